What follows belongs to an exercise in optimizing a design on an open flow for small area, a short achievable clock period and few clock cycles per item; a production flow would make more cautious choices.
Only simulation tests tie the RTL to the original design; equivalence was not proved.
Runs are listed by start time; runs that overlapped did not see each other's results, and the first one shown may already differ from the original design.
Not every run is shown, and edits may drop behaviour that the tests do not exercise.

==> flow/design.v <==
`timescale 1ns / 1ps
module DEC(a, d);
    parameter DATAWIDTH = 8;
    input [DATAWIDTH-1:0] a;
    output reg [DATAWIDTH-1:0] d;
    always @ (a) begin
        d <= a - 1;
    end
endmodule
`timescale 1ns / 1ps
module INC(a, d);
    parameter DATAWIDTH = 0;
    input [DATAWIDTH-1:0] a;
    output reg [DATAWIDTH-1:0] d;
    always @ (a) begin
       d <= a + 1;
    end
endmodule
`timescale 1ns / 1ps
module MOD(a, b, rem);
    parameter DATAWIDTH = 0;
    input [DATAWIDTH-1:0] a, b;
    output reg [DATAWIDTH-1:0] rem;
    always @ (a, b) begin
       rem <= a % b;
    end
endmodule
`timescale 1ns / 1ps
module COMP(a, b, gt, lt, eq);
    parameter DATAWIDTH = 2;
    input [DATAWIDTH-1:0] a, b;
    output reg gt, lt, eq;
    always @ (a, b) begin
        gt <= 0; lt <= 0; eq <= 0;
        if(a > b)
            gt <= 1;
        else if(a < b) 
            lt <= 1;
        else 
            eq <= 1;
    end
endmodule
`timescale 1ns / 1ps
module MUX2x1(a, b, sel, d);
    parameter DATAWIDTH = 2;
    input [DATAWIDTH-1:0] a, b;
    input sel;
    output reg [DATAWIDTH-1:0] d;
    always @ (a, b, sel) begin
        if(~sel)
            d <= a;
        else
            d <= b;
    end
endmodule
`timescale 1ns / 1ps
module REG(d, clk, rst, q);
    parameter DATAWIDTH = 16;
    input [DATAWIDTH-1:0] d;
    input clk, rst;
    output reg [DATAWIDTH-1:0] q;
    always @(posedge clk) begin
        if(rst)
            q <= 0;
        else 
            q <= d;
    end
endmodule
`timescale 1ns / 1ps
module circuit8(a, b, c, zero, clk, rst, start, z, done);
    input [63:0] a, b, c, zero;
    input clk, rst;
    input start;
    output [63:0] z;
    output done;
    wire [63:0] e, f, g, zwire;
    wire  gEQz;
    DEC     #(.DATAWIDTH(64))   DEC_0(a, e);
    INC     #(.DATAWIDTH(64))   INC_0(c, f);
    MOD     #(.DATAWIDTH(64))   MOD_0(a, c, g);
    COMP    #(.DATAWIDTH(64))   COMP_0(.a(g), .b(zero), .eq(gEQz));
    MUX2x1  #(.DATAWIDTH(64))   MUX2x1_0(f, e, gEQz, zwire);
    REG     #(.DATAWIDTH(64))   REG_0(zwire, clk, rst, z);
    REG     #(.DATAWIDTH(1))    REG_1(start, clk, rst, done);
endmodule
==> flow/run.sh <==
#!/bin/bash
# synth_recipe.tcl (not shown) runs the flow's synth.tcl, then flattens the netlist and writes it again
# the make line also repeats each setting of config.mk as NAME=value (left out here)
make -C /OpenROAD-flow-scripts/flow DESIGN_CONFIG=/design/flow/config.mk WORK_HOME=/design/flow/orfs CLKGATE_MAP_FILE= SYNTH_SCRIPT=/design/flow/synth_recipe.tcl finish
==> flow/config.mk <==
export PLATFORM = sky130hd
export DESIGN_NAME = circuit8
export DESIGN_NICKNAME = circuit8
export VERILOG_FILES = /design/flow/design.v
export SDC_FILE = /design/flow/constraint.sdc
export NUM_CORES = 4
export LEC_CHECK = 0
export CAP_MARGIN = 20
export CORE_MARGIN = 2
export CORE_UTILIZATION = 25
export SETUP_SLACK_MARGIN = 5
export SLEW_MARGIN = 20
==> flow/constraint.sdc <==
create_clock -name core_clock -period 250.0 [get_ports {clk}]
set_input_delay 50.0000 -clock core_clock [delete_from_list [all_inputs] [get_ports {clk}]]
set_output_delay 50.0000 -clock core_clock [all_outputs]
set_load 0.01 [all_outputs]
==> impl_metrics.env, run 1 <==
export IMPL_min_path_type="in -> reg"
export IMPL_syn_inst=19700
export IMPL_synth_top_family_by_area="compound AO/OA/AOI/OAI gates"
export IMPL_synth_seq_area_share_pct=1.00
export IMPL_fmax_ghz=0.00417
export IMPL_routed_wl_mm=857
export IMPL_numCtsBuffers=9
export IMPL_htree_num_levels=3
export IMPL_yosys_area_share_xor_xnor_pct=11.6
export IMPL_clk_pin_slew_worst_paths_ns=0.06
export IMPL_cts_sinks=65
export IMPL_syn2layout_area_growth_pct=51.8
export IMPL_grt_overflow=0
export IMPL_slew_violations=0
export IMPL_worst_pin_slew_ns=1.38
export IMPL_slowest_stage="clkdlybuf4s50_1"
export IMPL_synthMuxAreaShare_pct=2.11
export IMPL_cp_buffers_inverters=224
export IMPL_finalCoreUtilization_pct=38.1
export IMPL_vias=187000
export IMPL_finalCriticalPeriod_ns=239.93
export IMPL_place_ws_ns=2.04
export IMPL_worstPathArrival_ns=240.11
export IMPL_crit_end="REG_0.q[47]"
export IMPL_holdCritStartpoint="start"
export IMPL_worstHoldPathCells=2
export IMPL_cts_root_buffer_cell="clkbuf_16"
export IMPL_dieArea_um2=524000
export IMPL_yosysWarnings=7
export IMPL_grt_max_degree=66
export IMPL_die_w_um=724
export IMPL_path_common_cell="buf_4"
export IMPL_avgSynthCellArea_um2=6.57
export IMPL_wl_per_cell_um=25.5
export IMPL_synth_seq_cells=65
export IMPL_die_height_um=724
export IMPL_crit_type="in -> reg"
export IMPL_slew_headroom_pct=7.77
export IMPL_drive_gt1_share_pct=30.9
export IMPL_synth_fa_ha_area_share_pct=20.7
export IMPL_rsz0062_at_grt="no"
export IMPL_status="timing/DRC/antenna clean"
export IMPL_drtIter0Drc=20600
export IMPL_setup_ws_ns=10.07
export IMPL_hold_violations=0
export IMPL_ys_flop_type="dfxtp_1"
export IMPL_max_cap_violations=0
export IMPL_fin_crit_sh_pct=96.0
export IMPL_grt_pass1_vias=176000
export IMPL_endpoint_kind="register"
export IMPL_required_ns=250.18
export IMPL_cts_tree="built"
export IMPL_core_area_um2=517000
export IMPL_grt_first_pass_wirelength_mm=1210
export IMPL_initial_core_util_pct=25.1
export IMPL_fin_tns_setup_ns=0
export IMPL_grt_use_total_pct=31.0
export IMPL_synth_top_area_share_pct=20.7
export IMPL_synth_top_area_cell="ha_1"
export IMPL_crit_path_start="c[35]"
export IMPL_ios=324
export IMPL_holdPathEnd="REG_1.q"
export IMPL_hpwlAfterDp_mm=727
export IMPL_synth_compound_area_share_pct=33.7
export IMPL_start_kind="primary input"
export IMPL_synth_edf_count=0
export IMPL_antenna_found_initial=69
export IMPL_firstDrtPassIters=9
export IMPL_gp_congestion=1.09
export IMPL_cp_slowest_stage_delay_ns=0.78
export IMPL_final_cell_mix="buf_4, nand2_1, ha_1, nor2_1, a21oi_1"
export IMPL_io_buffer_count=259
export IMPL_vias_per_cell=5.56
export IMPL_route_detailed_drc=0
export IMPL_synthArstFlopShare_pct=0
export IMPL_critical_path_top_delay_family="compound AO/OA/AOI/OAI gates"
export IMPL_fp_row_count=264
export IMPL_mostFrequentLayoutCell="buf_4"
export IMPL_synth_area_um2=130000
export IMPL_drtAntennaViolNets=0
export IMPL_cp_num_cells=1158
export IMPL_synthTopCellsByArea="ha_1, nand2_1, xnor2_1, a21oi_1, nor2_1"
export IMPL_yosysUniqueCellTypes=122
export IMPL_clockBufferDepth=2
export IMPL_nets=29100
export IMPL_setup_viol=0
export IMPL_synthSimpleGateAreaFrac_pct=26.7
export IMPL_cp_max_fo=31
## kinds of logic (layout without fill, tap and decap cells)
group,after synthesis,after routing
XOR/XNOR,1720,1720
AO/OA/AOI/OAI,6638,6638
multiplexers,254,254
flip-flops,65,65
AND/OR/NAND/NOR,7484,7484
buffers and inverters,1408,8412
adder cells (fa/ha/maj),2149,2149
other,0,27
## cell type report
type                    instances  area, µm²
inverters                     740       2830
clock buffers                  10        239
diodes                         27       67.6
fillers                     55000     320000
repair buffers               7656      59200
flip-flops and latches         65       1300
clock inverters                 6       51.3
well taps                    6916       8650
multi-input cells           18200     124000
## cell usage after synthesis, types with 43 or more instances
master,n
a31o_2,77
a31oi_1,301
or4_1,48
o31ai_1,144
nand3_1,536
or3_1,235
mux2_2,155
clkbuf_1,507
and4_1,62
o2111ai_1,60
o21a_1,447
and3_1,179
nor2_1,2084
o31a_1,51
nor2b_1,281
o21bai_1,215
a311oi_1,51
a21o_1,875
nand2b_1,202
a21oi_1,1793
buf_1,121
ha_1,2148
a2111oi_0,43
inv_1,735
a211oi_1,223
o211ai_1,164
nor4_1,97
a211o_1,74
mux2i_1,99
nor3_1,536
o221ai_1,48
o21ai_0,1168
nand2_1,2517
xor2_1,653
a21boi_0,102
dfxtp_1,65
o21ai_1,78
o22ai_1,77
and2_1,161
nand4_1,250
xnor2_1,1067
or2_2,138
a221o_1,48
a221oi_1,78
## repair_timing
item,4_1_cts,5_1_grt
setup buffers,0,36
gates resized for setup,23,213
endpoints found under the setup margin,64,64
pin swaps,0,20
hold endpoints to repair,0,0
hold buffers,0,0
## metrics by stage
step / area, µm² / hold WS [ns] / instances
2_1_floorplan: 130000 / 50.13 / 19700
3_3_place_gp: 195000 / 50.56 / 33600
3_5_place_dp: 195000 / 50.56 / 33600
4_1_cts: 196000 / 50.21 / 33600
5_1_grt: 197000 / 50.21 / 33600
6_report: 197000 / 50.21 / 33700
## routing by layer
layer / wire length, µm / vias up / global-route usage (%) / share of wire [%]
met1: 352000 / 88800 / 40.1 / 41
met4: 67200 / 34 / 19.7 / 7.8
met3: 79100 / 2000 / 4.76 / 9.2
met2: 359000 / 9323 / 47.8 / 42
met5: 227 / - / 0 / 0.026
li1: - / 86900 / - / -
## state kept, by name, summed over array words and instances, names as in the netlist
name / flops
REG_0.q: 64
REG_1.q: 1
Testbench counts, summed over its fixed seeds: cycles 12,000, items 12,000.
Power of run 1 is not shown: the default activity estimate is doubtful for this run.
==> run 2: changes to the inputs <==
==> flow/design.v (replaced) <==
module DEC(a, d);
    parameter DATAWIDTH = 8;
    input  [DATAWIDTH-1:0] a;
    output [DATAWIDTH-1:0] d;
    wire [DATAWIDTH:0] bw;
    assign bw[0] = 1'b1;
    genvar i;
    generate
        for (i = 0; i < DATAWIDTH; i = i + 1) begin : b
            assign d[i] = a[i] ^ bw[i];
            assign bw[i+1] = bw[i] & ~a[i];
        end
    endgenerate
endmodule
module INC(a, d);
    parameter DATAWIDTH = 8;
    input  [DATAWIDTH-1:0] a;
    output [DATAWIDTH-1:0] d;
    wire [DATAWIDTH:0] cy;
    assign cy[0] = 1'b1;
    genvar i;
    generate
        for (i = 0; i < DATAWIDTH; i = i + 1) begin : b
            assign d[i] = a[i] ^ cy[i];
            assign cy[i+1] = cy[i] & a[i];
        end
    endgenerate
endmodule
module MOD(R, D, first, rk, dsh, gm1);
    parameter K = 8;
    localparam NG = (64 + K - 1) / K;
    localparam DW = 64 + K - 1;
    localparam SB = (NG > 32) ? 6 : (NG > 16) ? 5 : (NG > 8) ? 4 : (NG > 4) ? 3 : 2;
    input  [63:0]     R;
    input  [DW-1:0]   D;
    input             first;
    output reg [63:0]   rk;
    output reg [DW-1:0] dsh;
    output reg [5:0]    gm1;
    function [5:0] lzg;
        input [63:0] x;
        integer i;
        reg [K*NG-1:0] xe;
        begin
            xe = {x, {(K*NG-64){1'b0}}};
            lzg = NG - 1;
            for (i = NG - 1; i >= 0; i = i - 1)
                if (|xe[K*NG-1-K*i -: K]) lzg = i;
        end
    endfunction
    function [64:0] subge;
        input [63:0] a, b;
        reg [63:0] p, gg, pp;
        integer l, j;
        begin
            p  = a ^ ~b;
            gg = a & ~b;
            gg[0] = gg[0] | p[0];       
            pp = p;
            for (l = 0; l < 6; l = l + 1)
                for (j = (2 << l) - 1; j < 64; j = j + (2 << l)) begin
                    gg[j] = gg[j] | (pp[j] & gg[j - (1 << l)]);
                    pp[j] = pp[j] & pp[j - (1 << l)];
                end
            for (l = 4; l >= 0; l = l - 1)
                for (j = (3 << l) - 1; j < 64; j = j + (2 << l)) begin
                    gg[j] = gg[j] | (pp[j] & gg[j - (1 << l)]);
                    pp[j] = pp[j] & pp[j - (1 << l)];
                end
            subge = {gg[63], p ^ {gg[62:0], 1'b1}};
        end
    endfunction
    reg [6:0]    gw;
    reg [64:0]   t;
    reg [DW-1:0] dv;
    integer i;
    always @* begin
        gw  = {1'b0, lzg(D[63:0])} - {1'b0, lzg(R)};
        gm1 = (first && !gw[6]) ? gw[5:0] : 6'd0;
        dsh = first ? {D[63:0], {(K-1){1'b0}}} : D;
        for (i = 0; i < SB; i = i + 1)
            if (gm1[i]) dsh = dsh << (K << i);
        rk = R;
        for (i = 0; i < K; i = i + 1) begin
            dv = dsh >> i;
            t = subge(rk, dv[63:0]);
            if (t[64] && (dv >> 64) == 0)
                rk = t[63:0];
        end
    end
endmodule
`timescale 1ns / 1ps
module COMP(a, b, gt, lt, eq);
    parameter DATAWIDTH = 2;
    input [DATAWIDTH-1:0] a, b;
    output reg gt, lt, eq;
    always @ (a, b) begin
        gt <= 0; lt <= 0; eq <= 0;
        if(a > b)
            gt <= 1;
        else if(a < b) 
            lt <= 1;
        else 
            eq <= 1;
    end
endmodule
`timescale 1ns / 1ps
module MUX2x1(a, b, sel, d);
    parameter DATAWIDTH = 2;
    input [DATAWIDTH-1:0] a, b;
    input sel;
    output reg [DATAWIDTH-1:0] d;
    always @ (a, b, sel) begin
        if(~sel)
            d <= a;
        else
            d <= b;
    end
endmodule
`timescale 1ns / 1ps
module REG(d, clk, rst, q);
    parameter DATAWIDTH = 16;
    input [DATAWIDTH-1:0] d;
    input clk, rst;
    output reg [DATAWIDTH-1:0] q;
    always @(posedge clk) begin
        if(rst)
            q <= 0;
        else 
            q <= d;
    end
endmodule
module circuit8(a, b, c, zero, clk, rst, start, z, done);
    input [63:0] a, b, c, zero;
    input clk, rst;
    input start;
    output [63:0] z;
    output done;
    localparam K  = 8;                 
    localparam DW = 64 + K - 1;        
    reg         busy, first, done_r;
    reg  [5:0]  cnt;                   
    reg  [63:0] Zr;                    
    reg  [63:0] R;                     
    reg  [63:0] ZR;                    
    reg  [DW-1:0] D;                   
    wire [63:0]   rk;
    wire [DW-1:0] dsh;
    wire [5:0]    gm1;
    MOD #(.K(K)) steps (.R(R), .D(D), .first(first), .rk(rk), .dsh(dsh), .gm1(gm1));
    wire fin = first ? (gm1 == 6'd0) : (cnt == 6'd0);
    wire [63:0] cfin = dsh[K-1 +: 64];
    wire eq = (rk == ZR);
    wire [63:0] am1, cp1;
    DEC #(.DATAWIDTH(64)) dec0 (.a(Zr), .d(am1));
    INC #(.DATAWIDTH(64)) inc0 (.a(cfin), .d(cp1));
    wire [63:0] res = eq ? am1 : cp1;
    always @(posedge clk) begin
        if (start) begin
            Zr <= a;
            R  <= a;
            D  <= {{(K-1){1'b0}}, c};
            ZR <= zero;
        end else begin
            R <= rk;
            D <= dsh >> K;
            if (busy && fin) Zr <= res;
        end
    end
    always @(posedge clk) begin
        if (rst) begin
            busy <= 1'b0;
            done_r <= 1'b0;
            first <= 1'b0;
            cnt <= 6'd0;
        end else if (start) begin
            busy <= 1'b1;
            done_r <= 1'b0;
            first <= 1'b1;
            cnt <= 6'd0;
        end else begin
            first <= 1'b0;
            cnt <= first ? gm1 - 6'd1 : cnt - 6'd1;
            done_r <= busy & fin;
            if (fin) busy <= 1'b0;
        end
    end
    assign z = Zr;
    assign done = done_r;
endmodule
==> run 2 against run 1 <==
  * Largest cell class unchanged
  * Utilization shrank 9.1 points
  * Synthesized area shrank 64%
  * Hold slack lost 50 ns
==> impl_metrics.env, run 2 <==
export IMPL_fill_cells=19900
export IMPL_grt_first_pass_wirelength_mm=340
export IMPL_initial_core_util_pct=25.2
export IMPL_cts_resized=0
export IMPL_ios=324
export IMPL_grt_use_met2_pct=36.1
export IMPL_die_w_um=437
export IMPL_endpoint_kind="register"
export IMPL_dieArea_um2=191000
export IMPL_regArea_um2=6590
export IMPL_grt_max_degree=136
export IMPL_start_kind="primary input"
export IMPL_drtAntennaViolNets=0
export IMPL_htree_num_levels=1
export IMPL_synth_area_um2=46800
export IMPL_worst_pin_slew_ns=1.37
export IMPL_crit_end="Zr[45]"
export IMPL_yosys_top_cells_count="nand2_1, ha_1, a21oi_1"
export IMPL_drtIter0Drc=6470
export IMPL_grt_busiest_layer="met2"
export IMPL_grt_use_total_pct=24.6
export IMPL_synth_seq_area_share_pct=14.1
export IMPL_rr_startpoint="R[16]"
export IMPL_routed_wl_mm=246
export IMPL_drive_gt1_share_pct=5.87
export IMPL_nets=7312
export IMPL_r2r_slack_ns=201.88
export IMPL_cts_tree="built"
export IMPL_fin_crit_sh_pct=20.9
export IMPL_slew_headroom_pct=8.64
export IMPL_crit_type="in -> reg"
export IMPL_finalCriticalPeriod_ns=52.20
export IMPL_syn_inst=5987
export IMPL_max_cap_violations=0
export IMPL_gp_congestion=1.07
export IMPL_synthTopCellsByArea="ha_1, fa_1, edfxtp_1, dfxtp_1, a21oi_1"
export IMPL_synth_seq_cells=265
export IMPL_cp_max_fo=87
export IMPL_multi_input_area_um2=37600
export IMPL_die_height_um=437
export IMPL_crit_path_start="start"
export IMPL_required_ns=250.43
export IMPL_cts_hold_buf=0
export IMPL_grtUsageMet3_pct=6.41
export IMPL_postCtsSetupBuffers=0
export IMPL_vias_per_cell=5.74
export IMPL_antenna_found_initial=20
export IMPL_yosysUniqueCellTypes=99
export IMPL_hold_violations=0
export IMPL_min_path_type="reg -> reg"
export IMPL_clk_pin_slew_worst_paths_ns=0.07
export IMPL_synth_top_area_share_pct=16.9
export IMPL_io_buffer_count=259
export IMPL_clockBufferDepth=3
export IMPL_syn2layout_area_growth_pct=15.1
export IMPL_hpwlAfterDp_mm=199
export IMPL_vias=49800
export IMPL_r2r_cells=143
export IMPL_synth_most_common_cell="nand2_1"
export IMPL_status="timing/DRC/antenna clean"
export IMPL_gr_usage_met1_pct=32.1
export IMPL_setup_viol=0
export IMPL_fin_tns_setup_ns=0
export IMPL_finalClockSkew_ns=0.0408
export IMPL_yosysWarnings=2
export IMPL_r2r_end="Zr[51]"
export IMPL_synth_top_area_cell="ha_1"
export IMPL_cts_root_buffer_cell="clkbuf_16"
export IMPL_avgSynthCellArea_um2=7.82
export IMPL_worstPathArrival_ns=52.63
export IMPL_fmax_ghz=0.0192
export IMPL_synth_edf_count=128
export IMPL_final_cell_mix="nand2_1, ha_1, a21oi_1, nor2_1, o21ai_0"
export IMPL_core_area_um2=186000
export IMPL_cts_sinks=265
export IMPL_route_detailed_drc=0
export IMPL_synthArstFlopShare_pct=0
export IMPL_wl_per_cell_um=28.4
export IMPL_mostFrequentLayoutCell="nand2_1"
export IMPL_ys_flop_type="dfxtp_1"
export IMPL_numCtsBuffers=31
export IMPL_slew_violations=0
export IMPL_fp_row_count=158
export IMPL_rsz0062_at_grt="no"
export IMPL_clock_latency_ns=0.68
export IMPL_firstDrtPassIters=8
export IMPL_grt_pass1_vias=46300
export IMPL_grt_overflow=0
## run 2: cell types whose count changed after synthesis, moves of 703 or more
cell / delta
xnor2_1: -909
o21ai_0: -726
a21oi_1: -1253
a21o_1: -703
nor2_1: -1610
ha_1: -1516
nand2_1: -1821
## run 2: critical path: stages
cell and delay, ns:
buf_8 0.22, buf_4 0.66, buf_4 0.81, nand2b_1 0.48
o31a_1 0.23, o311a_1 0.10
## run 2: through the flow
stage	instance area [µm²]	hold WS, ns	util (%)	std cells	setup WS [ns]
floorplan	46800	0.455	-	5987	197.11
global placement	52700	0.476	28.4	8608	197.18
detailed placement	52800	0.503	28.4	8610	197.17
CTS	53800	0.518	29.0	8668	197.87
global route	53900	0.581	29.0	8670	197.68
finish	53900	0.524	29.0	8677	197.80
## run 2: worst min-delay path by stage
stage / from / to / slack [ns] / cells past startpoint
final: busy / busy / 0.52 / 2
after global routing: busy / busy / 0.58 / 2
after CTS: busy / busy / 0.52 / 2
after detailed placement: busy / busy / 0.50 / 2
after global placement: busy / busy / 0.48 / 2
after floorplan: busy / done_r / 0.45 / 2
## run 2: final cells by class
cell class | count | share of cell area, %
Sequential cell | 265 | 12.2
Antenna cell | 9 | 0.0418
Clock buffer | 35 | 1.60
Clock inverter | 23 | 0.376
Inverter | 420 | 2.93
Timing Repair Buffer | 425 | 7.18
Multi-Input combinational cell | 5020 | 69.9
Tap cell | 2480 | 5.76
## run 2: kinds of logic (layout without fill, tap and decap cells)
| logic type | Yosys count | in the layout | synth area share, % |
|---|---|---|---|
| adders and majority gates | 890 | 890 | 27.9 |
| buffers and inverters | 702 | 903 | 5.93 |
| xor gates and xnor gates | 332 | 332 | 6.21 |
| DFF | 265 | 265 | 14.1 |
| other | 0 | 9 | 0 |
| AOI/OAI and AO/OA | 1812 | 1812 | 24.4 |
| and+or+nand+nor | 1871 | 1871 | 18.9 |
| muxes | 115 | 115 | 2.57 |
## run 2: routing by layer
metal  up-vias  routed length (µm)
met4        10               18000
met5         -                  62
met2      2972              101000
li1      22000                   -
met3       621               29500
met1     24300               97100
Testbench counts for the RTL of run 2, summed over its fixed seeds: cycles 51,579, items 12,000.
Power of run 2 is not shown: default switching activity piles up to over one toggle a cycle in this logic, so the estimate is an artifact.
==> run 3: changes to the inputs <==
--- a/flow/design.v
+++ b/flow/design.v
@@ -26,17 +26,17 @@
         end
     endgenerate
 endmodule
-module MOD(R, D, first, rk, dsh, gm1);
+module MOD(NR, C, first, cnt, nrk, idx);
     parameter K = 8;
     localparam NG = (64 + K - 1) / K;
     localparam DW = 64 + K - 1;
     localparam SB = (NG > 32) ? 6 : (NG > 16) ? 5 : (NG > 8) ? 4 : (NG > 4) ? 3 : 2;
-    input  [63:0]     R;
-    input  [DW-1:0]   D;
+    input  [63:0]     NR;
+    input  [63:0]     C;
     input             first;
-    output reg [63:0]   rk;
-    output reg [DW-1:0] dsh;
-    output reg [5:0]    gm1;
+    input  [5:0]      cnt;
+    output reg [63:0] nrk;
+    output reg [5:0]  idx;
     function [5:0] lzg;
         input [63:0] x;
         integer i;
@@ -48,44 +48,60 @@
                 if (|xe[K*NG-1-K*i -: K]) lzg = i;
         end
     endfunction
-    function [64:0] subge;
+    localparam B = 4, NB = 64 / B, LB = 4;
+    function [64:0] add;
         input [63:0] a, b;
-        reg [63:0] p, gg, pp;
-        integer l, j;
+        reg [63:0] p, g;
+        reg [NB-1:0] bg, bp;
+        reg [64:0] cy;
+        reg gt;
+        integer l, j, k;
         begin
-            p  = a ^ ~b;
-            gg = a & ~b;
-            gg[0] = gg[0] | p[0];       
-            pp = p;
-            for (l = 0; l < 6; l = l + 1)
-                for (j = (2 << l) - 1; j < 64; j = j + (2 << l)) begin
-                    gg[j] = gg[j] | (pp[j] & gg[j - (1 << l)]);
-                    pp[j] = pp[j] & pp[j - (1 << l)];
+            p = a ^ b;
+            g = a & b;
+            for (j = 0; j < NB; j = j + 1) begin
+                gt = g[B*j];
+                for (k = 1; k < B; k = k + 1)
+                    gt = g[B*j+k] | (p[B*j+k] & gt);
+                bg[j] = gt;
+                bp[j] = &p[B*j +: B];
+            end
+            for (l = 0; l < LB; l = l + 1)
+                for (j = (2 << l) - 1; j < NB; j = j + (2 << l)) begin
+                    bg[j] = bg[j] | (bp[j] & bg[j - (1 << l)]);
+                    bp[j] = bp[j] & bp[j - (1 << l)];
                 end
-            for (l = 4; l >= 0; l = l - 1)
-                for (j = (3 << l) - 1; j < 64; j = j + (2 << l)) begin
-                    gg[j] = gg[j] | (pp[j] & gg[j - (1 << l)]);
-                    pp[j] = pp[j] & pp[j - (1 << l)];
+            for (l = LB - 2; l >= 0; l = l - 1)
+                for (j = (3 << l) - 1; j < NB; j = j + (2 << l)) begin
+                    bg[j] = bg[j] | (bp[j] & bg[j - (1 << l)]);
+                    bp[j] = bp[j] & bp[j - (1 << l)];
                 end
-            subge = {gg[63], p ^ {gg[62:0], 1'b1}};
+            cy[0] = 1'b0;
+            for (j = 0; j < NB; j = j + 1) begin
+                for (k = 0; k < B - 1; k = k + 1)
+                    cy[B*j+k+1] = g[B*j+k] | (p[B*j+k] & cy[B*j+k]);
+                cy[B*j+B] = bg[j];
+            end
+            add = {cy[64], p ^ cy[63:0]};
         end
     endfunction
     reg [6:0]    gw;
+    reg [DW-1:0] dsh;
     reg [64:0]   t;
     reg [DW-1:0] dv;
     integer i;
     always @* begin
-        gw  = {1'b0, lzg(D[63:0])} - {1'b0, lzg(R)};
-        gm1 = (first && !gw[6]) ? gw[5:0] : 6'd0;
-        dsh = first ? {D[63:0], {(K-1){1'b0}}} : D;
+        gw  = {1'b0, lzg(C)} - {1'b0, lzg(~NR)};
+        idx = first ? (gw[6] ? 6'd0 : gw[5:0]) : cnt;
+        dsh = {C, {(K-1){1'b0}}};
         for (i = 0; i < SB; i = i + 1)
-            if (gm1[i]) dsh = dsh << (K << i);
-        rk = R;
+            if (idx[i]) dsh = dsh << (K << i);
+        nrk = NR;
         for (i = 0; i < K; i = i + 1) begin
             dv = dsh >> i;
-            t = subge(rk, dv[63:0]);
-            if (t[64] && (dv >> 64) == 0)
-                rk = t[63:0];
+            t = add(nrk, dv[63:0]);
+            if (!t[64] && (dv >> 64) == 0)
+                nrk = t[63:0];
         end
     end
 endmodule
@@ -137,33 +153,29 @@
     output [63:0] z;
     output done;
     localparam K  = 8;                 
-    localparam DW = 64 + K - 1;        
     reg         busy, first, done_r;
     reg  [5:0]  cnt;                   
     reg  [63:0] Zr;                    
-    reg  [63:0] R;                     
+    reg  [63:0] NR;                    
     reg  [63:0] ZR;                    
-    reg  [DW-1:0] D;                   
-    wire [63:0]   rk;
-    wire [DW-1:0] dsh;
-    wire [5:0]    gm1;
-    MOD #(.K(K)) steps (.R(R), .D(D), .first(first), .rk(rk), .dsh(dsh), .gm1(gm1));
-    wire fin = first ? (gm1 == 6'd0) : (cnt == 6'd0);
-    wire [63:0] cfin = dsh[K-1 +: 64];
-    wire eq = (rk == ZR);
+    reg  [63:0] C;                     
+    wire [63:0] nrk;
+    wire [5:0]  idx;
+    MOD #(.K(K)) steps (.NR(NR), .C(C), .first(first), .cnt(cnt), .nrk(nrk), .idx(idx));
+    wire fin = (idx == 6'd0);
+    wire eq = (nrk == ~ZR);
     wire [63:0] am1, cp1;
     DEC #(.DATAWIDTH(64)) dec0 (.a(Zr), .d(am1));
-    INC #(.DATAWIDTH(64)) inc0 (.a(cfin), .d(cp1));
+    INC #(.DATAWIDTH(64)) inc0 (.a(C), .d(cp1));
     wire [63:0] res = eq ? am1 : cp1;
     always @(posedge clk) begin
         if (start) begin
             Zr <= a;
-            R  <= a;
-            D  <= {{(K-1){1'b0}}, c};
+            NR <= ~a;
+            C  <= c;
             ZR <= zero;
         end else begin
-            R <= rk;
-            D <= dsh >> K;
+            NR <= nrk;
             if (busy && fin) Zr <= res;
         end
     end
@@ -180,7 +192,7 @@
             cnt <= 6'd0;
         end else begin
             first <= 1'b0;
-            cnt <= first ? gm1 - 6'd1 : cnt - 6'd1;
+            cnt <= idx - 6'd1;
             done_r <= busy & fin;
             if (fin) busy <= 1'b0;
         end
==> run 3 against run 2 <==
  * Still clean
  * Die area shrank 5.0%
  * Non-clock buffer count shrank 53
  * Register-to-register slack lost 0.66 ns
  * Synthesized area shrank 5.1%
  * Routed wire length shrank 6.6%
  * Clock skew shrank 0.019 ns
  * Setup slack gained 0.22 ns
  * Via count shrank 12%
  * Hold slack lost 0.0047 ns
  * First-iteration DRC count shrank 18%
  * Utilization is essentially flat
  * Critical endpoint is now NR[47]
  * Highest routed layer unchanged
==> impl_metrics.env, run 3 <==
export IMPL_status="timing/DRC/antenna clean"
export IMPL_min_path_type="reg -> reg"
export IMPL_r2r_cells=132
export IMPL_finalCriticalPeriod_ns=51.98
export IMPL_crit_type="in -> reg"
export IMPL_fin_crit_sh_pct=20.8
export IMPL_synth_seq_cells=265
export IMPL_cp_slowest_stage_delay_ns=0.80
export IMPL_worst_pin_slew_ns=1.29
export IMPL_die_w_um=426
export IMPL_dieArea_um2=181000
export IMPL_cts_resized=0
export IMPL_clockBufferDepth=3
export IMPL_r2r_slack_ns=201.22
export IMPL_start_kind="primary input"
export IMPL_yosysWarnings=2
export IMPL_cts_hold_buf=0
export IMPL_ys_flop_type="edfxtp_1"
export IMPL_wl_per_cell_um=29.6
export IMPL_fp_row_count=154
export IMPL_synth_seq_area_share_pct=16.3
export IMPL_hpwlAfterDp_mm=188
export IMPL_clk_pin_slew_worst_paths_ns=0.06
export IMPL_die_height_um=426
export IMPL_grt_first_pass_wirelength_mm=318
export IMPL_synthArstFlopShare_pct=0
export IMPL_vias_per_cell=5.65
export IMPL_numCtsBuffers=34
export IMPL_mostFrequentLayoutCell="ha_1"
export IMPL_rsz0062_at_grt="no"
export IMPL_crit_path_start="start"
export IMPL_critical_path_cell_chain="buf_8 -> buf_4 -> nand2b_1 -> o31ai_1"
export IMPL_grt_use_total_pct=24.6
export IMPL_gp_congestion=1.07
export IMPL_initial_core_util_pct=25.2
export IMPL_vias=43900
export IMPL_finalClockSkew_ns=0.0221
export IMPL_synth_top_area_share_pct=16.9
export IMPL_slew_violations=0
export IMPL_rr_startpoint="NR[24]"
export IMPL_crit_end="NR[47]"
export IMPL_required_ns=250.42
export IMPL_placed_cells_incl_taps=7700
export IMPL_drtAntennaViolNets=0
export IMPL_nets=6616
export IMPL_io_buffer_count=259
export IMPL_firstDrtPassIters=6
export IMPL_multi_input_area_um2=34300
export IMPL_r2r_end="Zr[26]"
export IMPL_antenna_found_initial=27
export IMPL_slew_headroom_pct=13.3
export IMPL_grt_max_degree=103
export IMPL_endpoint_kind="register"
export IMPL_fin_cells=7772
export IMPL_drive_gt1_share_pct=5.68
export IMPL_worstPathArrival_ns=52.40
export IMPL_synth_top_area_cell="ha_1"
export IMPL_final_cell_mix="ha_1, inv_1, nand2_1, nor2_1"
export IMPL_regArea_um2=7230
export IMPL_grt_overflow=0
export IMPL_syn2layout_area_growth_pct=15.3
export IMPL_synth_area_um2=44400
export IMPL_route_detailed_drc=0
export IMPL_fill_cells=18700
export IMPL_clock_latency_ns=0.62
export IMPL_syn_inst=5203
export IMPL_max_cap_violations=0
export IMPL_setup_viol=0
export IMPL_cts_root_buffer_cell="clkbuf_16"
export IMPL_core_area_um2=176000
export IMPL_yosysUniqueCellTypes=93
export IMPL_cp_max_fo=102
export IMPL_avgSynthCellArea_um2=8.54
export IMPL_htree_num_levels=2
export IMPL_ios=324
export IMPL_drtIter0Drc=5320
export IMPL_routed_wl_mm=230
export IMPL_cts_tree="built"
export IMPL_hold_violations=0
export IMPL_fin_tns_setup_ns=0
export IMPL_postCtsSetupBuffers=0
export IMPL_worstHoldPathCells=2
export IMPL_fmax_ghz=0.0192
export IMPL_slowest_stage="buf_4"
export IMPL_synthTopCellsByArea="ha_1, fa_1, edfxtp_1, inv_1, nand2_1"
export IMPL_place_ws_ns=197.46
export IMPL_yosys_top_cells_count="ha_1, inv_1, nand2_1"
export IMPL_synth_most_common_cell="ha_1"
export IMPL_setup_ws_ns=198.02
export IMPL_synth_edf_count=192
export IMPL_cts_sinks=265
export IMPL_grt_pass1_vias=42100
run 3: cell count changes in the layout (fill, tap and decap cells not counted), sizes merged, moves of 86 or more:
| cell | change |
|---|---|
| nand2 | -200 |
| xor2 | -86 |
| inv | +149 |
| o21ai | -165 |
| a21oi | -178 |
| fa | +103 |
run 3: cell families after synthesis:
family,count (synthesis),synth area share [%]
mux,182,4.24
flops,265,16.3
compound gates,1338,19.7
simple gates,1501,16.3
xor+xnor,168,3.31
fa+ha+maj,961,33.2
buf+inv,788,7.02
run 3: area by class of cell:
type	instances	area share [%]
Clock buffer	41	1.73
Antenna cell	10	0.0489
Clock inverter	21	0.503
Tap cell	2340	5.72
Sequential cell	265	14.1
Multi-Input combinational cell	4150	66.9
Inverter	573	4.20
Timing Repair Buffer	372	6.75
run 3: critical path, delay by kind of cell:
family,cells,cell delay [ns]
buffers and inverters,2,1.31
AO/OA/AOI/OAI,1,0.40
AND/OR/NAND/NOR,1,0.59
run 3: metal layers:
layer,global-route usage [%],vias to the layer above,wire (µm)
met2,37.4,2661,98000
met5,0,-,172
met3,5.58,636,23200
met1,30.5,21600,87900
met4,17.9,26,20400
li1,-,19000,-
run 3: how the worst min path moves through the flow:
stage,from,to
global route,busy,busy
detailed placement,busy,busy
finish,busy,busy
CTS,busy,busy
floorplan,busy,busy
global placement,busy,busy
run 3: through the flow:
stage | instance area [µm²] | hold slack [ns] | util, %
3_3_place_gp | 50000 | 0.471 | 28.4
2_1_floorplan | 44400 | 0.457 | -
3_5_place_dp | 50100 | 0.501 | 28.4
4_1_cts | 51200 | 0.515 | 29.0
5_1_grt | 51200 | 0.565 | 29.0
6_report | 51200 | 0.519 | 29.1
Testbench counts for the RTL of run 3, summed over its fixed seeds: cycles 51,579, items 12,000.
Power of run 3 is left out for the same reason.
==> run 4: changes to the inputs <==
--- a/flow/design.v
+++ b/flow/design.v
@@ -48,9 +48,10 @@
                 if (|xe[K*NG-1-K*i -: K]) lzg = i;
         end
     endfunction
-    localparam B = 4, NB = 64 / B, LB = 4;
+    localparam B = 2, NB = 64 / B, LB = 5;
     function [64:0] add;
         input [63:0] a, b;
+        input        ci;
         reg [63:0] p, g;
         reg [NB-1:0] bg, bp;
         reg [64:0] cy;
@@ -66,6 +67,7 @@
                 bg[j] = gt;
                 bp[j] = &p[B*j +: B];
             end
+            bg[0] = bg[0] | (bp[0] & ci);
             for (l = 0; l < LB; l = l + 1)
                 for (j = (2 << l) - 1; j < NB; j = j + (2 << l)) begin
                     bg[j] = bg[j] | (bp[j] & bg[j - (1 << l)]);
@@ -76,7 +78,7 @@
                     bg[j] = bg[j] | (bp[j] & bg[j - (1 << l)]);
                     bp[j] = bp[j] & bp[j - (1 << l)];
                 end
-            cy[0] = 1'b0;
+            cy[0] = ci;
             for (j = 0; j < NB; j = j + 1) begin
                 for (k = 0; k < B - 1; k = k + 1)
                     cy[B*j+k+1] = g[B*j+k] | (p[B*j+k] & cy[B*j+k]);
@@ -89,6 +91,7 @@
     reg [DW-1:0] dsh;
     reg [64:0]   t;
     reg [DW-1:0] dv;
+    reg [63:0]   x;
     integer i;
     always @* begin
         gw  = {1'b0, lzg(C)} - {1'b0, lzg(~NR)};
@@ -96,13 +99,18 @@
         dsh = {C, {(K-1){1'b0}}};
         for (i = 0; i < SB; i = i + 1)
             if (idx[i]) dsh = dsh << (K << i);
-        nrk = NR;
+        x = NR;
         for (i = 0; i < K; i = i + 1) begin
             dv = dsh >> i;
-            t = add(nrk, dv[63:0]);
-            if (!t[64] && (dv >> 64) == 0)
-                nrk = t[63:0];
-        end
+            if (i % 2 == 0) begin
+                t = add(x, dv[63:0], 1'b0);
+                x = (!t[64] && (dv >> 64) == 0) ? ~t[63:0] : ~x;
+            end else begin
+                t = add(x, ~dv[63:0], 1'b1);
+                x = (t[64] && (dv >> 64) == 0) ? ~t[63:0] : ~x;
+            end
+        end
+        nrk = (K % 2 == 0) ? x : ~x;
     end
 endmodule
 `timescale 1ns / 1ps
@@ -169,14 +177,14 @@
     INC #(.DATAWIDTH(64)) inc0 (.a(C), .d(cp1));
     wire [63:0] res = eq ? am1 : cp1;
     always @(posedge clk) begin
-        if (start) begin
+        if (!busy) begin
             Zr <= a;
             NR <= ~a;
             C  <= c;
             ZR <= zero;
         end else begin
             NR <= nrk;
-            if (busy && fin) Zr <= res;
+            if (fin) Zr <= res;
         end
     end
     always @(posedge clk) begin
==> run 4 against run 3 <==
  * Critical path depth down 3
  * Clock skew is 0.0052 ns higher
  * Critical endpoint is now z[46]
  * Clock-buffer cell count decreased by 9
  * Register-to-register slack better by 3.3 ns
  * Global-route usage decreased by 5.0 points
  * Hold slack gained 0.095 ns
  * Non-clock buffer count down 35
  * Flip-flop and latch count stayed put
==> impl_metrics.env, run 4 <==
export IMPL_avgSynthCellArea_um2=8.51
export IMPL_vias_per_cell=5.30
export IMPL_synth_seq_cells=265
export IMPL_yosysUniqueCellTypes=107
export IMPL_synthTopCellsByArea="ha_1, edfxtp_1, fa_1, a21oi_1, a21o_1"
export IMPL_slew_violations=0
export IMPL_placed_area_um2=46800
export IMPL_multi_input_area_um2=32200
export IMPL_worstPathArrival_ns=1.59
export IMPL_syn2layout_area_growth_pct=14.9
export IMPL_synth_seq_area_share_pct=17.4
export IMPL_finalClockSkew_ns=0.0274
export IMPL_synth_edf_count=192
export IMPL_die_w_um=412
export IMPL_grt_max_degree=104
export IMPL_gp_congestion=1.01
export IMPL_fill_cells=17500
export IMPL_slowest_stage="clkdlybuf4s50_1"
export IMPL_wl_per_cell_um=23.6
export IMPL_clk_pin_slew_worst_paths_ns=0.07
export IMPL_drive_gt1_share_pct=4.42
export IMPL_drtIter0Drc=3556
export IMPL_mostFrequentLayoutCell="ha_1"
export IMPL_cts_sinks=265
export IMPL_synthArstFlopShare_pct=0
export IMPL_min_path_type="reg -> reg"
export IMPL_synth_top_area_cell="ha_1"
export IMPL_routed_wl_mm=172
export IMPL_vias=38500
export IMPL_finalCriticalPeriod_ns=51.59
export IMPL_numCtsBuffers=26
export IMPL_initial_core_util_pct=25.2
export IMPL_start_kind="register"
export IMPL_critical_path_top_delay_family="buffers and inverters"
export IMPL_ios=324
export IMPL_fmax_ghz=0.0194
export IMPL_cp_slowest_stage_delay_ns=0.61
export IMPL_cp_max_fo=2
export IMPL_cts_root_buffer_cell="clkbuf_16"
export IMPL_hold_violations=0
export IMPL_rsz0062_at_grt="no"
export IMPL_syn_inst=4880
export IMPL_crit_type="reg -> out"
export IMPL_ys_flop_type="edfxtp_1"
export IMPL_endpoint_kind="output pin"
export IMPL_antenna_found_initial=7
export IMPL_io_buffer_count=259
export IMPL_die_height_um=412
export IMPL_core_area_um2=165000
export IMPL_hpwlAfterDp_mm=144
export IMPL_cts_hold_buf=0
export IMPL_fin_cells=7276
export IMPL_critical_path_cell_chain="clkdlybuf4s50_1"
export IMPL_clock_latency_ns=0.60
export IMPL_placed_cells_incl_taps=7225
export IMPL_dieArea_um2=169000
export IMPL_firstDrtPassIters=6
export IMPL_place_ws_ns=198.59
export IMPL_grtUsageMet3_pct=2.34
export IMPL_cp_buffers_inverters=1
export IMPL_fin_tns_setup_ns=0
export IMPL_grt_busiest_layer="met2"
export IMPL_final_cell_mix="ha_1, a21oi_1, nand2_1, inv_1, nor2_1"
export IMPL_yosys_top_cells_count="ha_1, a21oi_1, nand2_1"
export IMPL_fin_crit_sh_pct=20.6
export IMPL_grt_first_pass_wirelength_mm=248
export IMPL_synth_top_area_share_pct=18.4
export IMPL_route_detailed_drc=0
export IMPL_grt_use_met2_pct=30.5
export IMPL_nets=6163
export IMPL_max_cap_violations=0
export IMPL_cts_resized=0
export IMPL_postCtsSetupBuffers=0
export IMPL_gr_usage_met1_pct=26.0
export IMPL_fp_row_count=149
export IMPL_design_area_um2=47700
export IMPL_yosysWarnings=2
export IMPL_cts_tree="built"
export IMPL_grt_pass1_vias=37100
export IMPL_slew_headroom_pct=24.0
export IMPL_grt_overflow=0
export IMPL_clockBufferDepth=3
export IMPL_required_ns=200.00
export IMPL_setup_ws_ns=198.41
export IMPL_regArea_um2=7230
export IMPL_synth_most_common_cell="ha_1"
export IMPL_htree_num_levels=1
export IMPL_status="timing/DRC/antenna clean"
export IMPL_setup_viol=0
export IMPL_worst_pin_slew_ns=1.13
export IMPL_drtAntennaViolNets=0
export IMPL_synth_area_um2=41500
export IMPL_grt_use_total_pct=19.6
[run 4: cell types whose count changed in the layout (fill, tap and decap cells not counted), sizes merged, moves of 54 or more]
cell   change
xnor2     +84
o21ai     +67
inv      -192
a21o     +163
nor2      -54
xor2      +76
a21oi     +76
fa       -134
nand2     -89
[run 4: cells by family after synthesis]
family                   share of synthesized area [%]
buffers and inverters                             5.37
XOR/XNOR                                          6.94
flip-flops                                        17.4
AO/OA/AOI/OAI                                     21.3
other                                          0.00903
multiplexers                                      5.13
adder cells (fa/ha/maj)                           29.6
AND/OR/NAND/NOR                                   14.3
[run 4: layer usage]
metal,routed length (µm),up-vias
met1,73900,18700
met5,48,-
met4,11400,8
met3,11300,321
li1,-,17900
met2,74900,1555
[run 4: cell type report]
type	instances	area share, %
well taps	2189	5.74
diodes	2	0.0105
repair buffers	337	6.65
inverters	383	3.02
multi-input cells	4052	67.5
clock inverters	16	0.425
flip-flops and latches	265	15.1
clock buffers	32	1.48
[run 4: stage by stage]
stage / hold slack (ns) / util (%)
global placement: 0.565 / 28.4
CTS: 0.600 / 28.9
global route: 0.645 / 28.9
detailed placement: 0.580 / 28.4
finish: 0.613 / 28.9
floorplan: 0.536 / -
[run 4: path summary, 6_finish.rpt]
kind | end | start | slack, ns | cells after the start
max | z[46] | Zr[46] | 198.41 | 1
min | cnt[4] | cnt[4] | 0.61 | 3
max reg2reg | Zr[0] | NR[9] | 204.50 | 145
min reg2reg | cnt[4] | cnt[4] | 0.61 | 3
Testbench counts for the RTL of run 4, summed over its fixed seeds: cycles 51,579, items 12,000.
Power of run 4 is left out for the same reason.
==> run 5: changes to the inputs <==
--- a/flow/config.mk
+++ b/flow/config.mk
@@ -8,5 +8,6 @@
 export CAP_MARGIN = 20
 export CORE_MARGIN = 2
 export CORE_UTILIZATION = 25
+export CTS_BUF_LIST = sky130_fd_sc_hd__clkbuf_4 sky130_fd_sc_hd__clkbuf_8
 export SETUP_SLACK_MARGIN = 5
 export SLEW_MARGIN = 20
==> run 5 against run 4 <==
  * Clock skew is 0.017 ns higher
  * Final cell count is 0.37% higher
  * Via count is 0.33% higher
  * Hold slack worse by 0.0083 ns
  * Utilization hardly changed
  * Flip-flop and latch count stayed put
  * Clock-buffer cell count is 18 higher
  * Synthesized area stayed put
  * Synthesized cell count stayed put
  * Highest routed layer unchanged
==> impl_metrics.env, run 5 <==
export IMPL_cp_slowest_stage_delay_ns=0.61
export IMPL_start_kind="register"
export IMPL_cp_num_cells=1
export IMPL_drtIter0Drc=3638
export IMPL_required_ns=200.00
export IMPL_setup_viol=0
export IMPL_synthMuxAreaShare_pct=5.13
export IMPL_die_height_um=412
export IMPL_grt_first_pass_wirelength_mm=248
export IMPL_worst_pin_slew_ns=1.15
export IMPL_cts_root_buffer_cell="clkbuf_8"
export IMPL_antenna_found_initial=6
export IMPL_endpoint_kind="output pin"
export IMPL_yosys_top_cells_count="ha_1, a21oi_1, nand2_1"
export IMPL_fp_row_count=149
export IMPL_syn_inst=4880
export IMPL_routed_wl_mm=172
export IMPL_avgSynthCellArea_um2=8.51
export IMPL_yosysUniqueCellTypes=107
export IMPL_cts_resized=0
export IMPL_fin_crit_sh_pct=20.6
export IMPL_drtAntennaViolNets=0
export IMPL_grt_overflow=0
export IMPL_r2r_end="Zr[0]"
export IMPL_slew_violations=0
export IMPL_ys_flop_type="edfxtp_1"
export IMPL_die_w_um=412
export IMPL_initial_core_util_pct=25.2
export IMPL_firstDrtPassIters=8
export IMPL_final_cell_mix="ha_1, a21oi_1, nand2_1, inv_1, nor2_1"
export IMPL_grt_pass1_vias=37300
export IMPL_cp_max_fo=2
export IMPL_synth_area_um2=41500
export IMPL_cts_sinks=265
export IMPL_rsz0062_at_grt="no"
export IMPL_crit_type="reg -> out"
export IMPL_synth_seq_cells=265
export IMPL_synth_most_common_cell="ha_1"
export IMPL_worstPathArrival_ns=1.62
export IMPL_grt_use_total_pct=19.6
export IMPL_postCtsSetupBuffers=0
export IMPL_yosysWarnings=2
export IMPL_mostFrequentLayoutCell="ha_1"
export IMPL_synthTopCellsByArea="ha_1, edfxtp_1, fa_1, a21oi_1, a21o_1"
export IMPL_route_detailed_drc=0
export IMPL_hold_violations=0
export IMPL_max_cap_violations=0
export IMPL_nets=6176
export IMPL_synth_top_area_cell="ha_1"
export IMPL_clockBufferDepth=3
export IMPL_r2r_cells=146
export IMPL_r2r_slack_ns=204.57
export IMPL_dieArea_um2=169000
export IMPL_status="timing/DRC/antenna clean"
export IMPL_synth_seq_area_share_pct=17.4
export IMPL_yosys_area_share_xor_xnor_pct=6.94
export IMPL_grt_max_degree=104
export IMPL_slew_headroom_pct=20.8
export IMPL_synth_fa_ha_area_share_pct=29.6
export IMPL_slowest_stage="clkdlybuf4s50_1"
export IMPL_synthArstFlopShare_pct=0
export IMPL_wl_per_cell_um=23.5
export IMPL_synthSimpleGateAreaFrac_pct=14.3
export IMPL_critical_path_top_delay_family="buffers and inverters"
export IMPL_vias=38700
export IMPL_synth_compound_area_share_pct=21.3
export IMPL_crit_path_start="Zr[46]"
export IMPL_clk_pin_slew_worst_paths_ns=0.08
export IMPL_min_path_type="reg -> reg"
export IMPL_clock_latency_ns=0.62
export IMPL_syn2layout_area_growth_pct=14.8
export IMPL_critical_path_cell_chain="clkdlybuf4s50_1"
export IMPL_cts_hold_buf=0
export IMPL_cp_buffers_inverters=1
export IMPL_fin_tns_setup_ns=0
export IMPL_hpwlAfterDp_mm=144
export IMPL_synth_edf_count=192
export IMPL_gp_congestion=1.01
export IMPL_synth_top_family_by_area="adder cells"
export IMPL_numCtsBuffers=40
export IMPL_fmax_ghz=0.0194
export IMPL_finalCriticalPeriod_ns=51.62
export IMPL_htree_num_levels=2
export IMPL_core_area_um2=165000
export IMPL_io_buffer_count=259
export IMPL_drive_gt1_share_pct=4.87
export IMPL_vias_per_cell=5.30
export IMPL_cts_tree="built"
export IMPL_rr_startpoint="NR[9]"
export IMPL_finalClockSkew_ns=0.0447
export IMPL_ios=324
export IMPL_synth_top_area_share_pct=18.4
export IMPL_crit_end="z[46]"
run 5: cell counts after synthesis:
Identical to the previous run, type by type.
run 5: per-stage QoR:
step	instances	cell area [µm²]	utilization, %	setup slack (ns)	hold slack (ns)
6_report	7303	47700	28.9	198.38	0.605
5_1_grt	7300	47700	28.9	198.34	0.645
4_1_cts	7299	47700	28.9	198.34	0.599
3_5_place_dp	7225	46800	28.4	198.59	0.580
3_3_place_gp	7225	46800	28.4	198.58	0.565
2_1_floorplan	4885	41500	-	199.39	0.536
run 5: how the worst min path moves through the flow:
stage,startpoint,end,cells after the start
after detailed placement,cnt[4],cnt[4],3
after global routing,cnt[4],cnt[4],3
after CTS,cnt[4],cnt[4],3
after floorplan,cnt[4],cnt[4],3
final,cnt[4],cnt[4],3
after global placement,cnt[4],cnt[4],3
run 5: routing by layer:
layer	global-route usage, %	vias to the layer above	share of wire [%]
met5	0	-	0.020
met1	25.9	18800	43
met2	30.6	1559	44
met3	2.47	341	6.5
met4	11.3	6	6.9
li1	-	18000	-
run 5: cell type report:
cell class	count	area, µm²
diodes	4	10.0
clock buffers	50	638
clock inverters	24	225
fillers	17500	117000
inverters	383	1440
multi-input cells	4052	32200
flip-flops and latches	265	7230
well taps	2189	2740
repair buffers	336	3170
run 5: cells by family (layout without fill, tap and decap cells):
logic type / count (synthesis) / after routing
buffers and inverters: 568 / 793
AOI/OAI and AO/OA: 1414 / 1414
xor gates and xnor gates: 328 / 328
adders and majority gates: 847 / 847
muxes: 210 / 210
and+or+nand+nor: 1247 / 1247
DFF: 265 / 265
other: 1 / 10
Power of run 5 is left out for the same reason.
==> run 6: changes to the inputs <==
==> flow/flow/run.sh (new file) <==
#!/bin/bash
# Standard layout, with the port buffers made of sky130_fd_sc_hd__buf_1
# instead of the delay buffer the placer would pick.
set -e
cp standard.sh standard_sh.log
export BUFFER_PORTS_ARGS="-buffer_cell sky130_fd_sc_hd__buf_1"
bash standard.sh > standard.log 2>&1
==> flow/standard.sh (new file) <==
#!/bin/bash
# synth_recipe.tcl (not shown) runs the flow's synth.tcl, then flattens the netlist and writes it again
# the make line also repeats each setting of config.mk as NAME=value (left out here)
make -C /OpenROAD-flow-scripts/flow DESIGN_CONFIG=/design/flow/config.mk WORK_HOME=/design/flow/orfs CLKGATE_MAP_FILE= SYNTH_SCRIPT=/design/flow/synth_recipe.tcl "${@:-finish}"
--- a/flow/config.mk
+++ b/flow/config.mk
@@ -8,6 +8,5 @@
 export CAP_MARGIN = 20
 export CORE_MARGIN = 2
 export CORE_UTILIZATION = 25
-export CTS_BUF_LIST = sky130_fd_sc_hd__clkbuf_4 sky130_fd_sc_hd__clkbuf_8
 export SETUP_SLACK_MARGIN = 5
 export SLEW_MARGIN = 20
removed: flow/run.sh
==> run 6 against run 5 <==
  * Setup slack improved by 0.40 ns
  * Via count increased by 0.42%
  * Synthesized area unchanged
  * Clock skew fell by 0.012 ns
  * Utilization shrank 0.94 points
  * Sequential share of layout area grew 0.51 points
  * Still clean
  * Critical path type unchanged
  * Die area unchanged
==> impl_metrics.env, run 6 <==
export IMPL_status="timing/DRC/antenna clean"
export IMPL_ys_flop_type="edfxtp_1"
export IMPL_gp_congestion=1.03
export IMPL_clk_pin_slew_worst_paths_ns=0.08
export IMPL_grt_use_total_pct=20.0
export IMPL_setup_viol=0
export IMPL_synthArstFlopShare_pct=0
export IMPL_clock_latency_ns=0.61
export IMPL_worstHoldPathCells=3
export IMPL_slew_violations=0
export IMPL_holdCritStartpoint="cnt[4]"
export IMPL_cts_hold_buf=0
export IMPL_dieArea_um2=169000
export IMPL_critical_path_cell_chain="buf_1"
export IMPL_drive_gt1_share_pct=4.52
export IMPL_r2r_slack_ns=203.42
export IMPL_yosysWarnings=2
export IMPL_die_w_um=412
export IMPL_fp_row_count=149
export IMPL_synth_top_area_share_pct=18.4
export IMPL_htree_num_levels=1
export IMPL_worstPathArrival_ns=1.23
export IMPL_syn_inst=4880
export IMPL_min_path_type="reg -> reg"
export IMPL_max_cap_violations=0
export IMPL_r2r_end="Zr[0]"
export IMPL_drtIter0Drc=3846
export IMPL_mostFrequentLayoutCell="ha_1"
export IMPL_cts_resized=0
export IMPL_cts_sinks=265
export IMPL_synth_top_area_cell="ha_1"
export IMPL_endpoint_kind="output pin"
export IMPL_ios=324
export IMPL_initial_core_util_pct=25.2
export IMPL_yosysUniqueCellTypes=107
export IMPL_cp_buffers_inverters=1
export IMPL_rr_startpoint="NR[9]"
export IMPL_worst_pin_slew_ns=1.19
export IMPL_avgSynthCellArea_um2=8.51
export IMPL_hold_violations=0
export IMPL_finalCriticalPeriod_ns=51.23
export IMPL_nets=6165
export IMPL_synth_seq_cells=265
export IMPL_cp_max_fo=2
export IMPL_wl_per_cell_um=24.1
export IMPL_r2r_cells=141
export IMPL_fin_crit_sh_pct=20.5
export IMPL_route_detailed_drc=0
export IMPL_synth_edf_count=192
export IMPL_rsz0062_at_grt="no"
export IMPL_synth_area_um2=41500
export IMPL_holdPathEnd="cnt[4]"
export IMPL_slowest_stage="edfxtp_1"
export IMPL_synthTopCellsByArea="ha_1, edfxtp_1, fa_1, a21oi_1, a21o_1"
export IMPL_vias=38800
export IMPL_core_area_um2=165000
export IMPL_firstDrtPassIters=6
export IMPL_required_ns=200.00
export IMPL_cp_slowest_stage_delay_ns=0.38
export IMPL_vias_per_cell=5.33
export IMPL_start_kind="register"
export IMPL_slew_headroom_pct=20.3
export IMPL_grt_overflow=0
export IMPL_grt_max_degree=129
export IMPL_final_cell_mix="ha_1, a21oi_1, nand2_1, inv_1, nor2_1"
export IMPL_cts_tree="built"
export IMPL_critical_path_top_delay_family="flip-flops"
export IMPL_fmax_ghz=0.0195
export IMPL_routed_wl_mm=176
export IMPL_antenna_found_initial=2
export IMPL_postCtsSetupBuffers=0
export IMPL_clockBufferDepth=3
export IMPL_grt_first_pass_wirelength_mm=253
export IMPL_synth_most_common_cell="ha_1"
export IMPL_crit_type="reg -> out"
export IMPL_grt_pass1_vias=37200
export IMPL_finalClockSkew_ns=0.0329
export IMPL_io_buffer_count=259
export IMPL_yosys_top_cells_count="ha_1, a21oi_1, nand2_1"
export IMPL_synth_seq_area_share_pct=17.4
export IMPL_numCtsBuffers=26
export IMPL_drtAntennaViolNets=0
export IMPL_die_height_um=412
export IMPL_syn2layout_area_growth_pct=11.1
export IMPL_fin_tns_setup_ns=0
export IMPL_cts_root_buffer_cell="clkbuf_16"
export IMPL_hpwlAfterDp_mm=147
[run 6: cell count changes in the layout (fill, tap and decap cells not counted), moves of 2 or more]
cell / previous run / this run
clkinv_1: 10 / 1
clkbuf_8: 42 / 1
clkbuf_4: 8 / 0
clkinv_2: 6 / 4
inv_6: 1 / 4
clkinvlp_4: 2 / 0
clkbuf_16: 0 / 27
a21oi_1: 429 / 431
a21oi_2: 7 / 5
buf_1: 0 / 259
clkdlybuf4s50_1: 259 / 0
clkbuf_1: 0 / 3
buf_4: 77 / 79
diode_2: 4 / 7
[run 6: logic make-up (layout without fill, tap and decap cells)]
| logic type | Yosys count | after routing | synth area share, % |
|---|---|---|---|
| other | 1 | 13 | 0.00903 |
| XOR/XNOR | 328 | 328 | 6.94 |
| adder cells (fa/ha/maj) | 847 | 847 | 29.6 |
| multiplexers | 210 | 210 | 5.13 |
| buffers and inverters | 568 | 770 | 5.37 |
| AND/OR/NAND/NOR | 1247 | 1247 | 14.3 |
| flip-flops | 265 | 265 | 17.4 |
| AO/OA/AOI/OAI | 1414 | 1414 | 21.3 |
[run 6: metal layers]
layer	vias up	global-route usage (%)	part of all wire (%)
li1	18000	-	-
met1	18800	26.2	42
met2	1682	31.8	44
met3	353	2.34	7.1
met4	4	11.4	6.8
met5	-	0	0.015
[run 6: final cells by class]
| type | instances | area (µm²) |
|---|---|---|
| Sequential cell | 265 | 7230 |
| Antenna cell | 7 | 17.5 |
| Timing Repair Buffer | 339 | 1570 |
| Inverter | 383 | 1440 |
| Clock inverter | 17 | 218 |
| Tap cell | 2189 | 2740 |
| Fill cell | 17700 | 119000 |
| Clock buffer | 31 | 701 |
| Multi-Input combinational cell | 4052 | 32200 |
[run 6: worst max path at each step]
| stage | startpoint | endpoint | slack (ns) | depth (start not counted) |
|---|---|---|---|---|
| 3_5_place_dp | a[39] | Zr[39] | 198.97 | 3 |
| 3_3_place_gp | a[38] | Zr[38] | 198.95 | 3 |
| 5_1_grt | Zr[53] | z[53] | 198.72 | 1 |
| 6_report | Zr[51] | z[51] | 198.77 | 1 |
| 2_1_floorplan | start | done_r | 199.39 | 3 |
| 4_1_cts | Zr[53] | z[53] | 198.73 | 1 |
[run 6: per-stage QoR]
stage	instance area [µm²]	hold slack, ns	cells	utilization [%]	setup WS [ns]
2_1_floorplan	41500	0.536	4885	-	199.39
3_3_place_gp	45200	0.557	7226	27.4	198.95
3_5_place_dp	45200	0.575	7228	27.4	198.97
4_1_cts	46100	0.591	7276	28.0	198.73
5_1_grt	46100	0.612	7276	28.0	198.72
6_report	46100	0.594	7283	28.0	198.77
Power of run 6 is left out for the same reason.
==> run 7: changes to the inputs <==
--- a/flow/config.mk
+++ b/flow/config.mk
@@ -5,8 +5,8 @@
 export SDC_FILE = /design/flow/constraint.sdc
 export NUM_CORES = 4
 export LEC_CHECK = 0
-export CAP_MARGIN = 20
+export CAP_MARGIN = 0
 export CORE_MARGIN = 2
 export CORE_UTILIZATION = 25
 export SETUP_SLACK_MARGIN = 5
-export SLEW_MARGIN = 20
+export SLEW_MARGIN = 0
==> run 7 against run 6 <==
  * Hold slack gained 0.0029 ns
  * Flip-flop and latch count stayed put
  * Clock-buffer cell count unchanged
  * Setup slack better by 0.021 ns
  * Final cell count hardly changed
  * Synthesized cell count did not move
  * Sequential share of layout area barely moved
  * Still clean
==> impl_metrics.env, run 7 <==
export IMPL_fin_crit_sh_pct=20.5
export IMPL_finalCriticalPeriod_ns=51.21
export IMPL_min_path_type="reg -> reg"
export IMPL_synth_top_area_share_pct=18.4
export IMPL_cp_slowest_stage_delay_ns=0.37
export IMPL_grt_use_total_pct=20.0
export IMPL_grt_first_pass_wirelength_mm=253
export IMPL_cts_resized=0
export IMPL_ios=324
export IMPL_yosys_top_cells_count="ha_1, a21oi_1, nand2_1"
export IMPL_die_height_um=412
export IMPL_final_cell_mix="ha_1, a21oi_1, nand2_1, inv_1, nor2_1"
export IMPL_status="timing/DRC/antenna clean"
export IMPL_worst_pin_slew_ns=1.31
export IMPL_mostFrequentLayoutCell="ha_1"
export IMPL_start_kind="register"
export IMPL_synth_area_um2=41500
export IMPL_cp_buffers_inverters=1
export IMPL_postCtsSetupBuffers=0
export IMPL_required_ns=200.00
export IMPL_grt_max_degree=129
export IMPL_slew_violations=0
export IMPL_firstDrtPassIters=6
export IMPL_grt_overflow=0
export IMPL_synthArstFlopShare_pct=0
export IMPL_drive_gt1_share_pct=4.52
export IMPL_synth_top_area_cell="ha_1"
export IMPL_drtAntennaViolNets=0
export IMPL_ys_flop_type="edfxtp_1"
export IMPL_numCtsBuffers=26
export IMPL_fin_tns_setup_ns=0
export IMPL_cts_hold_buf=0
export IMPL_holdWs_ns=0.597
export IMPL_synthTopCellsByArea="ha_1, edfxtp_1, fa_1, a21oi_1, a21o_1"
export IMPL_yosysWarnings=2
export IMPL_fmax_ghz=0.0195
export IMPL_syn2layout_area_growth_pct=11.1
export IMPL_finalClockSkew_ns=0.0338
export IMPL_critical_path_top_delay_family="flip-flops"
export IMPL_gp_congestion=1.03
export IMPL_syn_inst=4880
export IMPL_cts_sinks=265
export IMPL_vias_per_cell=5.34
export IMPL_avgSynthCellArea_um2=8.51
export IMPL_io_buffer_count=259
export IMPL_setup_viol=0
export IMPL_synth_seq_area_share_pct=17.4
export IMPL_clk_pin_slew_worst_paths_ns=0.07
export IMPL_routed_wl_mm=176
export IMPL_synth_edf_count=192
export IMPL_slowest_stage="edfxtp_1"
export IMPL_route_detailed_drc=0
export IMPL_core_area_um2=165000
export IMPL_fp_row_count=149
export IMPL_critical_path_cell_chain="buf_1"
export IMPL_yosysUniqueCellTypes=107
export IMPL_cts_root_buffer_cell="clkbuf_16"
export IMPL_crit_type="reg -> out"
export IMPL_endpoint_kind="output pin"
export IMPL_wl_per_cell_um=24.1
export IMPL_max_cap_violations=0
export IMPL_cts_tree="built"
export IMPL_rsz0062_at_grt="no"
export IMPL_antenna_found_initial=1
export IMPL_synth_seq_cells=265
export IMPL_synth_most_common_cell="ha_1"
export IMPL_clock_latency_ns=0.60
export IMPL_hold_violations=0
export IMPL_slew_headroom_pct=12.1
export IMPL_cp_max_fo=2
export IMPL_hpwlAfterDp_mm=147
export IMPL_dieArea_um2=169000
export IMPL_clockBufferDepth=3
export IMPL_drtIter0Drc=3886
export IMPL_vias=38900
export IMPL_grt_pass1_vias=37200
export IMPL_die_w_um=412
export IMPL_htree_num_levels=1
export IMPL_initial_core_util_pct=25.2
export IMPL_nets=6163
export IMPL_worstPathArrival_ns=1.21
==> run 7: changes by cell type in the layout (fill, tap and decap cells not counted), moves of 2 or more <==
cell,before,now
bufinv_16,4,2
clkbuf_1,3,1
clkbuf_16,27,29
diode_2,7,4
inv_4,0,2
o21ai_0,329,331
o21ai_1,18,16
==> run 7: final timing paths <==
path | slack (ns) | from | depth (start not counted) | to
setup / recovery | 198.80 | Zr[53] | 1 | z[53]
hold / removal | 0.60 | cnt[4] | 3 | cnt[4]
setup reg to reg | 203.69 | NR[8] | 142 | Zr[0]
hold reg to reg | 0.60 | cnt[4] | 3 | cnt[4]
==> run 7: cells by family (layout without fill, tap and decap cells) <==
family | Yosys count | count (layout) | synth area share, %
compound gates | 1414 | 1414 | 21.3
xor+xnor | 328 | 328 | 6.94
fa+ha+maj | 847 | 847 | 29.6
buf+inv | 568 | 768 | 5.37
flops | 265 | 265 | 17.4
mux | 210 | 210 | 5.13
other cells | 1 | 10 | 0.00903
simple gates | 1247 | 1247 | 14.3
==> run 7: cell type report <==
type	instances	area, µm²
antenna	4	10.0
clock buffer	31	743
clock inverter	17	171
fill	17700	119000
inverter	383	1440
multi-input combinational	4052	32200
sequential	265	7230
tap	2189	2740
timing repair buffer	337	1560
==> run 7: layer usage <==
metal,up-vias,wire (µm),GRT usage (%)
li1,17900,-,-
met1,19000,74500,26.4
met2,1651,77000,31.6
met3,358,11500,2.12
met4,2,12600,12.0
met5,-,13,0
==> run 7: stage by stage <==
| step | instances | setup slack [ns] | instance area, µm² | util (%) |
|---|---|---|---|---|
| after floorplan | 4885 | 199.39 | 41500 | - |
| after global placement | 7226 | 198.95 | 45200 | 27.4 |
| after detailed placement | 7226 | 198.96 | 45200 | 27.4 |
| after CTS | 7274 | 198.75 | 46100 | 27.9 |
| after global routing | 7274 | 198.75 | 46100 | 27.9 |
| final | 7278 | 198.80 | 46100 | 28.0 |
Power of run 7 is left out for the same reason.
==> run 8: changes to the inputs <==
==> flow/config.mk (replaced) <==
export PLATFORM = sky130hd
export DESIGN_NAME = circuit8
export DESIGN_NICKNAME = circuit8
export VERILOG_FILES = /design/flow/design.v
export SDC_FILE = /design/flow/constraint.sdc
export NUM_CORES = 4
export LEC_CHECK = 0
export CAP_MARGIN = 20
export CORE_MARGIN = 2
export CORE_UTILIZATION = 50
export SETUP_SLACK_MARGIN = 5
export SLEW_MARGIN = 20
==> run 8 against run 7 <==
  * Synthesized area did not move
  * Routed wire length fell by 9.0%
  * Setup slack improved by 0.041 ns
  * Hold slack improved by 0.0044 ns
  * Utilization rose by 26 points
  * Global-route usage rose by 17 points
  * Fmax barely moved
  * First-iteration DRC count rose by 15%
  * Sequential share of layout area rose by 0.54 points
  * Non-clock buffer count did not move
  * Final cell count fell by 15%
  * Still clean on timing, DRC and antenna
  * Via count fell by 1.4%
  * Highest routed layer unchanged
==> impl_metrics.env, run 8 <==
export IMPL_yosysWarnings=2
export IMPL_fmax_ghz=0.0195
export IMPL_grt_first_pass_wirelength_mm=234
export IMPL_synthTopCellsByArea="ha_1, edfxtp_1, fa_1, a21oi_1, a21o_1"
export IMPL_grt_max_degree=100
export IMPL_mostFrequentLayoutCell="ha_1"
export IMPL_start_kind="register"
export IMPL_finalCriticalPeriod_ns=51.16
export IMPL_cts_hold_buf=0
export IMPL_grt_overflow=0
export IMPL_rsz0062_at_grt="no"
export IMPL_htree_num_levels=1
export IMPL_die_height_um=292
export IMPL_clockBufferDepth=3
export IMPL_cp_max_fo=2
export IMPL_gp_congestion=1.01
export IMPL_cp_slowest_stage_delay_ns=0.44
export IMPL_hold_violations=0
export IMPL_syn2layout_area_growth_pct=7.38
export IMPL_hpwlAfterDp_mm=134
export IMPL_status="timing/DRC/antenna clean"
export IMPL_slowest_stage="edfxtp_1"
export IMPL_synth_seq_area_share_pct=17.4
export IMPL_slew_headroom_pct=20.6
export IMPL_dieArea_um2=85400
export IMPL_avgSynthCellArea_um2=8.51
export IMPL_clk_pin_slew_worst_paths_ns=0.07
export IMPL_design_area_um2=44600
export IMPL_route_detailed_drc=0
export IMPL_cts_root_buffer_cell="clkbuf_16"
export IMPL_synth_most_common_cell="ha_1"
export IMPL_synthArstFlopShare_pct=0
export IMPL_placed_cells_incl_taps=6106
export IMPL_drtAntennaViolNets=0
export IMPL_setup_ws_ns=198.84
export IMPL_min_path_type="reg -> reg"
export IMPL_synth_area_um2=41500
export IMPL_vias_per_cell=6.23
export IMPL_vias=38400
export IMPL_critical_path_cell_chain="buf_1"
export IMPL_cts_resized=0
export IMPL_required_ns=200.00
export IMPL_setup_viol=0
export IMPL_drtIter0Drc=4467
export IMPL_crit_type="reg -> out"
export IMPL_place_ws_ns=199.21
export IMPL_antenna_found_initial=10
export IMPL_die_w_um=292
export IMPL_ios=324
export IMPL_wl_per_cell_um=26.0
export IMPL_fp_row_count=105
export IMPL_initial_core_util_pct=50.6
export IMPL_routed_wl_mm=160
export IMPL_yosysUniqueCellTypes=107
export IMPL_cts_tree="built"
export IMPL_postCtsSetupBuffers=0
export IMPL_nets=6161
export IMPL_firstDrtPassIters=6
export IMPL_fin_cells=6158
export IMPL_synth_edf_count=192
export IMPL_final_cell_mix="ha_1, a21oi_1, nand2_1, inv_1, nor2_1"
export IMPL_fin_crit_sh_pct=20.5
export IMPL_clock_latency_ns=0.56
export IMPL_worstPathArrival_ns=1.16
export IMPL_ys_flop_type="edfxtp_1"
export IMPL_fill_cells=7926
export IMPL_synth_seq_cells=265
export IMPL_cts_sinks=265
export IMPL_finalClockSkew_ns=0.0229
export IMPL_numCtsBuffers=24
export IMPL_slew_violations=0
export IMPL_max_cap_violations=0
export IMPL_cp_buffers_inverters=1
export IMPL_endpoint_kind="output pin"
export IMPL_drive_gt1_share_pct=4.31
export IMPL_syn_inst=4880
export IMPL_grt_use_total_pct=36.9
export IMPL_yosys_top_cells_count="ha_1, a21oi_1, nand2_1"
export IMPL_synth_top_area_share_pct=18.4
export IMPL_fin_tns_setup_ns=0
export IMPL_placed_area_um2=43800
export IMPL_grt_pass1_vias=35700
export IMPL_io_buffer_count=259
export IMPL_core_area_um2=82100
export IMPL_synth_top_area_cell="ha_1"
export IMPL_critical_path_top_delay_family="flip-flops"
export IMPL_worst_pin_slew_ns=1.16
[run 8: cell counts after synthesis]
No cell type changed its count.
[run 8: per-layer routing]
| layer | track usage [%] | vias up | wire, µm |
|---|---|---|---|
| met5 | 0 | - | 22 |
| li1 | - | 17900 | - |
| met4 | 15.6 | 4 | 7870 |
| met2 | 53.2 | 1757 | 64900 |
| met1 | 55.3 | 18400 | 72600 |
| met3 | 4.22 | 281 | 14500 |
[run 8: path summary, 6_finish.rpt]
kind / cells past startpoint / slack (ns) / startpoint / end
setup reg to reg: 150 / 206.62 / NR[9] / Zr[0]
setup / recovery: 1 / 198.84 / Zr[45] / z[45]
hold / removal: 3 / 0.60 / cnt[4] / cnt[4]
hold reg to reg: 3 / 0.60 / cnt[4] / cnt[4]
[run 8: cell type report]
type / instances / area, µm² / share of cell area (%)
multi-input combinational: 4052 / 32200 / 72.2
tap: 1070 / 1340 / 3.00
clock buffer: 27 / 633 / 1.42
clock inverter: 17 / 161 / 0.362
timing repair buffer: 337 / 1560 / 3.49
sequential: 265 / 7230 / 16.2
antenna: 7 / 17.5 / 0.0393
inverter: 383 / 1440 / 3.24
[run 8: cells by family after synthesis]
group,synth area share [%]
AO/OA/AOI/OAI,21.3
AND/OR/NAND/NOR,14.3
adder cells (fa/ha/maj),29.6
buffers and inverters,5.37
XOR/XNOR,6.94
flip-flops,17.4
multiplexers,5.13
other,0.00903
[run 8: through the flow]
step | util, % | hold slack [ns]
finish | 54.3 | 0.601
global route | 54.3 | 0.663
CTS | 54.3 | 0.603
detailed placement | 53.3 | 0.583
global placement | 53.3 | 0.567
floorplan | - | 0.536
Power of run 8 is left out for the same reason.
==> run 9: changes to the inputs <==
--- a/flow/config.mk
+++ b/flow/config.mk
@@ -8,5 +8,7 @@
 export CAP_MARGIN = 20
 export CORE_MARGIN = 2
 export CORE_UTILIZATION = 50
+export CTS_CLUSTER_DIAMETER = 90
+export CTS_CLUSTER_SIZE = 25
 export SETUP_SLACK_MARGIN = 5
 export SLEW_MARGIN = 20
==> run 9 against run 8 <==
  * Still clean on timing, DRC and antenna
  * Clock skew rose by 0.019 ns
  * Clock-buffer cell count fell by 4
  * Sequential share of layout area is 0.14 points higher
  * Hold slack improved by 0.0024 ns
  * Fmax about the same
  * Flip-flop and latch count stayed put
  * First-iteration DRC count down 4.4%
  * Non-clock buffer count did not move
  * Critical path depth unchanged
  * Die area did not move
  * Register-to-register slack got worse by 0.23 ns
  * Synthesized area is the same
  * Critical endpoint is now z[0]
==> impl_metrics.env, run 9 <==
export IMPL_io_buffer_count=259
export IMPL_fp_row_count=105
export IMPL_syn_inst=4880
export IMPL_vias=38300
export IMPL_synth_edf_count=192
export IMPL_htree_num_levels=1
export IMPL_required_ns=200.00
export IMPL_finalCoreUtilization_pct=53.8
export IMPL_grt_use_total_pct=36.8
export IMPL_synth_most_common_cell="ha_1"
export IMPL_clk_pin_slew_worst_paths_ns=0.12
export IMPL_critical_path_cell_chain="buf_1"
export IMPL_cp_buffers_inverters=1
export IMPL_numCtsBuffers=14
export IMPL_final_cell_mix="ha_1, a21oi_1, nand2_1, inv_1, nor2_1"
export IMPL_placed_area_um2=43800
export IMPL_start_kind="register"
export IMPL_synth_seq_cells=265
export IMPL_hpwlAfterDp_mm=134
export IMPL_finalClockSkew_ns=0.0419
export IMPL_fin_tns_setup_ns=0
export IMPL_yosys_top_cells_count="ha_1, a21oi_1, nand2_1"
export IMPL_firstDrtPassIters=6
export IMPL_critical_path_top_delay_family="flip-flops"
export IMPL_design_area_um2=44200
export IMPL_mostFrequentLayoutCell="ha_1"
export IMPL_cts_resized=0
export IMPL_crit_type="reg -> out"
export IMPL_r2r_slack_ns=206.39
export IMPL_gp_congestion=1.01
export IMPL_synth_top_area_cell="ha_1"
export IMPL_clockBufferDepth=3
export IMPL_setup_viol=0
export IMPL_core_area_um2=82100
export IMPL_wl_per_cell_um=26.1
export IMPL_endpoint_kind="output pin"
export IMPL_die_height_um=292
export IMPL_grt_pass1_vias=35600
export IMPL_dieArea_um2=85400
export IMPL_routed_wl_mm=160
export IMPL_status="timing/DRC/antenna clean"
export IMPL_nets=6151
export IMPL_fmax_ghz=0.0195
export IMPL_slew_headroom_pct=19.3
export IMPL_regArea_um2=7230
export IMPL_yosysUniqueCellTypes=107
export IMPL_slew_violations=0
export IMPL_synthArstFlopShare_pct=0
export IMPL_fill_cells=7960
export IMPL_synth_seq_area_share_pct=17.4
export IMPL_multi_input_area_um2=32200
export IMPL_max_cap_violations=0
export IMPL_synth_area_um2=41500
export IMPL_ys_flop_type="edfxtp_1"
export IMPL_vias_per_cell=6.24
export IMPL_syn2layout_area_growth_pct=6.46
export IMPL_cp_slowest_stage_delay_ns=0.46
export IMPL_yosysWarnings=2
export IMPL_cts_tree="built"
export IMPL_synth_top_area_share_pct=18.4
export IMPL_drtIter0Drc=4272
export IMPL_synthTopCellsByArea="ha_1, edfxtp_1, fa_1, a21oi_1, a21o_1"
export IMPL_fin_crit_sh_pct=20.5
export IMPL_cts_root_buffer_cell="clkbuf_16"
export IMPL_rsz0062_at_grt="no"
export IMPL_cts_sinks=265
export IMPL_clock_latency_ns=0.54
export IMPL_finalCriticalPeriod_ns=51.15
export IMPL_slowest_stage="edfxtp_1"
export IMPL_die_w_um=292
export IMPL_placed_cells_incl_taps=6106
export IMPL_drive_gt1_share_pct=3.87
export IMPL_grt_max_degree=100
export IMPL_route_detailed_drc=0
export IMPL_worst_pin_slew_ns=1.20
export IMPL_ios=324
export IMPL_initial_core_util_pct=50.6
export IMPL_grt_first_pass_wirelength_mm=234
export IMPL_avgSynthCellArea_um2=8.51
export IMPL_fin_cells=6137
export IMPL_drtAntennaViolNets=0
export IMPL_worstPathArrival_ns=1.15
export IMPL_hold_violations=0
export IMPL_cts_hold_buf=0
export IMPL_grt_overflow=0
export IMPL_postCtsSetupBuffers=0
export IMPL_min_path_type="reg -> reg"
export IMPL_cp_max_fo=2
export IMPL_antenna_found_initial=11
-- run 9: changes by cell type in the layout (fill, tap and decap cells not counted), moves of 2 or more --
cell        before  now
inv_6            4    1
bufinv_16        2    0
clkbuf_1         2    8
clkinv_2         2    0
clkbuf_16       25   15
clkinv_1         4    1
clkinvlp_4       6    0
-- run 9: stage by stage --
stage / hold slack (ns) / setup WS (ns)
global route: 0.668 / 198.84
finish: 0.603 / 198.85
global placement: 0.567 / 199.18
floorplan: 0.536 / 199.39
detailed placement: 0.583 / 199.21
CTS: 0.611 / 198.84
-- run 9: metal layers --
metal / part of all wire, % / vias up / GRT usage [%] / wire length (µm)
li1: - / 17900 / - / -
met1: 46 / 18400 / 55.2 / 72900
met2: 41 / 1755 / 53.3 / 65500
met3: 8.8 / 255 / 4.15 / 14100
met4: 4.6 / 4 / 15.0 / 7420
met5: 0.014 / - / 0 / 22
-- run 9: cell type report --
class                           count  area share, %
Multi-Input combinational cell   4052           72.9
Sequential cell                   265           16.4
Timing Repair Buffer              337           3.52
Inverter                          383           3.26
Tap cell                         1070           3.03
Clock buffer                       23          0.917
Antenna cell                        6         0.0340
Clock inverter                      1         0.0255
-- run 9: path summary, 6_finish.rpt --
| kind | startpoint | endpoint | cells past startpoint |
|---|---|---|---|
| setup / recovery | Zr[0] | z[0] | 1 |
| hold / removal | cnt[4] | cnt[4] | 3 |
| setup reg to reg | NR[9] | Zr[0] | 150 |
| hold reg to reg | cnt[4] | cnt[4] | 3 |
-- run 9: cells by family (layout without fill, tap and decap cells) --
group,Yosys count,count (layout),share of synthesized area [%]
buffers and inverters,568,744,5.37
XOR/XNOR,328,328,6.94
AND/OR/NAND/NOR,1247,1247,14.3
adder cells (fa/ha/maj),847,847,29.6
AO/OA/AOI/OAI,1414,1414,21.3
other,1,12,0.00903
flip-flops,265,265,17.4
multiplexers,210,210,5.13
-- run 9: worst min-delay path, stage by stage (launching register included) --
cell and delay [ns]:
dfxtp_1 0.31, nand2_1 0.10, xnor2_1 0.08, nor2_1 0.08
Power of run 9 is left out for the same reason.
==> run 10: changes to the inputs <==
--- a/flow/config.mk
+++ b/flow/config.mk
@@ -7,8 +7,8 @@
 export LEC_CHECK = 0
 export CAP_MARGIN = 20
 export CORE_MARGIN = 2
-export CORE_UTILIZATION = 50
-export CTS_CLUSTER_DIAMETER = 90
-export CTS_CLUSTER_SIZE = 25
+export CORE_UTILIZATION = 65
+export CTS_CLUSTER_DIAMETER = 80
+export CTS_CLUSTER_SIZE = 20
 export SETUP_SLACK_MARGIN = 5
 export SLEW_MARGIN = 20
==> run 10 against run 9 <==
  * Non-clock buffer count shrank 6
  * Clock skew shrank 0.019 ns
  * Routed wire length fell by 5.2%
  * Via count up 3.7%
  * Hold slack got worse by 0.012 ns
  * Clock-buffer cell count up 5
  * Highest routed layer unchanged
  * Largest cell class unchanged
  * Critical endpoint unchanged
==> impl_metrics.env, run 10 <==
export IMPL_slowest_stage="edfxtp_1"
export IMPL_htree_num_levels=1
export IMPL_status="timing/DRC/antenna clean"
export IMPL_yosysUniqueCellTypes=107
export IMPL_numCtsBuffers=17
export IMPL_worstHoldPathCells=3
export IMPL_route_detailed_drc=0
export IMPL_ios=324
export IMPL_firstDrtPassIters=6
export IMPL_critical_path_cell_chain="buf_1"
export IMPL_crit_end="z[0]"
export IMPL_avgSynthCellArea_um2=8.51
export IMPL_synth_top_area_cell="ha_1"
export IMPL_hpwlAfterDp_mm=126
export IMPL_synth_top_area_share_pct=18.4
export IMPL_rr_startpoint="NR[14]"
export IMPL_finalCriticalPeriod_ns=51.15
export IMPL_initial_core_util_pct=65.8
export IMPL_fin_tns_setup_ns=0
export IMPL_die_height_um=257
export IMPL_clk_pin_slew_worst_paths_ns=0.10
export IMPL_cp_num_cells=1
export IMPL_synth_seq_cells=265
export IMPL_cts_resized=0
export IMPL_synth_edf_count=192
export IMPL_crit_path_start="Zr[0]"
export IMPL_antenna_found_initial=2
export IMPL_cp_buffers_inverters=1
export IMPL_slew_violations=0
export IMPL_synth_area_um2=41500
export IMPL_grt_overflow=0
export IMPL_fp_row_count=92
export IMPL_synthArstFlopShare_pct=0
export IMPL_clockBufferDepth=3
export IMPL_grt_use_total_pct=44.8
export IMPL_slew_headroom_pct=17.5
export IMPL_die_w_um=257
export IMPL_core_area_um2=63100
export IMPL_vias=39700
export IMPL_required_ns=200.00
export IMPL_synth_most_common_cell="ha_1"
export IMPL_r2r_slack_ns=205.34
export IMPL_ys_flop_type="edfxtp_1"
export IMPL_cts_tree="built"
export IMPL_max_cap_violations=0
export IMPL_endpoint_kind="output pin"
export IMPL_critical_path_top_delay_family="flip-flops"
export IMPL_cts_hold_buf=0
export IMPL_worstPathArrival_ns=1.15
export IMPL_grt_pass1_vias=36700
export IMPL_rsz0062_at_grt="no"
export IMPL_vias_per_cell=6.72
export IMPL_min_path_type="reg -> reg"
export IMPL_yosysWarnings=2
export IMPL_drtAntennaViolNets=0
export IMPL_r2r_end="Zr[0]"
export IMPL_start_kind="register"
export IMPL_postCtsSetupBuffers=0
export IMPL_worst_pin_slew_ns=1.20
export IMPL_wl_per_cell_um=25.7
export IMPL_drive_gt1_share_pct=3.81
export IMPL_gp_congestion=1.05
export IMPL_final_cell_mix="ha_1, a21oi_1, nand2_1, inv_1, nor2_1"
export IMPL_crit_type="reg -> out"
export IMPL_synth_seq_area_share_pct=17.4
export IMPL_hold_violations=0
export IMPL_yosys_top_cells_count="ha_1, a21oi_1, nand2_1"
export IMPL_drtIter0Drc=5417
export IMPL_dieArea_um2=65900
export IMPL_fin_crit_sh_pct=20.5
export IMPL_mostFrequentLayoutCell="ha_1"
export IMPL_io_buffer_count=259
export IMPL_fmax_ghz=0.0195
export IMPL_syn2layout_area_growth_pct=5.91
export IMPL_cts_sinks=265
export IMPL_syn_inst=4880
export IMPL_grt_first_pass_wirelength_mm=224
export IMPL_cp_slowest_stage_delay_ns=0.46
export IMPL_finalClockSkew_ns=0.0233
export IMPL_grt_max_degree=183
export IMPL_cts_root_buffer_cell="clkbuf_16"
export IMPL_routed_wl_mm=152
export IMPL_setup_viol=0
export IMPL_clock_latency_ns=0.54
export IMPL_synthTopCellsByArea="ha_1, edfxtp_1, fa_1, a21oi_1, a21o_1"
export IMPL_r2r_cells=146
export IMPL_cp_max_fo=2
export IMPL_nets=6148
## run 10: cell counts after synthesis
No cell type changed its count.
## run 10: cell type report
type / instances / area (µm²)
Tap cell: 846 / 1060
Antenna cell: 2 / 5.00
Clock buffer: 28 / 488
Inverter: 383 / 1440
Timing Repair Buffer: 331 / 1540
Clock inverter: 2 / 25.0
Sequential cell: 265 / 7230
Multi-Input combinational cell: 4052 / 32200
Fill cell: 5258 / 19100
## run 10: logic make-up after synthesis
group | after synthesis | synth area share (%)
DFF | 265 | 17.4
AOI/OAI and AO/OA | 1414 | 21.3
other | 1 | 0.00903
adders and majority gates | 847 | 29.6
and+or+nand+nor | 1247 | 14.3
buffers and inverters | 568 | 5.37
muxes | 210 | 5.13
xor gates and xnor gates | 328 | 6.94
## run 10: worst min-delay path by stage
stage	startpoint	end	slack (ns)
6_report	cnt[4]	cnt[4]	0.59
5_1_grt	cnt[4]	cnt[4]	0.64
4_1_cts	cnt[4]	cnt[4]	0.59
3_5_place_dp	cnt[4]	cnt[4]	0.56
3_3_place_gp	cnt[4]	cnt[4]	0.56
2_1_floorplan	cnt[4]	cnt[4]	0.54
## run 10: worst register-to-register path: cells and delay by family, from the launching register on
kind	cells	cell delay, ns
flip-flops	1	0.52
AND/OR/NAND/NOR	46	12.93
multiplexers	1	0.28
buffers and inverters	15	5.10
adder cells (fa/ha/maj)	13	4.95
XOR/XNOR	2	0.35
AO/OA/AOI/OAI	69	20.34
## run 10: per-stage QoR
stage / cell area (µm²) / hold WS (ns) / instances / utilization, % / worst slack, ns
2_1_floorplan: 41500 / 0.536 / 4885 / - / 199.39
5_1_grt: 44000 / 0.642 / 5907 / 69.7 / 198.83
4_1_cts: 43900 / 0.588 / 5905 / 69.7 / 198.85
3_3_place_gp: 43400 / 0.560 / 5875 / 68.8 / 199.13
6_report: 44000 / 0.591 / 5909 / 69.7 / 198.85
3_5_place_dp: 43400 / 0.564 / 5875 / 68.8 / 199.12
## run 10: metal layers
layer | track usage, % | part of all wire [%]
met1 | 64.4 | 41
met2 | 63.9 | 40
met3 | 8.71 | 13
met4 | 22.2 | 6.0
met5 | 0 | 0.0086
Power of run 10 is left out for the same reason.

[re-timing with driven ports]
The results above use ideal ports. As a check the final layouts listed here were re-extracted and re-timed, cells and wires unchanged.
Step 1 assumes that a clkbuf_16 drives the clock port and a buf_2 every other input.
Step 2 times the ports against the registers' clock, not the clock port: input delays grow and output delays shrink by t, the midpoint of the rising clock arrivals with the driver on.
Slacks: ideal ports / drivers / drivers and shift; pairs: ideal ports / drivers.
run | t, ns | setup WS [ns] | hold slack, ns | worst setup path after step 2 | pins driven straight from the clock port
run 1 | 0.379 | 10.070 / 10.058 / 9.679 | 50.213 / 50.195 / 50.574 | input to register | 1
run 2 | 0.736 | 197.800 / 197.825 / 197.089 | 0.524 / 0.524 / 0.524 | input to register | 1
run 3 | 0.663 | 198.016 / 198.029 / 197.365 | 0.519 / 0.519 / 0.519 | input to register | 1
run 4 | 0.635 | 198.408 / 198.358 / 198.509 | 0.613 / 0.613 / 0.613 | input to register | 1
run 5 | 0.639 | 198.379 / 198.333 / 198.513 | 0.605 / 0.605 / 0.605 | input to register | 1
run 6 | 0.637 | 198.774 / 198.726 / 198.884 | 0.594 / 0.594 / 0.594 | input to register | 1
run 7 | 0.634 | 198.795 / 198.748 / 198.881 | 0.597 / 0.597 / 0.597 | input to register | 1
run 8 | 0.615 | 198.836 / 198.774 / 199.160 | 0.601 / 0.601 / 0.601 | input to register | 1
run 9 | 0.576 | 198.848 / 198.788 / 199.151 | 0.603 / 0.603 / 0.603 | input to register | 1
run 10 | 0.579 | 198.848 / 198.793 / 199.072 | 0.591 / 0.591 / 0.591 | input to register | 1
After both steps setup and hold are still met in every run listed. For run 2, which loses most, drivers alone change the setup slack by +0.025 ns; drivers and shift together by -0.711 ns.
